This design comes from an exercise in tuning for small area, a short achievable clock period and few clock cycles on the open sky130 flow, not from production work.
In this exercise RTL edits were held to simulation tests only and were not proved equivalent to the original.
The runs stand in the order in which they began. Some may have run side by side, so a run need not build on the results above it, and the first need not be the original design.
Some runs may be left out. An edit can pass the tests and still lose a function that they never use.
No activity file was given, so power comes from the tool's default toggle rates.

**design.v**
```verilog
`timescale 1ns/1ps
package nn_pkg;
 localparam int K_SIZE = 3;
 localparam int PROD_W = 17;
 localparam int ACC_CONV_W = PROD_W + $clog2(K_SIZE*K_SIZE);
 localparam int RES_W = ACC_CONV_W + 1;
 localparam int W_W = 8;
 localparam int ACC_FC_W = 40;
 localparam int SHIFT_NORM = 6;
endpackage
`timescale 1ns/1ps
module window_gen_3x3_flat #(
 parameter int IMG_W = 8,
 parameter int IMG_H = 8
)(
 input logic clk,
 input logic rst,
 input logic in_valid,
 input logic signed [8:0] in_pixel,
 output logic win_valid,
 output logic [80:0] win_flat,  
 output logic [$clog2(IMG_W)-1:0] out_x,
 output logic [$clog2(IMG_H)-1:0] out_y
);
 logic signed [8:0] line1 [0:IMG_W-1];
 logic signed [8:0] line2 [0:IMG_W-1];
 logic signed [8:0] s0[0:2], s1[0:2], s2[0:2];
 int unsigned x, y;
 integer k;
 task automatic put9(input int idx, input logic signed [8:0] val);
 begin
 win_flat[idx*9 +: 9] <= val;
 end
 endtask
 always_ff @(posedge clk) begin
 if (rst) begin
 x <= 0; y <= 0;
 win_valid <= 0;
 out_x <= '0; out_y <= '0;
 win_flat <= '0;
 for (k = 0; k < IMG_W; k = k + 1) begin
 line1[k] <= '0;
 line2[k] <= '0;
 end
 for (k = 0; k < 3; k = k + 1) begin
 s0[k] <= '0; s1[k] <= '0; s2[k] <= '0;
 end
 end else begin
 win_valid <= 0;
 if (in_valid) begin
 s0[0] <= s0[1]; s0[1] <= s0[2]; s0[2] <= line2[x];
 s1[0] <= s1[1]; s1[1] <= s1[2]; s1[2] <= line1[x];
 s2[0] <= s2[1]; s2[1] <= s2[2]; s2[2] <= in_pixel;
 line2[x] <= line1[x];
 line1[x] <= in_pixel;
 if (y >= 2 && x >= 2) begin
 put9(0, s0[1]); put9(1, s0[2]); put9(2, line2[x]);
 put9(3, s1[1]); put9(4, s1[2]); put9(5, line1[x]);
 put9(6, s2[1]); put9(7, s2[2]); put9(8, in_pixel);
 win_valid <= 1;
 out_x <= x - 2;
 out_y <= y - 2;
 end
 if (x == IMG_W-1) begin
 x <= 0;
 if (y != IMG_H-1) y <= y + 1;
 else y <= 0;
 end else begin
 x <= x + 1;
 end
 end
 end
 end
endmodule
`timescale 1ns/1ps
import nn_pkg::*;
module nn_block_flat #(
 parameter int SHIFT_NORM = nn_pkg::SHIFT_NORM
)(
 input logic clk,
 input logic rst,
 input logic [80:0] win_flat,
 input logic signed [7:0] k00, k01, k02,
 input logic signed [7:0] k10, k11, k12,
 input logic signed [7:0] k20, k21, k22,
 input logic signed [7:0] bias,
 input logic signed [7:0] scale,
 input logic signed [7:0] offset,
 input logic signed [W_W-1:0] w0,
 input logic signed [W_W-1:0] w1,
 input logic signed [W_W-1:0] w2,
 output logic signed [RES_W-1:0] conv_result,
 output logic signed [RES_W-1:0] norm_result,
 output logic signed [ACC_FC_W-1:0] acc0,
 output logic signed [ACC_FC_W-1:0] acc1,
 output logic signed [ACC_FC_W-1:0] acc2
);
 function automatic logic signed [8:0] pix(input int idx);
 begin
 pix = $signed(win_flat[idx*9 +: 9]);
 end
 endfunction
 integer signed sum_temp;
 integer signed sum_next;
 always_comb begin
 sum_temp =
 pix(0)*k00 + pix(1)*k01 + pix(2)*k02 +
 pix(3)*k10 + pix(4)*k11 + pix(5)*k12 +
 pix(6)*k20 + pix(7)*k21 + pix(8)*k22;
 sum_next = (sum_temp <<< 1) + $signed(bias);
 end
 logic signed [RES_W-1:0] conv_reg;
 always_ff @(posedge clk) begin
 if (rst) conv_reg <= '0;
 else conv_reg <= sum_next[RES_W-1:0];
 end
 always_ff @(posedge clk) begin
 if (rst) conv_result <= '0;
 else conv_result <= conv_reg;
 end
 localparam int PROD_W = RES_W + 8;
 logic signed [PROD_W-1:0] prod;
 integer signed prod_shifted;
 integer signed sum_off;
 integer signed norm_next;
 always_comb begin
 prod = $signed(conv_reg) * $signed(scale);
 if (SHIFT_NORM > 0) prod_shifted = $signed(prod) >>> SHIFT_NORM;
 else if (SHIFT_NORM < 0) prod_shifted = $signed(prod) <<< (-SHIFT_NORM);
 else prod_shifted = $signed(prod);
 sum_off = prod_shifted + $signed(offset);
 norm_next = (sum_off < 0) ? 0 : sum_off;
 end
 always_ff @(posedge clk) begin
 if (rst) norm_result <= '0;
 else norm_result <= norm_next[RES_W-1:0];
 end
 always_comb begin
 acc0 = $signed(norm_result) * $signed(w0);
 acc1 = $signed(norm_result) * $signed(w1);
 acc2 = $signed(norm_result) * $signed(w2);
 end
endmodule
`timescale 1ns/1ps
import nn_pkg::*;
module nn_image_top #(
 parameter int IMG_W = 8,
 parameter int IMG_H = 8
)(
 input logic clk,
 input logic rst,
 input logic in_valid,
 input logic signed [8:0] in_pixel,
 input logic signed [7:0] k00, k01, k02,
 input logic signed [7:0] k10, k11, k12,
 input logic signed [7:0] k20, k21, k22,
 input logic signed [7:0] bias,
 input logic signed [7:0] scale,
 input logic signed [7:0] offset,
 input logic signed [W_W-1:0] w0,
 input logic signed [W_W-1:0] w1,
 input logic signed [W_W-1:0] w2,
 output logic out_valid,
 output logic signed [RES_W-1:0] conv_result,
 output logic signed [RES_W-1:0] norm_result,
 output logic signed [ACC_FC_W-1:0] acc0,
 output logic signed [ACC_FC_W-1:0] acc1,
 output logic signed [ACC_FC_W-1:0] acc2,
 output logic [$clog2(IMG_W)-1:0] out_x,
 output logic [$clog2(IMG_H)-1:0] out_y
);
 logic win_valid;
 logic [80:0] win_flat;  
 logic [$clog2(IMG_W)-1:0] win_x;
 logic [$clog2(IMG_H)-1:0] win_y;
 window_gen_3x3_flat #(
 .IMG_W(IMG_W),
 .IMG_H(IMG_H)
 ) u_win (
 .clk (clk),
 .rst (rst),
 .in_valid (in_valid),
 .in_pixel (in_pixel),
 .win_valid(win_valid),
 .win_flat (win_flat),
 .out_x (win_x),
 .out_y (win_y)
 );
 nn_block_flat #(
 .SHIFT_NORM(SHIFT_NORM)
 ) u_core (
 .clk (clk),
 .rst (rst),
 .win_flat (win_flat),
 .k00(k00), .k01(k01), .k02(k02),
 .k10(k10), .k11(k11), .k12(k12),
 .k20(k20), .k21(k21), .k22(k22),
 .bias (bias),
 .scale (scale),
 .offset (offset),
 .w0(w0),
 .w1(w1),
 .w2(w2),
 .conv_result(conv_result),
 .norm_result(norm_result),
 .acc0(acc0),
 .acc1(acc1),
 .acc2(acc2)
 );
 logic [1:0] vpipe;
 logic [$clog2(IMG_W)-1:0] x_pipe0, x_pipe1;
 logic [$clog2(IMG_H)-1:0] y_pipe0, y_pipe1;
 always_ff @(posedge clk) begin
 if (rst) begin
 vpipe <= 2'b00;
 x_pipe0 <= '0; x_pipe1 <= '0;
 y_pipe0 <= '0; y_pipe1 <= '0;
 end else begin
 vpipe <= {vpipe[0], win_valid};
 if (win_valid) begin
 x_pipe0 <= win_x;
 y_pipe0 <= win_y;
 end
 x_pipe1 <= x_pipe0;
 y_pipe1 <= y_pipe0;
 end
 end
 assign out_valid = vpipe[1];
 assign out_x = x_pipe1;
 assign out_y = y_pipe1;
endmodule
```
**run.sh**
```bash
#!/bin/bash
# synth_recipe.tcl (not shown) runs the flow's synth.tcl, then flattens the netlist and writes it again
# the make line also repeats each setting of config.mk as NAME=value (left out here)
make -C /OpenROAD-flow-scripts/flow DESIGN_CONFIG=/design/flow/config.mk WORK_HOME=/design/flow/orfs CLKGATE_MAP_FILE= SYNTH_SCRIPT=/design/flow/synth_recipe.tcl finish
```
**config.mk**
```make
export PLATFORM = sky130hd
export DESIGN_NAME = nn_image_top
export DESIGN_NICKNAME = nn_image_top
export VERILOG_FILES = /design/flow/design.v
export SDC_FILE = /design/flow/constraint.sdc
export NUM_CORES = 4
export LEC_CHECK = 0
export CAP_MARGIN = 20
export CORE_MARGIN = 2
export CORE_UTILIZATION = 40
export SLEW_MARGIN = 20
```
**constraint.sdc**
```tcl
create_clock -name core_clock -period 12.0 [get_ports {clk}]
set_input_delay 2.4000 -clock core_clock [delete_from_list [all_inputs] [get_ports {clk}]]
set_output_delay 2.4000 -clock core_clock [all_outputs]
set_load 0.01 [all_outputs]
```
==> run notes, run 1 <==
Reg power frac approximately 8.6%; GPL Wtd Cong around 0.95; detailed-router iteration count before antenna repair 5; Comb pwr share about 84%; Clk Latency, worst-skew pair ~0.60 ns; switching share of total power around 49%; CP Launch Point w0[4]; Final Skew approximately 0.021 ns; gr usage total about 20%; io pins roughly 300; ratio of cells with drive above 1 in the final layout between 3 and 4%; Via density 4.91; total gr overflow 0; Yosys warnings 6; Mapped Area approximately 70000 um2; worst hold path type reg2reg; status no timing/DRC/antenna violations; hold path endpoint u_win.win_flat[56]; count of final hold-check violations 0; max_slew headroom 23.0%; Die Ht about 420 um; TritonCTS buffer count 48; NetSw about 10 mW; RSZ-0062 raised after global routing false; crit path time final 11.40 ns; Biggest register u_win.win_flat; Post-Synthesis Cells roughly 7.5k; Pleak roughly 36 nW; Port Buffer Count ~300; crit start category primary input; register area share after synthesis between 10 and 15%; first-pass GRT wire length roughly 290000 um; CTS H-tree depth 2; Internal ~11 mW; DP HPWL between 100000 and 150000 um; reg-to-reg startpoint u_win.win_flat[77]; max reg flops slightly above 80; clk sinks roughly 430; post-CTS setup buffer count 0; Die ar. approximately 180000 um2; max-cap viol count 0; Clk pin slew, worst setup/hold paths roughly 0.060 ns; hold depth 2; Overall Power approximately 21 mW; Routed Antenna Nets 0; Crit Path Max Fanout 14; Setup TNS Final 0 ns; Crit. End Element output pin; clock buffer depth 3; vias in the first global route ~53k; #FFs+latches synth ~430; Final nets approximately 9.6k; largest net degree at the start of global routing 88; via count between 40k and 50k; Register-to-Register Path Depth 35; detailed router's first-iteration violation count 2270; WP data required about 9.6 ns; pwr dens between 200 and 300 nW/um2; Critical Path AT approximately 9.0 ns; synth unique cells 66; wire per inst between 15 and 20 um; FF-to-FF setup slack 2.58 ns; Top Registers u_win.win_flat (81), u_win.line1 (72), u_win.line2 (72); Most used DFF post-synth dfxtp_1; Worst Setup Path Type in2out; cts repair resizes 0; worst reg2reg path endpoint u_core.conv_reg[21]; cell repeated most along the worst path fa_1; Starting Density around two fifths; Final setup viols 0; FMAX around 90 MHz; Post-Route WL between 150000 and 200000 um; Rows 153; slowest CP cell clkdlybuf4s50_1; slew of the pin with the lowest slew margin approximately 1.1 ns; EDFF count, synth between 100 and 150; root buffer cell clkbuf_16; Post-synth ARST share 0%; CTS tree built; hold_buf cts 0; DRC Markers 0; core footprint ~170000 um2; CP peak stage delay about 0.83 ns; CP Cell Sequence clkdlybuf4s50_1 -> and2_1 -> fa_1 -> inv_1 -> fa_1 -> fa_1 -> inv_1 -> fa_1 -> ha_1 -> o21a_1 -> o21ai_0 -> or3_1 -> or4b_1 -> nand3_1 -> a311o_1 -> a221o_1 -> a21oi_1 -> xnor2_1 -> buf_4 -> clkdlybuf4s50_1; Pins Over Slew Limit 0; Hold Crit Start u_win.s2[1][2]; area delta synth->final 10.1%; Die X-Extent between 400 and 500 um; syn_area_per_cell a little over 9 um2; initial antenna violation count 15; worst vdd ir 0.378 mV; Clock power frac under 10%; fin crit share approximately 95%
-- cells in the final DEF (no fill, tap or decap), drive strengths merged, types with 89 or more instances in the layout --
cell type,count
o21ai,89
clkdlybuf4s50,300
edfxtp,144
and3,100
xnor2,246
inv,1570
xor2,127
nand2,601
dfxtp,289
nand2b,143
and2,803
fa,1227
nor2,437
ha,579
a21oi,218
-- final cells by class --
type	count	area, um2
fillers	16800	96800
multi-input cells	5240	52700
flip-flops and latches	433	10100
inverters	1565	5870
repair buffers	379	3610
well taps	2325	2910
clock buffers	67	1370
clock inverters	22	270
diodes	11	27.5
-- cells by family after synthesis --
family / synth area share [%]
compound gates: 6.04
simple gates: 17.0
mux: 2.07
buf+inv: 10.2
flops: 14.5
xor+xnor: 4.68
fa+ha+maj: 45.6
-- worst max-delay path by stage --
stage / end / slack (ns) / depth (start not counted)
after floorplan: u_core.conv_reg[21] / 1.36 / 36
after global placement: u_core.conv_reg[21] / 0.12 / 36
after detailed placement: u_core.conv_reg[21] / 0.10 / 36
after CTS: acc0[34] / 0.62 / 20
after global routing: u_core.conv_reg[21] / 0.04 / 36
final: acc0[37] / 0.60 / 20
-- power by group through the flow --
stage	Combinational (mW)	Sequential (mW)	Clock, mW
3_3_place_gp	17.3	1.81	0
6_report	17.4	1.78	1.55
4_1_cts	17.7	1.78	1.59
2_1_floorplan	12.3	1.78	0
3_5_place_dp	17.6	1.82	0
5_1_grt	19.6	1.79	1.65
-- metrics by stage --
step           setup WS [ns]  hold WS (ns)  cells  area (um2)  utilization (%)
2_1_floorplan           1.36         0.414   7516       69800                -
3_3_place_gp           0.116         0.440   9941       75100             43.3
3_5_place_dp           0.104         0.441   9942       75200             43.3
4_1_cts                0.616         0.440  10000       76800             44.2
5_1_grt               0.0428         0.457  10000       76800             44.2
6_report               0.600         0.439  10000       76800             44.2
-- cells in the mapped netlist, drive strengths merged, types with 12 or more instances --
master	n	area (um2)
mux2i	61	611
nand3	36	180
nand4	18	113
o21bai	33	248
fa	1227	24600
a31oi	12	75.1
a21o	67	503
buf	59	389
nor2b	70	438
o21ai	89	445
dfxtp	289	5790
a211oi	56	475
inv	1565	5870
or3	15	93.8
nand2	601	2260
nor2	437	1640
nor3	50	250
o31a	21	184
o21a	53	398
edfxtp	144	4320
clkbuf	219	822
and3	100	626
ha	579	7240
and2	803	5020
xnor2	246	2150
xor2	127	1110
a21oi	218	1090
nand2b	143	895
nor4	18	113
mux4	36	811
o41ai	20	175
-- routing by layer --
layer  wire [um]  vias up  track usage [%]
li1            -    23200                -
met1       74800    25000             25.9
met2       87400      936             35.4
met3        7220      183             1.97
met4        6050        6             6.27
met5          43        -                0
-- worst max-delay path, delay by kind of cell --
kind	cells	cell delay, ns
xor+xnor	1	0.22
simple gates	4	1.56
fa+ha+maj	5	2.23
compound gates	5	0.84
buf+inv	5	1.72
Testbench counts, summed over its fixed seeds: cycles 8,216.
## Run 2: large edit since run 1, in outline
design.v: 231 -> 7297 lines; modules unchanged: 0
  nn_image_top: edited, 86 -> 7284 lines, shown in part
  nn_fa: new, 4 lines
  nn_ha: new, 4 lines
  removed: window_gen_3x3_flat, nn_block_flat
  code outside the modules changed too, not shown
==> module nn_image_top, changes in run 2, first 67 of 7343 lines <==
@@ -12,75 +12,7273 @@
  input logic signed [7:0] bias,
  input logic signed [7:0] scale,
  input logic signed [7:0] offset,
- input logic signed [W_W-1:0] w0,
- input logic signed [W_W-1:0] w1,
- input logic signed [W_W-1:0] w2,
+ input logic signed [7:0] w0,
+ input logic signed [7:0] w1,
+ input logic signed [7:0] w2,
  output logic out_valid,
- output logic signed [RES_W-1:0] conv_result,
- output logic signed [RES_W-1:0] norm_result,
- output logic signed [ACC_FC_W-1:0] acc0,
- output logic signed [ACC_FC_W-1:0] acc1,
- output logic signed [ACC_FC_W-1:0] acc2,
- output logic [$clog2(IMG_W)-1:0] out_x,
- output logic [$clog2(IMG_H)-1:0] out_y
+ output logic signed [21:0] conv_result,
+ output logic signed [21:0] norm_result,
+ output logic signed [39:0] acc0,
+ output logic signed [39:0] acc1,
+ output logic signed [39:0] acc2,
+ output logic [2:0] out_x,
+ output logic [2:0] out_y
 );
- logic win_valid;
- logic [80:0] win_flat;  
- logic [$clog2(IMG_W)-1:0] win_x;
- logic [$clog2(IMG_H)-1:0] win_y;
- window_gen_3x3_flat #(
- .IMG_W(IMG_W),
- .IMG_H(IMG_H)
- ) u_win (
- .clk (clk),
- .rst (rst),
- .in_valid (in_valid),
- .in_pixel (in_pixel),
- .win_valid(win_valid),
- .win_flat (win_flat),
- .out_x (win_x),
- .out_y (win_y)
- );
- nn_block_flat #(
- .SHIFT_NORM(SHIFT_NORM)
- ) u_core (
- .clk (clk),
- .rst (rst),
- .win_flat (win_flat),
- .k00(k00), .k01(k01), .k02(k02),
- .k10(k10), .k11(k11), .k12(k12),
- .k20(k20), .k21(k21), .k22(k22),
- .bias (bias),
- .scale (scale),
- .offset (offset),
- .w0(w0),
- .w1(w1),
- .w2(w2),
- .conv_result(conv_result),
- .norm_result(norm_result),
- .acc0(acc0),
- .acc1(acc1),
- .acc2(acc2)
- );
- logic [1:0] vpipe;
- logic [$clog2(IMG_W)-1:0] x_pipe0, x_pipe1;
- logic [$clog2(IMG_H)-1:0] y_pipe0, y_pipe1;
==> module nn_fa as of run 2 <==
module nn_fa (input logic a, b, c, output logic s, co);
 assign s = a ^ b ^ c;
 assign co = (a & b) | (a & c) | (b & c);
endmodule
==> module nn_ha as of run 2 <==
module nn_ha (input logic a, b, output logic s, co);
 assign s = a ^ b;
 assign co = a & b;
endmodule
--- a/config.mk
+++ b/config.mk
@@ -9,3 +9,4 @@
 export CORE_MARGIN = 2
 export CORE_UTILIZATION = 40
 export SLEW_MARGIN = 20
+export SYNTH_HIERARCHICAL = 1
==> run 2 against run 1 <==
Against the previous run: utilization grew 2.1 points; clock power grew to 2.5 times the previous value; first-iteration DRC count shrank 6.8%; register-to-register slack gained 5.7 ns; still clean on timing, DRC and antenna; largest cell class unchanged.
==> run notes, run 2 <==
status no timing/DRC/antenna violations; Pleak 29.2 nW (-18%); max-cap viol count 0 (unchanged); slowest CP cell clkdlybuf4s50_1; syn_area_per_cell 13.1 um2 (+42%); area delta synth->final 15.1%; core footprint 152000 um2 (-13%); Biggest register SR; post-CTS setup buffer count 0 (unchanged); slew of the pin with the lowest slew margin 1.09 ns (-0.0405 ns); Final nets 6341 (-34%); dominant cell type by area after synthesis fa_1; Die ar. 156000 um2 (-12%); Post-Route WL 160000 um (-8.8%); CP peak stage delay 0.62 ns (-0.21 ns); Pins Over Slew Limit 0 (unchanged); Setup TNS Final 0 ns (unchanged); vias in the first global route 39.9k (-24%); synth unique cells 71 (+7.6%); count leader, synth and2_1; Final Cell Area 70300 um2 (-8.5%); clock buffer depth 3 (unchanged); Rows 143 (-6.5%); Internal 13.0 mW (+22%); Worst Path Buf+Inv 1 (-4); DP HPWL 121000 um (-16%); Most used DFF post-synth dfxtp_1; Crit. End Element output pin; worst vdd ir 0.205 mV (-46%); Clk pin slew, worst setup/hold paths 0.06 ns (about the same); worst hold path type reg2reg; Yosys top cell area share 35.9% (+0.74 points); WP data required 9.60 ns (about the same); max reg flops 162 (+100%); CTS H-tree depth 3 (+1); Comb pwr share 54.9% (-29 points); Synth area leaders fa_1 36%, dfxtp_1 31%, and2_1 11%; clk sinks 1096 (+150%); Routed Antenna Nets 0 (unchanged); #FFs+latches synth 1096 (+150%); busiest grt layer met2; commonest cells in the netlist 1100 x and2_1, 1097 x fa_1, 934 x dfxtp_1; Post-Synthesis Cells 4647 (-38%); wire per inst 22.7 um (+30%); FMAX 230 MHz (+160%); M1 GR Usage 25.3% (-0.61 points); Post-synth ARST share 0% (unchanged); Final setup viols 0 (unchanged); crit path time final 4.34 ns (-7.06 ns); Die Ht 395 um (-6.4%); CP Cell Sequence clkdlybuf4s50_1; most frequent cells in the layout 1100 x and2_1, 1097 x fa_1, 931 x dfxtp_1, 301 x clkdlybuf4s50_1, 283 x nand2_1; Crit Path Max Fanout 12 (-2); via count 35.5k (-28%); M3 GR Usage 4.04% (+2.1 points); cts repair resizes 0 (unchanged); Die X-Extent 395 um (-6.4%); ratio of cells with drive above 1 in the final layout 5.05% (+2.0 points); detailed-router iteration count before antenna repair 7 (+2); hold_buf cts 0 (unchanged); Starting Density 40.3% (+0.079 points); gr usage total 21.0% (+0.92 points); Via density 5.02 (+2.3%); root buffer cell clkbuf_16; CTS tree built; switching share of total power 40.8% (-8.2 points); Mapped Area 61100 um2 (-12%); RSZ-0062 raised after global routing false; first-pass GRT wire length 245000 um (-14%); detailed router's first-iteration violation count 2115 (-6.8%); Final Skew 0.0281 ns (+0.00680 ns); GPL Wtd Cong 0.875 (-7.8%); Top Registers SR (162), conv_d (84), k_q (72); io pins 303 (unchanged); DP Area 66000 um2 (-12%); Clk Latency, worst-skew pair 0.76 ns (+0.16 ns); EDFF count, synth 162 (+13%); critical path's top delay family buffers and inverters; Port Buffer Count 301 (-0.33%); total gr overflow 0 (unchanged); count of final hold-check violations 0 (unchanged); Critical Path AT 1.94 ns (-7.06 ns); register area share after synthesis 38.6% (+24 points); NetSw 8.92 mW (-12%); GR Layer Usage met2 36.9% (+1.5 points); pwr dens 311 nW/um2 (+15%); fin crit share 36.2% (-59 points); DRC Markers 0 (unchanged); initial antenna violation count 9 (-6); TritonCTS buffer count 121 (+150%); fin util 46.3% (+2.1 points); Reg power frac 27.1% (+19 points); Worst Setup Path Type reg2out; largest net degree at the start of global routing 81 (-8.0%); Yosys warnings 12 (+6); most common cell after layout, fill and taps aside and2_1; max_slew headroom 27.1% (+4.1 points); Clock power frac 18.0% (+11 points); crit start category register
run 2: changes by cell type after synthesis, moves of 130 or more:
cell	delta
nand2_1	-318
and2_1	+297
dfxtp_1	+645
ha_1	-391
nor2_1	-345
nand2b_1	-131
inv_1	-1534
xnor2_1	-171
fa_1	-130
run 2: layout make-up:
type                            count  area (um2)
Fill cell                       13600       81400
Multi-Input combinational cell   3354       36700
Sequential cell                  1096       23600
Clock buffer                      154        3350
Timing Repair Buffer              320        3160
Tap cell                         2030        2540
Clock inverter                     73         926
Inverter                           31         116
Antenna cell                        3        7.51
run 2: final timing paths:
path / from / endpoint / slack, ns / cells after the start
worst max-delay path: a0_q[28] / acc0[35] / 7.66 / 1
worst min-delay path: conv_d[0][19] / conv_d[1][19] / 0.32 / 0
worst max register to register: ca1_2084 / conv_q[17] / 8.32 / 11
worst min register to register: conv_d[0][19] / conv_d[1][19] / 0.32 / 0
run 2: cells by family after synthesis:
family                     synth area share [%]
DFF                                        38.6
and+or+nand+nor                            14.8
xor gates and xnor gates                   1.53
muxes                                    0.0655
buffers and inverters                      1.56
other                                    0.0123
AOI/OAI and AO/OA                          3.65
adders and majority gates                  39.8
run 2: stage by stage:
step	hold WS, ns	total power, mW	cells	setup slack [ns]
final	0.317	21.9	7061	7.66
after global routing	0.319	23.9	7058	7.52
after CTS	0.322	22.2	7058	7.55
after detailed placement	0.312	18.2	6831	8.35
after global placement	0.311	17.9	6831	8.31
after floorplan	0.310	14.1	4664	7.35
run 2: Yosys stat by module, one instance, submodules excluded:
module,cells,flops+latches
nn_image_top,3495,1096
nn_fa,1,0
nn_ha,1,0
run 2: metal layers:
layer | vias up | share of wire (%)
met2 | 1335 | 51
met3 | 287 | 6.9
met1 | 18500 | 38
met5 | - | 0
met4 | 0 | 3.9
li1 | 15400 | -
run 2: power groups by stage:
| stage | Combinational (mW) | Sequential, mW | Clock, mW |
|---|---|---|---|
| after floorplan | 8.35 | 5.77 | 0 |
| after global placement | 11.9 | 6.01 | 0 |
| after detailed placement | 12.2 | 6.03 | 0 |
| after CTS | 12.2 | 5.95 | 4.04 |
| after global routing | 13.7 | 6.07 | 4.18 |
| final | 12.0 | 5.92 | 3.93 |
Testbench counts for the RTL of run 2, summed over its fixed seeds: cycles 8,256.
==> run 3: too many edits to list; what changed since run 2 <==
design.v: 7297 -> 4527 lines; modules unchanged: 2
  nn_image_top: edited, 7284 -> 4511 lines, shown in part
  nn_bsel: new, 3 lines
==> module nn_image_top, changes in run 3, first 42 of 10184 lines <==
@@ -39,6 +39,179 @@
   bias_q <= bias; scale_q <= scale; offset_q <= offset;
   w_q[0] <= w0; w_q[1] <= w1; w_q[2] <= w2;
  end
+ logic [3:0] kb0_one, kb0_two, kb0_neg;
+ logic [3:0] kb1_one, kb1_two, kb1_neg;
+ logic [3:0] kb2_one, kb2_two, kb2_neg;
+ logic [3:0] kb3_one, kb3_two, kb3_neg;
+ logic [3:0] kb4_one, kb4_two, kb4_neg;
+ logic [3:0] kb5_one, kb5_two, kb5_neg;
+ logic [3:0] kb6_one, kb6_two, kb6_neg;
+ logic [3:0] kb7_one, kb7_two, kb7_neg;
+ logic [3:0] kb8_one, kb8_two, kb8_neg;
+ logic [3:0] scb_one, scb_two, scb_neg;
+ logic [3:0] wb0_one, wb0_two, wb0_neg;
+ logic [3:0] wb1_one, wb1_two, wb1_neg;
+ logic [3:0] wb2_one, wb2_two, wb2_neg;
+ always_ff @(posedge clk) begin
+  kb0_one[0] <= k00[0] ^ 1'b0;
+  kb0_two[0] <= (k00[1] & ~k00[0] & ~1'b0) | (~k00[1] & k00[0] & 1'b0);
+  kb0_neg[0] <= k00[1];
+  kb0_one[1] <= k00[2] ^ k00[1];
+  kb0_two[1] <= (k00[3] & ~k00[2] & ~k00[1]) | (~k00[3] & k00[2] & k00[1]);
+  kb0_neg[1] <= k00[3];
+  kb0_one[2] <= k00[4] ^ k00[3];
+  kb0_two[2] <= (k00[5] & ~k00[4] & ~k00[3]) | (~k00[5] & k00[4] & k00[3]);
+  kb0_neg[2] <= k00[5];
+  kb0_one[3] <= k00[6] ^ k00[5];
+  kb0_two[3] <= (k00[7] & ~k00[6] & ~k00[5]) | (~k00[7] & k00[6] & k00[5]);
+  kb0_neg[3] <= k00[7];
+  kb1_one[0] <= k01[0] ^ 1'b0;
+  kb1_two[0] <= (k01[1] & ~k01[0] & ~1'b0) | (~k01[1] & k01[0] & 1'b0);
+  kb1_neg[0] <= k01[1];
+  kb1_one[1] <= k01[2] ^ k01[1];
+  kb1_two[1] <= (k01[3] & ~k01[2] & ~k01[1]) | (~k01[3] & k01[2] & k01[1]);
+  kb1_neg[1] <= k01[3];
+  kb1_one[2] <= k01[4] ^ k01[3];
+  kb1_two[2] <= (k01[5] & ~k01[4] & ~k01[3]) | (~k01[5] & k01[4] & k01[3]);
+  kb1_neg[2] <= k01[5];
+  kb1_one[3] <= k01[6] ^ k01[5];
+  kb1_two[3] <= (k01[7] & ~k01[6] & ~k01[5]) | (~k01[7] & k01[6] & k01[5]);
+  kb1_neg[3] <= k01[7];
==> module nn_bsel as of run 3 <==
module nn_bsel (input logic one, two, neg, a, b, output logic e);
 assign e = ((one & a) | (two & b)) ^ neg;
endmodule
==> run 3 against run 2 <==
Against the previous run: sequential power fell by 3%; first-iteration DRC count decreased by 5.3%; non-clock buffer count increased by 52; setup slack gained 0.077 ns; area after synthesis down 6.2%; design area shrank 4.8%; clock-buffer cell count is 9 lower; fmax rose by 1.8%; utilization increased by 0.83 points; total power fell by 4.1%; final cell count down 4.9%.
==> run notes, run 3 <==
worst hold path type reg2reg; pwr dens 313 nW/um2 (+0.73%); hold slack 0.295 ns (-0.0220 ns); Biggest register SR; Die X-Extent 383 um (-3.1%); Top Registers SR (162), conv_d (84), norm_d (42); largest net degree at the start of global routing 78 (-3.7%); Port Buffer Count 301 (unchanged); root buffer cell clkbuf_16; fin crit share 35.5% (-0.64 points); count of final hold-check violations 0 (unchanged); clk sinks 1036 (-5.5%); core footprint 142000 um2 (-6.5%); Most used DFF post-synth dfxtp_1; Setup TNS Final 0 ns (unchanged); post-CTS setup buffer count 0 (unchanged); Via density 5.20 (+3.5%); Critical Path AT 1.86 ns (-0.08 ns); Post-Synthesis Cells 4266 (-8.2%); Starting Density 40.4% (+0.11 points); max-cap viol count 0 (unchanged); DRC Markers 0 (unchanged); Crit Path Max Fanout 12 (unchanged); Final nets 5654 (-11%); Crit. End Element output pin; DP HPWL 110000 um (-9.0%); syn_area_per_cell 13.4 um2 (+2.2%); clock buffer depth 3 (unchanged); Final Cell Area 67000 um2 (-4.8%); critical path's top delay family buffers and inverters; CTS H-tree depth 3 (unchanged); Die ar. 146000 um2 (-6.1%); ratio of cells with drive above 1 in the final layout 19.3% (+14 points); Clk Latency, worst-skew pair 0.76 ns (about the same); Final Skew 0.0591 ns (+0.0310 ns); Routed Antenna Nets 0 (unchanged); register area share after synthesis 39.0% (+0.46 points); Clk pin slew, worst setup/hold paths 0.06 ns (about the same); cts repair resizes 0 (unchanged); Die Ht 383 um (-3.1%); max_slew headroom 32.5% (+5.4 points); dominant cell type by area after synthesis dfxtp_1; CTS tree built; slew of the pin with the lowest slew margin 1.01 ns (-0.0800 ns); Post-synth ARST share 0% (unchanged); wire per inst 22.2 um (-2.1%); TritonCTS buffer count 116 (-4.1%); Pins Over Slew Limit 0 (unchanged); Worst Setup Path Type reg2out; Rows 138 (-3.5%); first-pass GRT wire length 228000 um (-6.9%); synth unique cells 60 (-15%); Post-Route WL 149000 um (-6.9%); Yosys warnings 17 (+5); Placed Instances 6501 (-4.8%); #FFs+latches synth 1036 (-5.5%); io pins 303 (unchanged); gr usage total 20.4% (-0.57 points); DP Area 63000 um2 (-4.6%); status no timing/DRC/antenna violations; hold_buf cts 0 (unchanged); EDFF count, synth 162 (unchanged); crit path time final 4.26 ns (-0.0774 ns); count leader, synth dfxtp_1; via count 34.9k (-1.5%); area delta synth->final 16.8%; commonest cells in the netlist 874 x dfxtp_1, 792 x xnor2_1, 648 x a22oi_2; Antenna diodes 0 (-3); GPL Wtd Cong 0.887 (+1.4%); Final setup viols 0 (unchanged); most common cell after layout, fill and taps aside dfxtp_1; FMAX 235 MHz (+1.8%); CP Cell Sequence clkdlybuf4s50_1; WP data required 9.60 ns (about the same); worst vdd ir 0.322 mV (+57%); max reg flops 162 (unchanged); Yosys top cell area share 30.5% (-5.4 points); CP peak stage delay 0.62 ns (about the same); Worst Path Buf+Inv 1 (unchanged); Synth area leaders dfxtp_1 31%, fa_1 19%, a22oi_2 14%; crit start category register; Mapped Area 57300 um2 (-6.2%); initial antenna violation count 2 (-7); detailed router's first-iteration violation count 2003 (-5.3%); slowest CP cell clkdlybuf4s50_1; total gr overflow 0 (unchanged); Post-Layout Cell Count 6717 (-4.9%); vias in the first global route 36.8k (-7.6%); Pleak 24.2 nW (-17%); most frequent cells in the layout 871 x dfxtp_1, 792 x xnor2_1, 648 x a22oi_2, 556 x fa_1, 301 x clkdlybuf4s50_1; RSZ-0062 raised after global routing false; detailed-router iteration count before antenna repair 7 (unchanged)
==> run 3: cell count changes after synthesis, moves of 44 or more <==
cell,change
ha_1,+49
inv_1,+64
xnor2_1,+717
dfxtp_1,-60
fa_1,-541
xor2_1,+49
nand2_1,-172
a22oi_2,+648
o21ai_0,+44
and2_1,-1091
clkbuf_1,-126
==> run 3: power by group <==
group	total, mW	internal, mW	switching [mW]
registers	5.72	4.96	0.760
logic	11.6	5.37	6.26
clock network	3.63	2.11	1.52
==> run 3: stage by stage <==
stage | util (%) | total power, mW | setup WS [ns]
detailed placement | 44.4 | 17.6 | 8.47
CTS | 47.2 | 21.3 | 7.65
global placement | 44.4 | 17.3 | 8.50
floorplan | - | 13.4 | 7.32
global route | 47.2 | 22.8 | 7.61
finish | 47.2 | 21.0 | 7.74
==> run 3: final timing paths <==
| path | from | to | slack (ns) | cells after the start |
|---|---|---|---|---|
| worst max-delay path | a2_q[28] | acc2[31] | 7.74 | 1 |
| worst min-delay path | conv_d[2][10] | conv_d[3][10] | 0.30 | 0 |
| worst max register to register | kb0_neg[3] | negcnt[1] | 8.51 | 7 |
| worst min register to register | conv_d[2][10] | conv_d[3][10] | 0.30 | 0 |
==> run 3: cell type report <==
class | count | area [um2]
Clock buffer | 145 | 3190
Timing Repair Buffer | 372 | 3550
Sequential cell | 1036 | 22400
Clock inverter | 71 | 778
Tap cell | 1890 | 2360
Multi-Input combinational cell | 3108 | 34400
Inverter | 95 | 357
Fill cell | 12800 | 75000
==> run 3: layer usage <==
metal	GRT usage, %	routed length, um	up-vias
met5	0	0	-
met4	6.56	4650	0
met3	3.28	6710	234
met2	34.5	72800	858
met1	26.8	64900	17800
li1	-	-	16000
==> run 3: Yosys stat by module (local to each module, per instance) <==
module / cells inside / flip-flops and latches / times used
nn_ha: 1 / 0 / 102
nn_image_top: 2318 / 1036 / 1
nn_bsel: 2 / 0 / 648
nn_fa: 1 / 0 / 550
==> run 3: cell families after synthesis <==
kind of cell | count (synthesis) | share of synthesized area (%)
DFF | 1036 | 39.0
AOI/OAI and AO/OA | 1001 | 18.1
xor gates and xnor gates | 873 | 13.3
adders and majority gates | 793 | 24.6
and+or+nand+nor | 411 | 3.67
buffers and inverters | 149 | 1.21
other | 2 | 0.0131
muxes | 1 | 0.0175
Testbench counts for the RTL of run 3, summed over its fixed seeds: cycles 8,256.
==> run 4: too many edits to list; what changed since run 3 <==
design.v: 4527 -> 4559 lines; modules unchanged: 3
  nn_image_top: edited, 4511 -> 4540 lines, shown in part
  nn_bseln: new, 3 lines
==> module nn_image_top, changes in run 4, first 101 of 5189 lines <==
@@ -210,8 +210,11 @@
   wb2_two[3] <= (w2[7] & ~w2[6] & ~w2[5]) | (~w2[7] & w2[6] & w2[5]);
   wb2_neg[3] <= w2[7];
  end
- logic [3:0] negcnt;
- always_ff @(posedge clk) negcnt <= 4'(kb0_neg[3]) + 4'(kb1_neg[3]) + 4'(kb2_neg[3]) + 4'(kb3_neg[3]) + 4'(kb4_neg[3]) + 4'(kb5_neg[3]) + 4'(kb6_neg[3]) + 4'(kb7_neg[3]) + 4'(kb8_neg[3]);
+ logic [2:0] negc0, negc1;
+ always_ff @(posedge clk) begin
+  negc0 <= 3'(kb0_neg[3]) + 3'(kb1_neg[3]) + 3'(kb2_neg[3]) + 3'(kb3_neg[3]);
+  negc1 <= 3'(kb4_neg[3]) + 3'(kb5_neg[3]) + 3'(kb6_neg[3]) + 3'(kb7_neg[3]) + 3'(kb8_neg[3]);
+ end
  logic [8:0] SR [0:17];
  logic [2:0] xc, yc;
  always_ff @(posedge clk) begin
@@ -763,376 +766,376 @@
  wire s527;
  wire c528;
  wire s529;
- wire c530;
- wire s531;
- wire c532;
- wire s533;
- wire c534;
- wire s535;
- wire c536;
- wire s537;
- wire c538;
- wire s539;
- wire c540;
- wire s541;
- wire c542;
- wire s543;
- wire c544;
- wire s545;
- wire c546;
- wire s547;
- wire c548;
- wire s549;
- wire c550;
- wire s551;
- wire c552;
- wire s553;
- wire c554;
- wire s555;
- wire c556;
- wire s557;
- wire c558;
- wire s559;
- wire c560;
- wire s561;
- wire c562;
- wire s563;
- wire c564;
- wire s565;
- wire c566;
- wire s567;
- wire c568;
- wire s569;
- wire c570;
- wire s571;
- wire c572;
- wire s573;
- wire c574;
- wire s575;
- wire c576;
- wire s577;
- wire c578;
- wire s579;
- wire c580;
- wire s581;
- wire c582;
- wire s583;
- wire c584;
- wire s585;
- wire c586;
- wire s587;
- wire c588;
- wire s589;
- wire c590;
- wire s591;
- wire c592;
- wire s593;
- wire c594;
- wire s595;
- wire c596;
- wire s597;
- wire c598;
- wire s599;
- wire c600;
- wire s601;
- wire c602;
- wire s603;
- wire c604;
- wire s605;
- wire c606;
- wire s607;
- wire c608;
- wire s609;
- wire c610;
- wire s611;
- wire c612;
==> module nn_bseln as of run 4 <==
module nn_bseln (input logic one, two, neg, a, b, output logic e);
 assign e = ~(((one & a) | (two & b)) ^ neg);
endmodule
removed: run.sh
==> flow/run.sh (new file) <==
#!/bin/bash
# Own layout flow: the standard ORFS flow (standard.sh), with two changes to how the
# layout is made, none to the design's constraints:
#  1. synthesis maps logic with ORFS's ABC speed script minus its final buffer/upsize/dnsize
#     steps (the registers are exactly the standard synthesis's; only gate sizes differ);
#  2. the port buffers that ORFS inserts at global placement are buf_4 cells.
# Each tool's output goes to a log file in this folder.
set -euo pipefail
W=$(pwd)
mkdir -p "$W/scripts_mod"
cp -r "$FLOW_HOME/scripts/." "$W/scripts_mod/"
sed -i -e '/^buffer -c$/d' -e '/^upsize -c$/d' -e '/^dnsize -c$/d' "$W/scripts_mod/abc_speed.script"
SCRIPTS_DIR="$W/scripts_mod" bash standard.sh synth > "$W/synth.log" 2>&1
SETUP_SLACK_MARGIN=8.4 BUFFER_PORTS_ARGS="-buffer_cell sky130_fd_sc_hd__buf_4" bash standard.sh > "$W/layout.log" 2>&1
test -f "$W/out/final.def"
==> standard.sh (new file) <==
#!/bin/bash
# synth_recipe.tcl (not shown) runs the flow's synth.tcl, then flattens the netlist and writes it again
# the make line also repeats each setting of config.mk as NAME=value (left out here)
make -C /OpenROAD-flow-scripts/flow DESIGN_CONFIG=/design/flow/config.mk WORK_HOME=/design/flow/orfs CLKGATE_MAP_FILE= SYNTH_SCRIPT=/design/flow/synth_recipe.tcl "${@:-finish}"
--- a/config.mk
+++ b/config.mk
@@ -7,6 +7,9 @@
 export LEC_CHECK = 0
 export CAP_MARGIN = 20
 export CORE_MARGIN = 2
-export CORE_UTILIZATION = 40
+export CORE_UTILIZATION = 62
+export CTS_CLUSTER_DIAMETER = 100
+export CTS_CLUSTER_SIZE = 20
+export PLACE_DENSITY = 0.72
 export SLEW_MARGIN = 20
 export SYNTH_HIERARCHICAL = 1
==> run 4 against run 3 <==
Against the previous run: clock-buffer cell count fell by 69; wire length fell by 10%; area after synthesis fell by 5.6%; critical path depth did not move; global-route usage rose by 9.8 points; combinational power fell by 5%; flip-flop and latch count rose by 5; first-iteration DRC count rose by 77%; final cell count fell by 13%; sequential power rose by 0.9%.
==> run notes, run 4 <==
status no timing/DRC/antenna violations; EDFF count, synth 162 (unchanged); Port Buffer Count 301 (unchanged); Most used DFF post-synth dfxtp_1; Starting Density 62.4% (+22 points); max-cap viol count 0 (unchanged); Crit Path Max Fanout 6 (-6); Rows 108 (-22%); Via density 5.99 (+15%); Yosys warnings 17 (unchanged); initial antenna violation count 3 (+1); Clk Latency, worst-skew pair 0.69 ns (-0.07 ns); setup ws final 8.40 ns (+0.666 ns); Worst Path Buf+Inv 1 (unchanged); Top Registers SR (162), conv_d (84), norm_d (42); commonest cells in the netlist 879 x dfxtp_1, 746 x xnor2_1, 649 x a22oi_1; CP Cell Sequence buf_6; gr usage total 30.2% (+9.8 points); dominant cell type by area after synthesis dfxtp_1; critical path's top delay family flip-flops; count leader, synth dfxtp_1; CTS H-tree depth 2 (-1); Final Skew 0.0320 ns (-0.0272 ns); FMAX 278 MHz (+19%); area delta synth->final 10.2%; DRC Markers 0 (unchanged); Die ar. 89600 um2 (-39%); Clk pin slew, worst setup/hold paths 0.09 ns (+0.03 ns); Clock power frac 10.7% (-6.6 points); largest net degree at the start of global routing 78 (unchanged); Biggest register SR; worst reg2reg path endpoint ca0_982; Worst Setup Path Type reg2out; NetSw 7.87 mW (-7.9%); syn_area_per_cell 12.5 um2 (-6.7%); hold_buf cts 0 (unchanged); Setup TNS Final 0 ns (unchanged); wire per inst 22.9 um (+3.1%); pwr dens 315 nW/um2 (+0.58%); multi-input logic area 30900 um2 (-10%); FF/Latch Area 22500 um2 (+0.69%); clock buffer depth 3 (unchanged); Register-to-Register Path Depth 6 (-1); M3 GR Usage 4.04% (+0.76 points); clk sinks 1041 (+0.48%); Yosys top cell area share 32.5% (+2.0 points); Routed Antenna Nets 0 (unchanged); WP data required 9.60 ns (about the same); GR Layer Usage met2 50.3% (+16 points); fin crit share 30.0% (-5.6 points); RSZ-0062 raised after global routing true; hold slack 0.326 ns (+0.0314 ns); Final setup viols 0 (unchanged); synth unique cells 57 (-5.0%); vias in the first global route 35.7k (-3.0%); FF-to-FF setup slack 8.67 ns (+0.16 ns); total gr overflow 0 (unchanged); ratio of cells with drive above 1 in the final layout 9.31% (-10 points); pre-CTS setup slack 8.72 ns (+0.245 ns); crit path time final 3.60 ns (-0.666 ns); Die X-Extent 299 um (-22%); worst vdd ir 0.279 mV (-13%); TritonCTS buffer count 58 (-50%); Overall Power 18.8 mW (-10%); detailed router's first-iteration violation count 3537 (+77%); worst hold path type reg2reg; core footprint 86600 um2 (-39%); Filler Cell Count 6396 (-50%); Mapped Area 54100 um2 (-5.6%); most common cell after layout, fill and taps aside dfxtp_1; Pleak 22.7 nW (-6.4%); switching share of total power 41.9% (+1.1 points); Post-Route WL 134000 um (-10%); slew of the pin with the lowest slew margin 1.09 ns (+0.0766 ns); Pins Over Slew Limit 0 (unchanged); register area share after synthesis 41.5% (+2.5 points); reg-to-reg startpoint SR[17][8]; Die Ht 299 um (-22%); slowest CP cell dfxtp_4; detailed-router iteration count before antenna repair 6 (-1); Post-Synthesis Cells 4317 (+1.2%); max_slew headroom 27.3% (-5.2 points); Comb pwr share 58.6% (+3.2 points); hold path endpoint conv_d[1][1]; Critical Path AT 1.20 ns (-0.66 ns); Placed Instances 5777 (-11%); CTS tree built; Internal 10.9 mW (-12%); max reg flops 162 (unchanged); CP peak stage delay 0.41 ns (-0.21 ns); first-pass GRT wire length 209000 um (-8.6%); hold depth 0 (unchanged); DP HPWL 101000 um (-8.6%); Final nets 5599 (-0.97%); CP Launch Point a0_s; Crit. End Element output pin; GPL Wtd Cong 0.948 (+6.9%); count of final hold-check violations 0 (unchanged); most frequent cells in the layout 847 x dfxtp_1, 746 x xnor2_1, 649 x a22oi_1, 541 x fa_1, 303 x buf_4; Synth area leaders dfxtp_1 33%, fa_1 20%, xnor2_1 12%; crit start category register; root buffer cell clkbuf_16; Post-Layout Cell Count 5861 (-13%); busiest grt layer met2; via count 35.1k (+0.48%); #FFs+latches synth 1041 (+0.48%); Hold Crit Start conv_d[0][1]; io pins 303 (unchanged); M1 GR Usage 39.7% (+13 points); Reg power frac 30.7% (+3.4 points); Post-synth ARST share 0% (unchanged)
## run 4: kinds of logic (layout without fill, tap and decap cells)
| kind of cell | Yosys count | count (layout) | synth area share (%) |
|---|---|---|---|
| and+or+nand+nor | 456 | 456 | 4.27 |
| muxes | 4 | 4 | 0.0740 |
| buffers and inverters | 157 | 545 | 1.33 |
| other | 2 | 3 | 0.0139 |
| AOI/OAI and AO/OA | 1013 | 1013 | 13.2 |
| DFF | 1041 | 1041 | 41.5 |
| xor gates and xnor gates | 861 | 861 | 13.9 |
| adders and majority gates | 783 | 783 | 25.6 |
## run 4: metrics by stage
step	utilization [%]	area, um2
after global routing	68.8	59600
after detailed placement	66.8	57800
final	68.8	59600
after floorplan	-	54100
after global placement	66.8	57800
after CTS	68.8	59600
## run 4: power by group through the flow
stage	logic [mW]	clock network (mW)	registers (mW)
CTS	11.0	2.07	5.77
floorplan	7.35	0	5.80
finish	11.0	2.02	5.77
global route	12.5	2.18	5.88
global placement	10.7	0	5.81
detailed placement	10.9	0	5.83
## run 4: per-module statistics from Yosys (local to each module, per instance)
| module | cell area, um2 | flip-flops and latches |
|---|---|---|
| nn_bsel | 16.3 | 0 |
| nn_fa | 20.0 | 0 |
| nn_bseln | 16.3 | 0 |
| nn_ha | 12.5 | 0 |
| nn_image_top | 31700 | 1041 |
## run 4: per-layer routing
layer	part of all wire, %	vias up
li1	-	16000
met1	40	17500
met2	49	1325
met3	6.5	261
met4	4.7	2
met5	0.0075	-
## run 4: layout make-up
cell class              count  share of cell area (%)
clock buffers              76                    2.56
flip-flops and latches   1041                    37.8
diodes                      1                 0.00420
well taps                1155                    2.42
inverters                 122                   0.768
multi-input cells        3119                    51.8
clock inverters             5                  0.0902
repair buffers            342                    4.55
## run 4: worst max path at each step
stage                           to  depth (start not counted)
after global routing      acc0[31]                          1
after floorplan            ca0_982                          6
after detailed placement   ca0_982                          6
final                     acc0[39]                          1
after CTS                 acc0[34]                          1
after global placement     ca0_973                          6
## run 4: repair_timing
item,in CTS,in global routing
pin swaps,0,0
buffers inserted,2,0
gates resized for setup,74,2
endpoints found under the setup margin,59,37
Testbench counts for the RTL of run 4, summed over its fixed seeds: cycles 8,256.
==> run 5, diff against run 4 <==
--- a/design.v
+++ b/design.v
@@ -4516,12 +4516,14 @@
   for (int i = 1; i < 2; i++) norm_d[i] <= norm_d[i-1];
  end
  logic [28:0] a0_q, a1_q, a2_q;
- logic a0_s, a1_s, a2_s;
+ logic a0_s, a1_s, a2_s, a0_e, a1_e, a2_e, a0_t, a1_t, a2_t;
  logic ov;
  logic [2:0] ox, oy;
  always_ff @(posedge clk) begin
   a0_q <= fc_sum0; a1_q <= fc_sum1; a2_q <= fc_sum2;
   a0_s <= (|norm_d[0]) & wb0_neg[3]; a1_s <= (|norm_d[0]) & wb1_neg[3]; a2_s <= (|norm_d[0]) & wb2_neg[3];
+  a0_e <= (|norm_q) & wb0_neg[3]; a1_e <= (|norm_q) & wb1_neg[3]; a2_e <= (|norm_q) & wb2_neg[3];
+  a0_t <= a0_e; a1_t <= a1_e; a2_t <= a2_e;
   ov <= vp[5] & ~rst_q & ~rst;
  end
  always_ff @(posedge clk) begin
@@ -4539,9 +4541,9 @@
  assign out_y = oy;
  assign conv_result = {conv_d[3][20], conv_d[3]};
  assign norm_result = {1'b0, norm_d[1]};
- assign acc0 = {{6{a0_s}}, {5{a0_q[28]}}, a0_q};
- assign acc1 = {{6{a1_s}}, {5{a1_q[28]}}, a1_q};
- assign acc2 = {{6{a2_s}}, {5{a2_q[28]}}, a2_q};
+ assign acc0 = {{4{a0_t}}, {4{a0_s}}, {3{a0_q[28]}}, a0_q};
+ assign acc1 = {{4{a1_t}}, {4{a1_s}}, {3{a1_q[28]}}, a1_q};
+ assign acc2 = {{4{a2_t}}, {4{a2_s}}, {3{a2_q[28]}}, a2_q};
 endmodule
 module nn_fa (input logic a, b, c, output logic s, co);
  assign s = a ^ b ^ c;
==> flow/run.sh (replaced) <==
#!/bin/bash
# Own layout flow: the standard ORFS flow (standard.sh), with these changes to how the
# layout is made, none to the design's constraints (clock period, I/O delays, loads):
#  1. synthesis maps logic with ORFS's ABC speed script minus its final buffer/upsize/dnsize
#     steps (the registers are exactly the standard synthesis's; only gate sizes differ);
#  2. the port buffers that ORFS inserts at global placement are buf_4 cells;
#  3. repair_timing works on every path slower than about 3.5 ns (SETUP_SLACK_MARGIN),
#     not only on paths that miss the 12 ns clock.
# Each tool's output goes to a log file in this folder.
set -euo pipefail
W=$(pwd)
mkdir -p "$W/scripts_mod"
cp -r "$FLOW_HOME/scripts/." "$W/scripts_mod/"
sed -i -e '/^buffer -c$/d' -e '/^upsize -c$/d' -e '/^dnsize -c$/d' "$W/scripts_mod/abc_speed.script"
SCRIPTS_DIR="$W/scripts_mod" bash standard.sh synth > "$W/synth.log" 2>&1
SETUP_SLACK_MARGIN=8.5 BUFFER_PORTS_ARGS="-buffer_cell sky130_fd_sc_hd__buf_4" bash standard.sh > "$W/layout.log" 2>&1
test -f "$W/out/final.def"
==> run 5 against run 4 <==
Against the previous run: combinational power about the same; synthesized cell count decreased by 0.65%; first-iteration DRC count decreased by 11%; clock skew increased by 0.0074 ns; sequential share of layout area about the same; clock-buffer cell count decreased by 1; critical path type unchanged; critical endpoint is now acc1[30].
==> run notes, run 5 <==
Routed Antenna Nets 0 (unchanged); DP HPWL 99800 um (-1.1%); max-cap viol count 0 (unchanged); first-pass GRT wire length 209000 um (+0.13%); pwr dens 313 nW/um2 (-0.78%); WP data required 9.60 ns (about the same); #FFs+latches synth 1047 (+0.58%); Yosys top cell area share 32.8% (+0.28 points); Pleak 22.9 nW (+0.87%); synth unique cells 57 (unchanged); Die ar. 89500 um2 (-0.17%); clock buffer depth 3 (unchanged); area delta synth->final 11.6%; max_slew headroom 31.1% (+3.8 points); syn_area_per_cell 12.6 um2 (+0.48%); dominant cell type by area after synthesis dfxtp_1; Post-Layout Cell Count 5843 (-0.31%); total gr overflow 0 (unchanged); crit start category register; Worst Setup Path Type reg2out; detailed router's first-iteration violation count 3149 (-11%); Yosys warnings 17 (unchanged); slew of the pin with the lowest slew margin 1.03 ns (-0.0573 ns); count of final hold-check violations 0 (unchanged); worst hold path type reg2reg; EDFF count, synth 162 (unchanged); TritonCTS buffer count 58 (unchanged); Crit Path Max Fanout 4 (-2); Mapped Area 54000 um2 (-0.17%); multi-input logic area 30700 um2 (-0.67%); Post-synth ARST share 0% (unchanged); Post-Route WL 134000 um (about the same); M1 GR Usage 40.1% (+0.42 points); M3 GR Usage 4.36% (+0.33 points); commonest cells in the netlist 885 x dfxtp_1, 740 x xnor2_1, 649 x a22oi_1; Filler Cell Count 6279 (-1.8%); Critical Path AT 1.16 ns (-0.04 ns); critical path's top delay family flip-flops; status no timing/DRC/antenna violations; max reg flops 162 (unchanged); fin crit share 29.7% (-0.27 points); Top Registers SR (162), conv_d (84), norm_d (42); Final nets 5580 (-0.34%); Post-Synthesis Cells 4289 (-0.65%); io pins 303 (unchanged); Most used DFF post-synth dfxtp_1; CP peak stage delay 0.39 ns (-0.02 ns); DRC Markers 0 (unchanged); register area share after synthesis 41.8% (+0.29 points); most common cell after layout, fill and taps aside dfxtp_1; RSZ-0062 raised after global routing true; Rows 108 (unchanged); GPL Wtd Cong 0.959 (+1.1%); root buffer cell clkbuf_16; initial antenna violation count 7 (+4); detailed-router iteration count before antenna repair 6 (unchanged); Final setup viols 0 (unchanged); Overall Power 18.8 mW (+0.25%); busiest grt layer met2; clk sinks 1047 (+0.58%); hold slack 0.324 ns (-0.00292 ns); CP Cell Sequence buf_6; vias in the first global route 35.8k (+0.11%); Die X-Extent 299 um (about the same); count leader, synth dfxtp_1; Clk pin slew, worst setup/hold paths 0.08 ns (about the same); slowest CP cell dfxtp_4; most frequent cells in the layout 747 x dfxtp_1, 740 x xnor2_1, 649 x a22oi_1, 541 x fa_1, 242 x ha_1; FF/Latch Area 22800 um2 (+1.2%); Setup TNS Final 0 ns (unchanged); Via density 5.99 (about the same); Synth area leaders dfxtp_1 33%, fa_1 20%, xnor2_1 12%; CTS tree built; FMAX 281 MHz (+0.92%); Crit. End Element output pin; crit path time final 3.56 ns (-0.0327 ns); Die Ht 299 um (about the same); worst vdd ir 0.313 mV (+12%); Worst Path Buf+Inv 1 (unchanged); via count 35.0k (-0.28%); Biggest register SR; Pins Over Slew Limit 0 (unchanged); Clk Latency, worst-skew pair 0.67 ns (-0.02 ns); GR Layer Usage met2 50.2% (-0.13 points); Port Buffer Count 301 (unchanged); Placed Instances 5751 (-0.45%); Final Skew 0.0394 ns (+0.00741 ns); wire per inst 23.0 um (+0.38%); core footprint 86500 um2 (-0.16%); largest net degree at the start of global routing 77 (-1.3%); Starting Density 62.4% (about the same); gr usage total 30.2% (about the same); CTS H-tree depth 2 (unchanged); ratio of cells with drive above 1 in the final layout 11.8% (+2.5 points)
[run 5: cell count changes after synthesis, moves of 7 or more]
| cell | delta |
|---|---|
| a21oi_1 | -20 |
| nor2_1 | +19 |
| nand2_1 | -17 |
| o21ai_0 | -11 |
| and3_1 | -10 |
| a211o_1 | -7 |
| a21o_1 | +7 |
| nor4_1 | +7 |
[run 5: worst paths after layout]
path	startpoint	end	slack [ns]	cells after the start
setup / recovery	a1_q[28]	acc1[30]	8.44	1
hold reg to reg	conv_d[2][17]	conv_d[3][17]	0.32	0
setup reg to reg	SR[15][3]	ca0_955	8.61	6
hold / removal	conv_d[2][17]	conv_d[3][17]	0.32	0
[run 5: cell families (layout without fill, tap and decap cells)]
group / after synthesis / in the layout / synth area share, %
XOR/XNOR: 856 / 856 / 13.9
other: 2 / 7 / 0.0139
adder cells (fa/ha/maj): 783 / 783 / 25.7
buffers and inverters: 161 / 555 / 1.36
multiplexers: 2 / 2 / 0.0371
AND/OR/NAND/NOR: 451 / 451 / 4.21
flip-flops: 1047 / 1047 / 41.8
AO/OA/AOI/OAI: 987 / 987 / 13.0
[run 5: what timing repair did]
item	4_1_cts	5_1_grt
hold buffers	0	0
hold endpoints to repair	0	0
resized for setup	264	55
pin swaps	0	1
setup endpoints to repair	170	183
setup buffers	7	2
[run 5: per-module statistics from Yosys, one instance, submodules excluded]
module	cell area, um2	times used
nn_fa	20.0	537
nn_bsel	16.3	608
nn_ha	12.5	91
nn_bseln	16.3	40
nn_image_top	31600	1
[run 5: metal layers]
metal	vias up	wire, um
li1	15900	-
met1	17400	54000
met2	1479	64800
met3	276	9540
met4	0	5860
met5	-	0
[run 5: worst reg2reg max path, stage by stage, from the launching register on]
cell	delay (ns)
edfxtp_1	0.55
a22oi_1	0.29
xnor2_1	0.14
fa_1	0.58
fa_1	0.68
fa_1	0.50
fa_1	0.51
[run 5: per-stage QoR]
step / setup slack [ns] / area, um2 / utilization [%]
global placement: 8.70 / 57800 / 66.8
CTS: 8.39 / 60100 / 69.5
finish: 8.44 / 60300 / 69.7
floorplan: 8.56 / 54000 / -
global route: 8.39 / 60200 / 69.7
detailed placement: 8.64 / 57800 / 66.8
[run 5: where the power goes]
part	total (mW)	internal [mW]	switching (mW)
registers	5.82	5.04	0.781
clock network	2.01	0.893	1.11
logic	11.0	5.12	5.90
total	18.8	11.0	7.79
[run 5: area by class of cell]
cell class,count,share of cell area (%)
multi-input cells,3081,51.0
flip-flops and latches,1047,37.8
repair buffers,351,5.43
clock buffers,75,2.55
well taps,1155,2.40
inverters,126,0.785
clock inverters,3,0.0436
diodes,5,0.0208
Testbench counts for the RTL of run 5, summed over its fixed seeds: cycles 8,256.
--- run 6: outline of the changes from run 5 ---
design.v: 4561 -> 5772 lines; modules unchanged: 4
  nn_image_top: edited, 4542 -> 5746 lines, shown in part
  nn_gp: new, 4 lines
  nn_g: new, 3 lines
==> module nn_image_top as of run 6, first 56 of 5746 lines <==
module nn_image_top #(
 parameter int IMG_W = 8,
 parameter int IMG_H = 8
)(
 input logic clk,
 input logic rst,
 input logic in_valid,
 input logic signed [8:0] in_pixel,
 input logic signed [7:0] k00, k01, k02,
 input logic signed [7:0] k10, k11, k12,
 input logic signed [7:0] k20, k21, k22,
 input logic signed [7:0] bias,
 input logic signed [7:0] scale,
 input logic signed [7:0] offset,
 input logic signed [7:0] w0,
 input logic signed [7:0] w1,
 input logic signed [7:0] w2,
 output logic out_valid,
 output logic signed [21:0] conv_result,
 output logic signed [21:0] norm_result,
 output logic signed [39:0] acc0,
 output logic signed [39:0] acc1,
 output logic signed [39:0] acc2,
 output logic [2:0] out_x,
 output logic [2:0] out_y
);
 logic [8:0] pix0;
 logic v0, rst_q;
 logic [7:0] k_q [0:8];
 logic [7:0] bias_q, scale_q, offset_q;
 logic [7:0] w_q [0:2];
 always_ff @(posedge clk) begin
  pix0 <= in_pixel;
  v0 <= in_valid & ~rst;
  rst_q <= rst;
  k_q[0] <= k00; k_q[1] <= k01; k_q[2] <= k02;
  k_q[3] <= k10; k_q[4] <= k11; k_q[5] <= k12;
  k_q[6] <= k20; k_q[7] <= k21; k_q[8] <= k22;
  bias_q <= bias; scale_q <= scale; offset_q <= offset;
  w_q[0] <= w0; w_q[1] <= w1; w_q[2] <= w2;
 end
 logic [3:0] kb0_one, kb0_two, kb0_neg;
 logic [3:0] kb1_one, kb1_two, kb1_neg;
 logic [3:0] kb2_one, kb2_two, kb2_neg;
 logic [3:0] kb3_one, kb3_two, kb3_neg;
 logic [3:0] kb4_one, kb4_two, kb4_neg;
 logic [3:0] kb5_one, kb5_two, kb5_neg;
 logic [3:0] kb6_one, kb6_two, kb6_neg;
 logic [3:0] kb7_one, kb7_two, kb7_neg;
 logic [3:0] kb8_one, kb8_two, kb8_neg;
 logic [3:0] scb_one, scb_two, scb_neg;
 logic [3:0] wb0_one, wb0_two, wb0_neg;
 logic [3:0] wb1_one, wb1_two, wb1_neg;
 logic [3:0] wb2_one, wb2_two, wb2_neg;
 always_ff @(posedge clk) begin
  kb0_one[0] <= k00[0] ^ 1'b0;
==> module nn_gp as of run 6 <==
module nn_gp (input logic gh, ph, gl, pl, output logic g, p);
 assign g = gh | (ph & gl);
 assign p = ph & pl;
endmodule
==> module nn_g as of run 6 <==
module nn_g (input logic gh, ph, gl, output logic g);
 assign g = gh | (ph & gl);
endmodule
==> run 6 against run 5 <==
Against the previous run: final cell count fell by 3.8%; die area fell by 1.2%; clock-buffer cell count rose by 2; clock power barely moved; non-clock buffer count rose by 1; critical endpoint is now acc0[34]; first-iteration DRC count fell by 13%.
==> run notes, run 6 <==
setup ws final 8.44 ns (-0.00166 ns); clk sinks 1047 (unchanged); DRC Markers 0 (unchanged); #FFs+latches synth 1047 (unchanged); GPL Wtd Cong 0.960 (+0.15%); hold slack 0.322 ns (-0.00112 ns); Worst Path Buf+Inv 1 (unchanged); first-pass GRT wire length 205000 um (-1.7%); Clk Latency, worst-skew pair 0.67 ns (about the same); Top Registers SR (162), conv_d (84), norm_d (42); Die Ht 297 um (-0.62%); FMAX 281 MHz (about the same); most common cell after layout, fill and taps aside dfxtp_1; Final setup viols 0 (unchanged); DP HPWL 100000 um (+0.18%); Register-to-Register Path Depth 5 (-1); Crit Path Max Fanout 4 (unchanged); commonest cells in the netlist 885 x dfxtp_1, 696 x xnor2_1, 648 x a22oi_1; worst reg2reg path endpoint ca0_973; worst vdd ir 0.282 mV (-10%); wire per inst 23.8 um (+3.8%); syn_area_per_cell 13.1 um2 (+3.9%); TritonCTS buffer count 58 (unchanged); Rows 107 (-0.93%); crit path time final 3.56 ns (+0.00166 ns); pre-CTS setup slack 8.70 ns (+0.0584 ns); crit start category register; Final Cell Area 59600 um2 (-1.1%); hold_buf cts 0 (unchanged); Reg power frac 31.6% (+0.7 points); ratio of cells with drive above 1 in the final layout 12.4% (+0.57 points); total gr overflow 0 (unchanged); register area share after synthesis 42.3% (+0.53 points); Synth area leaders dfxtp_1 33%, fa_1 20%, xnor2_1 11%; core footprint 85100 um2 (-1.5%); Yosys warnings 17 (unchanged); Pleak 23.8 nW (+4.0%); pwr dens 310 nW/um2 (-0.84%); Clock power frac 10.9% (+0.2 points); CP peak stage delay 0.40 ns (about the same); Starting Density 62.6% (+0.19 points); Routed Antenna Nets 0 (unchanged); Post-synth ARST share 0% (unchanged); gr usage total 30.3% (+0.16 points); Hold Crit Start conv_d[0][13]; Post-Route WL 134000 um (-0.14%); Setup TNS Final 0 ns (unchanged); Die X-Extent 297 um (-0.62%); area delta synth->final 11.7%; FF-to-FF setup slack 8.70 ns (+0.09 ns); Via density 5.89 (-1.8%); Internal 10.9 mW (-0.90%); WP data required 9.60 ns (about the same); status no timing/DRC/antenna violations; count leader, synth dfxtp_1; critical path's top delay family flip-flops; NetSw 7.52 mW (-3.5%); dominant cell type by area after synthesis dfxtp_1; count of final hold-check violations 0 (unchanged); slowest CP cell dfxtp_4; slew of the pin with the lowest slew margin 1.11 ns (+0.0753 ns); CTS tree built; Final nets 5370 (-3.8%); detailed router's first-iteration violation count 2746 (-13%); hold path endpoint conv_d[1][13]; Biggest register SR; worst hold path type reg2reg; Pins Over Slew Limit 0 (unchanged); root buffer cell clkbuf_16; Critical Path AT 1.16 ns (about the same); Final Skew 0.0282 ns (-0.0112 ns); DP Area 57100 um2 (-1.2%); Crit. End Element output pin; switching share of total power 40.7% (-0.64 points); Yosys top cell area share 33.2% (+0.41 points); RSZ-0062 raised after global routing true; io pins 303 (unchanged); Comb pwr share 57.5% (-1.0 points); max-cap viol count 0 (unchanged); CTS H-tree depth 2 (unchanged); fin util 70.0% (+0.29 points); Clk pin slew, worst setup/hold paths 0.08 ns (about the same); EDFF count, synth 162 (unchanged); largest net degree at the start of global routing 82 (+6.5%); CP Cell Sequence buf_6; Port Buffer Count 301 (unchanged); clock buffer depth 3 (unchanged); Most used DFF post-synth dfxtp_1; Post-Synthesis Cells 4076 (-5.0%); Die ar. 88400 um2 (-1.2%); detailed-router iteration count before antenna repair 6 (unchanged); fin crit share 29.7% (about the same); initial antenna violation count 6 (-1); Worst Setup Path Type reg2out; max_slew headroom 26.1% (-5.0 points); via count 33.1k (-5.5%); most frequent cells in the layout 746 x dfxtp_1, 696 x xnor2_1, 648 x a22oi_1, 540 x fa_1, 245 x ha_1; reg-to-reg startpoint kb0_neg[2]; vias in the first global route 33.7k (-5.7%); Mapped Area 53300 um2 (-1.2%); synth unique cells 29 (-49%); max reg flops 162 (unchanged); hold depth 0 (unchanged)
[run 6: cell types whose count changed after synthesis, moves of 44 or more]
cell / before / now
nand2_1: 114 / 68
nor2_1: 107 / 30
and2_0: 9 / 97
a21o_1: 53 / 215
xnor2_1: 740 / 696
xor2_1: 116 / 181
a21oi_1: 84 / 10
[run 6: Yosys stat by module, one instance, submodules excluded]
module        flops+latches  cells inside  copies in the design
nn_ha                     0             1                   221
nn_bseln                  0             2                    40
nn_bsel                   0             2                   608
nn_g                      0             1                   119
nn_image_top           1047          1711                     1
nn_fa                     0             1                   537
nn_gp                     0             2                    96
[run 6: worst max-delay path by stage]
stage / from / to / cells past startpoint / slack (ns)
after floorplan: SR[17][8] / ca0_982 / 6 / 9.00
after global placement: SR[9][8] / ca0_982 / 6 / 8.72
after detailed placement: SR[17][8] / ca0_973 / 6 / 8.70
after CTS: a1_q[28] / acc1[29] / 1 / 8.41
after global routing: a0_s / acc0[34] / 1 / 8.39
final: a0_s / acc0[34] / 1 / 8.44
[run 6: cell type report]
cell class,instances,area [um2]
antenna,3,7.51
tap,1144,1430
clock buffer,77,1530
inverter,98,368
fill,6203,25600
clock inverter,5,47.5
sequential,1047,22800
timing repair buffer,352,3270
multi-input combinational,2896,30100
[run 6: power groups by stage]
stage	clock network, mW	registers [mW]	logic, mW
CTS	2.06	5.83	10.6
detailed placement	0	5.83	10.4
finish	2.02	5.84	10.6
global route	2.19	5.95	11.8
global placement	0	5.81	10.1
floorplan	0	5.79	6.71
[run 6: repair_timing]
action	in CTS	in global routing
hold endpoints to repair	0	0
endpoints found under the setup margin	170	171
buffers inserted	7	3
gates resized for setup	271	44
[run 6: metrics by stage]
step	cells	power, mW
6_report	5622	18.5
4_1_cts	5616	18.5
2_1_floorplan	4076	12.5
3_5_place_dp	5527	16.3
3_3_place_gp	5527	15.9
5_1_grt	5622	20.0
[run 6: metal layers]
metal / GRT usage, % / wire [um]
met1: 40.2 / 54300
met2: 52.4 / 67600
met3: 3.11 / 7230
met4: 10.2 / 4950
met5: 0 / 0
[run 6: cell families (layout without fill, tap and decap cells)]
group | after synthesis | count (layout) | share of synthesized area, %
flops | 1047 | 1047 | 42.3
compound gates | 915 | 915 | 12.6
xor+xnor | 877 | 877 | 14.4
fa+ha+maj | 785 | 785 | 26.0
simple gates | 314 | 314 | 3.34
buf+inv | 133 | 532 | 1.18
mux | 3 | 3 | 0.0563
other cells | 2 | 5 | 0.0141
Testbench counts for the RTL of run 6, summed over its fixed seeds: cycles 8,256.
## Run 7: large edit since run 6, in outline
design.v: 5772 -> 5606 lines; modules unchanged: 6
  nn_image_top: edited, 5746 -> 5580 lines, shown in part
==> module nn_image_top as of run 7, first 56 of 5580 lines <==
module nn_image_top #(
 parameter int IMG_W = 8,
 parameter int IMG_H = 8
)(
 input logic clk,
 input logic rst,
 input logic in_valid,
 input logic signed [8:0] in_pixel,
 input logic signed [7:0] k00, k01, k02,
 input logic signed [7:0] k10, k11, k12,
 input logic signed [7:0] k20, k21, k22,
 input logic signed [7:0] bias,
 input logic signed [7:0] scale,
 input logic signed [7:0] offset,
 input logic signed [7:0] w0,
 input logic signed [7:0] w1,
 input logic signed [7:0] w2,
 output logic out_valid,
 output logic signed [21:0] conv_result,
 output logic signed [21:0] norm_result,
 output logic signed [39:0] acc0,
 output logic signed [39:0] acc1,
 output logic signed [39:0] acc2,
 output logic [2:0] out_x,
 output logic [2:0] out_y
);
 logic [8:0] pix0;
 logic v0, rst_q;
 logic [7:0] k_q [0:8];
 logic [7:0] bias_q, scale_q, offset_q;
 logic [7:0] w_q [0:2];
 always_ff @(posedge clk) begin
  pix0 <= in_pixel;
  v0 <= in_valid & ~rst;
  rst_q <= rst;
  k_q[0] <= k00; k_q[1] <= k01; k_q[2] <= k02;
  k_q[3] <= k10; k_q[4] <= k11; k_q[5] <= k12;
  k_q[6] <= k20; k_q[7] <= k21; k_q[8] <= k22;
  bias_q <= bias; scale_q <= scale; offset_q <= offset;
  w_q[0] <= w0; w_q[1] <= w1; w_q[2] <= w2;
 end
 logic [3:0] kb0_one, kb0_two, kb0_neg;
 logic [3:0] kb1_one, kb1_two, kb1_neg;
 logic [3:0] kb2_one, kb2_two, kb2_neg;
 logic [3:0] kb3_one, kb3_two, kb3_neg;
 logic [3:0] kb4_one, kb4_two, kb4_neg;
 logic [3:0] kb5_one, kb5_two, kb5_neg;
 logic [3:0] kb6_one, kb6_two, kb6_neg;
 logic [3:0] kb7_one, kb7_two, kb7_neg;
 logic [3:0] kb8_one, kb8_two, kb8_neg;
 logic [3:0] scb_one, scb_two, scb_neg;
 logic [3:0] wb0_one, wb0_two, wb0_neg;
 logic [3:0] wb1_one, wb1_two, wb1_neg;
 logic [3:0] wb2_one, wb2_two, wb2_neg;
 always_ff @(posedge clk) begin
  kb0_one[0] <= k00[0] ^ 1'b0;
==> run 7 against run 6 <==
Against the previous run: still clean on timing, DRC and antenna; hold slack barely moved; global-route usage decreased by 0.95 points; synthesized cell count is 1.7% lower; clock power fell by 5%; flip-flop and latch count shrank 59; utilization is 0.29 points lower; sequential share of layout area is 1.0 points lower; register-to-register slack worse by 0.13 ns; non-clock buffer count down 6; critical endpoint is now acc0[26]; largest power group unchanged; highest routed layer is now met5.
==> run notes, run 7 <==
Via density 5.93 (+0.70%); setup ws final 8.47 ns (+0.0293 ns); pre-CTS setup slack 8.63 ns (-0.0666 ns); Clk pin slew, worst setup/hold paths 0.09 ns (about the same); via count 32.5k (-1.9%); crit path time final 3.53 ns (-0.0293 ns); Port Buffer Count 301 (unchanged); fin crit share 29.5% (-0.24 points); critical path's top delay family flip-flops; slew of the pin with the lowest slew margin 1.17 ns (+0.0626 ns); CP Cell Sequence buf_6; status no timing/DRC/antenna violations; most frequent cells in the layout 696 x xnor2_1, 694 x dfxtp_1, 648 x a22oi_1, 540 x fa_1, 234 x ha_1; WP data required 9.60 ns (about the same); area delta synth->final 11.6% (about the same); Final Skew 0.0186 ns (-0.00963 ns); Clk Latency, worst-skew pair 0.64 ns (-0.03 ns); Pleak 23.1 nW (-2.9%); Post-Synth Adder-Cell Area 26.4% (+0.41 points); register area share after synthesis 41.2% (-1.2 points); vias in the first global route 32.8k (-2.6%); Worst Setup Path Type reg2out; Biggest register SR; NetSw 6.78 mW (-9.8%); Synth area leaders dfxtp_1 32%, fa_1 21%, xnor2_1 12%; mux share of post-synthesis cell area 0.0578% (+0.0015 points); CP peak stage delay 0.37 ns (-0.03 ns); Reg power frac 32.5% (+0.9 points); count of final hold-check violations 0 (unchanged); CTS tree built; Comb pwr share 56.2% (-1.3 points); Compound-Gate Fraction of Synth Area 12.9% (+0.28 points); count leader, synth dfxtp_1; Setup TNS Final 0 ns (unchanged); Die ar. 86200 um2 (-2.5%); Die X-Extent 294 um (-1.2%); RSZ-0062 raised after global routing true; Post-synth ARST share 0% (unchanged); fin util 69.7% (-0.29 points); DP HPWL 94000 um (-6.0%); hold slack 0.323 ns (+0.000449 ns); detailed router's first-iteration violation count 2574 (-6.3%); largest family of logic cells by synthesized area adder cells; Final setup viols 0 (unchanged); Top Registers SR (162), conv_d (84), norm_d (42); Most used DFF post-synth dfxtp_1; commonest cells in the netlist 826 x dfxtp_1, 696 x xnor2_1, 648 x a22oi_1; Overall Power 17.0 mW (-8.2%); largest net degree at the start of global routing 76 (-7.3%); wire per inst 22.8 um (-4.4%); hold_buf cts 0 (unchanged); Crit. End Element output pin; Post-Synthesis Cells 4006 (-1.7%); Routed Antenna Nets 0 (unchanged); clock buffer depth 3 (unchanged); Yosys top cell area share 31.8% (-1.4 points); total gr overflow 0 (unchanged); Rows 106 (-0.93%); post-synthesis xor/xnor area fraction 14.7% (+0.34 points); #FFs+latches synth 988 (-5.6%); max-cap viol count 0 (unchanged); Starting Density 62.4% (-0.22 points); dominant cell type by area after synthesis dfxtp_1; slowest CP cell dfxtp_4; Critical Path AT 1.13 ns (-0.03 ns); core footprint 83300 um2 (-2.2%); Simple-Gate Fraction of Synth Area 3.41% (+0.074 points); first-pass GRT wire length 194000 um (-5.4%); DRC Markers 0 (unchanged); clk sinks 988 (-5.6%); synth unique cells 29 (unchanged); worst hold path type reg2reg; crit start category register; io pins 303 (unchanged); max_slew headroom 21.9% (-4.2 points); GPL Wtd Cong 0.964 (+0.45%); most common cell after layout, fill and taps aside xnor2_1; Die Ht 294 um (-1.2%); syn_area_per_cell 13.0 um2 (-0.81%); gr usage total 29.4% (-0.95 points); FF-to-FF setup slack 8.57 ns (-0.13 ns); Internal 10.2 mW (-7.0%); Post-Route WL 125000 um (-6.8%); initial antenna violation count 7 (+1); Worst Path Buf+Inv 1 (unchanged); Crit Path Max Fanout 1 (-3); Final nets 5280 (-1.7%); Pins Over Slew Limit 0 (unchanged); Yosys warnings 17 (unchanged); ratio of cells with drive above 1 in the final layout 12.2% (-0.16 points); EDFF count, synth 162 (unchanged); switching share of total power 40.0% (-0.74 points); pwr dens 292 nW/um2 (-5.7%); Clock power frac 11.3% (+0.4 points); FMAX 283 MHz (+0.83%); CTS H-tree depth 2 (unchanged); max reg flops 162 (unchanged); worst vdd ir 0.164 mV (-42%); TritonCTS buffer count 55 (-5.2%); detailed-router iteration count before antenna repair 6 (unchanged); Filler Cell Count 6095 (-1.7%); root buffer cell clkbuf_16; Mapped Area 52000 um2 (-2.5%)
-- run 7: cell types whose count changed in the layout (fill, tap and decap cells not counted), sizes merged, moves of 2 or more --
cell | before | now
xor2 | 181 | 179
dfxtp | 885 | 826
buf | 352 | 346
ha | 245 | 234
clkinv | 100 | 107
a21o | 215 | 212
clkbuf | 77 | 73
-- run 7: worst reg2reg max path, delay by kind of cell (launching register included) --
kind                       cells  cell delay, ns
adders and majority gates      4            2.12
DFF                            1            0.57
xor gates and xnor gates       1            0.34
AOI/OAI and AO/OA              1            0.27
-- run 7: layout make-up --
| cell class | instances | area, um2 | share of cell area [%] |
|---|---|---|---|
| sequential | 988 | 21600 | 37.2 |
| clock buffer | 73 | 1470 | 2.52 |
| clock inverter | 4 | 40.0 | 0.0690 |
| antenna | 4 | 10.0 | 0.0172 |
| timing repair buffer | 346 | 3240 | 5.58 |
| inverter | 105 | 394 | 0.679 |
| tap | 1080 | 1350 | 2.33 |
| multi-input combinational | 2878 | 29900 | 51.6 |
-- run 7: power by group through the flow --
stage	clock, mW	sequential [mW]	combinational, mW
finish	1.91	5.52	9.54
global route	2.08	5.62	10.8
CTS	1.96	5.51	9.64
detailed placement	0	5.51	9.45
global placement	0	5.48	9.22
floorplan	0	5.49	6.26
-- run 7: stage by stage --
stage               std cells  instance area (um2)
global route             5476                58000
CTS                      5472                58000
detailed placement       5390                55600
floorplan                4006                52000
finish                   5478                58000
global placement         5390                55600
-- run 7: final timing paths --
path,depth (start not counted),end,startpoint
worst min-delay path,0,conv_d[1][1],conv_d[0][1]
worst min register to register,0,conv_d[1][1],conv_d[0][1]
worst max-delay path,1,acc0[26],a0_q[26]
worst max register to register,6,ca0_1036,SR[17][8]
-- run 7: kinds of logic (layout without fill, tap and decap cells) --
group / count (synthesis) / count (layout)
buffers and inverters: 140 / 528
flip-flops: 988 / 988
AO/OA/AOI/OAI: 912 / 912
multiplexers: 3 / 3
XOR/XNOR: 875 / 875
other: 1 / 5
AND/OR/NAND/NOR: 313 / 313
adder cells (fa/ha/maj): 774 / 774
-- run 7: per-module statistics from Yosys (local to each module, per instance) --
module | area [um2] | times used
nn_bsel | 16.3 | 608
nn_bseln | 16.3 | 40
nn_g | 7.51 | 117
nn_ha | 12.5 | 208
nn_image_top | 25900 | 1
nn_fa | 20.0 | 537
nn_gp | 13.8 | 95
-- run 7: per-layer routing --
| metal | vias up | global-route usage [%] | share of wire [%] |
|---|---|---|---|
| met4 | 8 | 12.1 | 4.7 |
| met5 | - | 0 | 0.047 |
| li1 | 14700 | - | - |
| met2 | 1185 | 50.1 | 50 |
| met3 | 247 | 3.80 | 5.8 |
| met1 | 16300 | 38.1 | 40 |
-- run 7: repair_timing --
action / CTS / global route
setup buffers: 5 / 2
resized for setup: 282 / 32
setup endpoints to repair: 170 / 166
Testbench counts for the RTL of run 7, summed over its fixed seeds: cycles 8,256.
==> run 8, diff against run 7 <==
==> flow/run.sh (replaced) <==
#!/bin/bash
# Own layout flow: the standard ORFS flow (standard.sh), with these changes to how the
# layout is made, none to the design's constraints (clock period, I/O delays, loads):
#  1. synthesis maps logic with ORFS's ABC speed script minus its final buffer/upsize/dnsize
#     steps (the registers are exactly the standard synthesis's; only gate sizes differ);
#  2. the port buffers that ORFS inserts at global placement are buf_1 cells (timing repair
#     then sizes them up where needed);
#  3. repair_timing works on every path slower than about 3.5 ns (SETUP_SLACK_MARGIN),
#     not only on paths that miss the 12 ns clock.
# Each tool's output goes to a log file in this folder.
set -euo pipefail
W=$(pwd)
mkdir -p "$W/scripts_mod"
cp -r "$FLOW_HOME/scripts/." "$W/scripts_mod/"
sed -i -e '/^buffer -c$/d' -e '/^upsize -c$/d' -e '/^dnsize -c$/d' "$W/scripts_mod/abc_speed.script"
SCRIPTS_DIR="$W/scripts_mod" bash standard.sh synth > "$W/synth.log" 2>&1
SETUP_SLACK_MARGIN=8.5 BUFFER_PORTS_ARGS="-buffer_cell sky130_fd_sc_hd__buf_1" bash standard.sh > "$W/layout.log" 2>&1
test -f "$W/out/final.def"
==> run 8 against run 7 <==
Against the previous run: wire length grew 0.49%; flip-flop and latch count did not move; sequential power decreased by 1%; critical path depth did not move; fmax barely moved; critical endpoint is now acc2[35]; largest power group unchanged.
==> run notes, run 8 <==
status no timing/DRC/antenna violations; CTS H-tree depth 2 (unchanged); gr usage total 29.3% (-0.14 points); Port Buffer Count 301 (unchanged); GPL Wtd Cong 0.964 (about the same); CP Cell Sequence buf_6; worst vdd ir 0.157 mV (-3.7%); most common cell after layout, fill and taps aside dfxtp_1; synth unique cells 29 (unchanged); vias in the first global route 32.7k (-0.39%); Post-synth ARST share 0% (unchanged); Clk Latency, worst-skew pair 0.65 ns (about the same); crit start category register; ratio of cells with drive above 1 in the final layout 8.01% (-4.2 points); Worst Path Buf+Inv 1 (unchanged); Clock power frac 11.4% (about the same); dominant cell type by area after synthesis dfxtp_1; total gr overflow 0 (unchanged); critical path's top delay family flip-flops; Final Cell Area 56900 um2 (-1.9%); detailed router's first-iteration violation count 2992 (+16%); Reg power frac 32.6% (about the same); Starting Density 62.4% (unchanged); Comb pwr share 56.1% (about the same); detailed-router iteration count before antenna repair 8 (+2); WP data required 9.60 ns (about the same); Via density 5.93 (about the same); Yosys warnings 17 (unchanged); Worst Setup Path Type reg2out; TritonCTS buffer count 55 (unchanged); Synth area leaders dfxtp_1 32%, fa_1 21%, xnor2_1 12%; clock buffer depth 3 (unchanged); first-pass GRT wire length 193000 um (-0.73%); core footprint 83300 um2 (unchanged); Post-Synthesis Cells 4006 (unchanged); CP peak stage delay 0.39 ns (+0.02 ns); Die X-Extent 294 um (unchanged); Setup TNS Final 0 ns (unchanged); Biggest register SR; Clk pin slew, worst setup/hold paths 0.09 ns (about the same); area delta synth->final 9.55%; crit path time final 3.53 ns (-0.00162 ns); syn_area_per_cell 13.0 um2 (unchanged); NetSw 6.76 mW (-0.34%); Final setup viols 0 (unchanged); pwr dens 295 nW/um2 (+0.77%); max_slew headroom 23.6% (+1.7 points); fin crit share 29.4% (about the same); slowest CP cell dfxtp_4; root buffer cell clkbuf_16; FMAX 283 MHz (about the same); Pleak 22.5 nW (-2.7%); DP HPWL 93500 um (-0.50%); io pins 303 (unchanged); commonest cells in the netlist 826 x dfxtp_1, 696 x xnor2_1, 648 x a22oi_1; clk sinks 988 (unchanged); Mapped Area 52000 um2 (unchanged); DRC Markers 0 (unchanged); Crit. End Element output pin; Most used DFF post-synth dfxtp_1; Filler Cell Count 6186 (+1.5%); EDFF count, synth 162 (unchanged); CTS tree built; max reg flops 162 (unchanged); Crit Path Max Fanout 4 (+3); DP Area 54500 um2 (-2.0%); worst hold path type reg2reg; largest net degree at the start of global routing 79 (+3.9%); register area share after synthesis 41.2% (unchanged); Pins Over Slew Limit 0 (unchanged); RSZ-0062 raised after global routing true; Critical Path AT 1.13 ns (about the same); Die ar. 86200 um2 (unchanged); Final nets 5284 (+0.076%); Final Skew 0.0318 ns (+0.0132 ns); via count 32.5k (+0.034%); wire per inst 22.9 um (+0.49%); max-cap viol count 0 (unchanged); initial antenna violation count 4 (-3); Yosys top cell area share 31.8% (unchanged); count leader, synth dfxtp_1; Top Registers SR (162), conv_d (84), norm_d (42); count of final hold-check violations 0 (unchanged); Die Ht 294 um (unchanged); switching share of total power 40.3% (+0.31 points); #FFs+latches synth 988 (unchanged); Routed Antenna Nets 0 (unchanged); Internal 10.0 mW (-1.6%); most frequent cells in the layout 752 x dfxtp_1, 696 x xnor2_1, 648 x a22oi_1, 540 x fa_1, 234 x ha_1; slew of the pin with the lowest slew margin 1.14 ns (-0.0248 ns); Rows 106 (unchanged); Post-Route WL 125000 um (+0.49%)
run 8: cell counts after synthesis:
Identical to the previous run, type by type.
run 8: stage by stage:
| step | hold WS [ns] | worst slack, ns | util, % | std cells | total power, mW |
|---|---|---|---|---|---|
| CTS | 0.319 | 8.43 | 68.0 | 5475 | 16.8 |
| global route | 0.328 | 8.42 | 68.4 | 5477 | 18.2 |
| floorplan | 0.310 | 9.03 | - | 4006 | 11.8 |
| global placement | 0.310 | 8.71 | 65.5 | 5393 | 14.4 |
| finish | 0.320 | 8.47 | 68.4 | 5478 | 16.8 |
| detailed placement | 0.312 | 8.66 | 65.5 | 5393 | 14.7 |
run 8: metal layers:
layer / vias to the layer above / GRT usage (%) / routed length, um
li1: 14700 / - / -
met1: 16300 / 38.4 / 50400
met2: 1178 / 49.6 / 62000
met3: 229 / 3.44 / 7160
met4: 2 / 12.1 / 5960
met5: - / 0 / 13
run 8: kinds of logic after synthesis:
group	count (synthesis)	synth area share, %
compound gates	912	12.9
xor+xnor	875	14.7
fa+ha+maj	774	26.4
buf+inv	140	1.26
flops	988	41.2
mux	3	0.0578
other cells	1	0.00721
simple gates	313	3.41
run 8: worst register-to-register path: cells and delay by family, from the launching register on:
kind,cells,cell delay (ns)
XOR/XNOR,1,0.18
flip-flops,1,0.71
AO/OA/AOI/OAI,1,0.20
adder cells (fa/ha/maj),4,2.15
run 8: area by class of cell:
cell class / count / area (um2) / share of cell area, %
timing repair buffer: 350 / 2260 / 3.97
clock inverter: 2 / 13.8 / 0.0242
antenna: 2 / 5.00 / 0.00879
tap: 1080 / 1350 / 2.37
clock buffer: 73 / 1490 / 2.61
sequential: 988 / 21500 / 37.8
inverter: 105 / 394 / 0.692
multi-input combinational: 2878 / 29900 / 52.6
run 8: worst paths after layout:
| path | from | endpoint | slack (ns) | cells after the start |
|---|---|---|---|---|
| worst min register to register | conv_d[0][1] | conv_d[1][1] | 0.32 | 0 |
| worst min-delay path | conv_d[0][1] | conv_d[1][1] | 0.32 | 0 |
| worst max register to register | SR[1][2] | ca0_1036 | 8.65 | 6 |
| worst max-delay path | a2_s | acc2[35] | 8.47 | 1 |
run 8: power by group through the flow:
stage / clock [mW] / sequential (mW) / combinational, mW
3_5_place_dp: 0 / 5.50 / 9.25
2_1_floorplan: 0 / 5.49 / 6.26
6_report: 1.91 / 5.46 / 9.41
3_3_place_gp: 0 / 5.48 / 8.97
5_1_grt: 2.07 / 5.56 / 10.6
4_1_cts: 1.96 / 5.44 / 9.43
run 8: repair_timing:
item | in CTS | in global routing
hold buffers | 0 | 0
pin swaps | 0 | 0
resized for setup | 274 | 65
endpoints found under the setup margin | 170 | 155
buffers inserted | 7 | 1
run 8: Yosys stat by module, one instance, submodules excluded:
module,flops+latches,cells,copies in the design,area (um2)
nn_bseln,0,2,40,16.3
nn_image_top,988,1658,1,25900
nn_fa,0,1,537,20.0
nn_gp,0,2,95,13.8
nn_bsel,0,2,608,16.3
nn_g,0,1,117,7.51
nn_ha,0,1,208,12.5
==> run 9, diff against run 8 <==
--- a/design.v
+++ b/design.v
@@ -5555,6 +5555,8 @@
  end
  logic [28:0] a0_q, a1_q, a2_q;
  logic a0_s, a1_s, a2_s, a0_e, a1_e, a2_e, a0_t, a1_t, a2_t;
+ logic ws2_0, ws2_1, ws2_2, ws3_0, ws3_1, ws3_2;
+ logic a0_u, a1_u, a2_u, a0_f, a1_f, a2_f, a0_v, a1_v, a2_v, a0_x, a1_x, a2_x;
  logic ov;
  logic [2:0] ox, oy;
  always_ff @(posedge clk) begin
@@ -5562,6 +5564,18 @@
   a0_s <= (|norm_d[0]) & wb0_neg[3]; a1_s <= (|norm_d[0]) & wb1_neg[3]; a2_s <= (|norm_d[0]) & wb2_neg[3];
   a0_e <= (|norm_q) & wb0_neg[3]; a1_e <= (|norm_q) & wb1_neg[3]; a2_e <= (|norm_q) & wb2_neg[3];
   a0_t <= a0_e; a1_t <= a1_e; a2_t <= a2_e;
+  ws2_0 <= wb0_neg[3]; ws3_0 <= ws2_0;
+  a0_u <= (|norm_d[0]) & ws2_0;
+  a0_f <= (|norm_q) & ws2_0; a0_v <= a0_f;
+  a0_x <= (|norm_d[0]) & ws3_0;
+  ws2_1 <= wb1_neg[3]; ws3_1 <= ws2_1;
+  a1_u <= (|norm_d[0]) & ws2_1;
+  a1_f <= (|norm_q) & ws2_1; a1_v <= a1_f;
+  a1_x <= (|norm_d[0]) & ws3_1;
+  ws2_2 <= wb2_neg[3]; ws3_2 <= ws2_2;
+  a2_u <= (|norm_d[0]) & ws2_2;
+  a2_f <= (|norm_q) & ws2_2; a2_v <= a2_f;
+  a2_x <= (|norm_d[0]) & ws3_2;
   ov <= vp[5] & ~rst_q & ~rst;
  end
  always_ff @(posedge clk) begin
@@ -5579,9 +5593,9 @@
  assign out_y = oy;
  assign conv_result = {conv_d[3][20], conv_d[3]};
  assign norm_result = {1'b0, norm_d[1]};
- assign acc0 = {{4{a0_t}}, {4{a0_s}}, {3{a0_q[28]}}, a0_q};
- assign acc1 = {{4{a1_t}}, {4{a1_s}}, {3{a1_q[28]}}, a1_q};
- assign acc2 = {{4{a2_t}}, {4{a2_s}}, {3{a2_q[28]}}, a2_q};
+ assign acc0 = {{2{a0_x}}, {2{a0_v}}, {2{a0_u}}, {2{a0_t}}, {2{a0_s}}, a0_q[28], a0_q};
+ assign acc1 = {{2{a1_x}}, {2{a1_v}}, {2{a1_u}}, {2{a1_t}}, {2{a1_s}}, a1_q[28], a1_q};
+ assign acc2 = {{2{a2_x}}, {2{a2_v}}, {2{a2_u}}, {2{a2_t}}, {2{a2_s}}, a2_q[28], a2_q};
 endmodule
 module nn_fa (input logic a, b, c, output logic s, co);
  assign s = a ^ b ^ c;
==> run 9 against run 8 <==
Against the previous run: setup slack got worse by 0.0078 ns; largest cell class unchanged; clock-buffer cell count rose by 2; wire length is 2.3% higher; clock skew down 0.0080 ns; still clean on timing, DRC and antenna; non-clock buffer count decreased by 4; design area grew 1.2%; critical endpoint is now acc2[28]; hold slack worse by 0.0062 ns; flip-flop and latch count is 18 higher; highest routed layer is now met4; area after synthesis rose by 0.82%; via count rose by 0.80%; fmax is 0.22% lower.
==> run notes, run 9 <==
pwr dens 293 nW/um2 (-0.69%); Port Buffer Count 301 (unchanged); syn_area_per_cell 13.0 um2 (+0.15%); ratio of cells with drive above 1 in the final layout 8.39% (+0.38 points); Post-Route WL 128000 um (+2.3%); dominant cell type by area after synthesis dfxtp_1; Yosys top cell area share 32.2% (+0.43 points); max reg flops 162 (unchanged); initial antenna violation count 2 (-2); Yosys warnings 17 (unchanged); FF-to-FF setup slack 8.60 ns (-0.05 ns); Pleak 22.7 nW (+0.97%); Biggest register SR; detailed-router iteration count before antenna repair 7 (-1); Post-synth ARST share 0% (unchanged); critical path's top delay family flip-flops; Final Skew 0.0239 ns (-0.00795 ns); slowest CP cell dfxtp_4; Starting Density 62.6% (+0.21 points); vias in the first global route 33.5k (+2.5%); most common cell after layout, fill and taps aside dfxtp_1; crit path time final 3.54 ns (+0.00782 ns); Die X-Extent 295 um (+0.41%); Most used DFF post-synth dfxtp_1; RSZ-0062 raised after global routing true; Final setup viols 0 (unchanged); worst reg2reg path endpoint ca0_1020; gr usage total 29.9% (+0.60 points); TritonCTS buffer count 56 (+1.8%); #FFs+latches synth 1006 (+1.8%); first-pass GRT wire length 198000 um (+2.7%); Worst Path Buf+Inv 1 (unchanged); fin crit share 29.5% (+0.065 points); count leader, synth dfxtp_1; CTS H-tree depth 2 (unchanged); Post-Synthesis Cells 4033 (+0.67%); hold depth 0 (unchanged); synth unique cells 30 (+3.4%); Setup TNS Final 0 ns (unchanged); CP peak stage delay 0.37 ns (-0.02 ns); Final nets 5308 (+0.45%); Internal 10.1 mW (+0.65%); worst hold path type reg2reg; Die Ht 295 um (+0.41%); clk sinks 1006 (+1.8%); Clk Latency, worst-skew pair 0.66 ns (about the same); count of final hold-check violations 0 (unchanged); EDFF count, synth 162 (unchanged); hold path endpoint a2_t; Rows 106 (unchanged); max-cap viol count 0 (unchanged); root buffer cell clkbuf_16; commonest cells in the netlist 844 x dfxtp_1, 696 x xnor2_1, 648 x a22oi_1; Pins Over Slew Limit 0 (unchanged); io pins 303 (unchanged); Register-to-Register Path Depth 6 (unchanged); Top Registers SR (162), conv_d (84), norm_d (42); Clock power frac 11.6% (+0.2 points); Mapped Area 52400 um2 (+0.82%); CTS tree built; Routed Antenna Nets 0 (unchanged); max_slew headroom 27.3% (+3.8 points); Die ar. 86900 um2 (+0.81%); Worst Setup Path Type reg2out; DRC Markers 0 (unchanged); total gr overflow 0 (unchanged); hold_buf cts 0 (unchanged); FMAX 282 MHz (-0.22%); slew of the pin with the lowest slew margin 1.09 ns (-0.0565 ns); Crit Path Max Fanout 2 (-2); worst vdd ir 0.156 mV (-0.90%); Reg power frac 33.0% (+0.4 points); WP data required 9.60 ns (about the same); core footprint 83700 um2 (+0.48%); Critical Path AT 1.14 ns (about the same); switching share of total power 40.2% (-0.11 points); Comb pwr share 55.4% (-0.7 points); Clk pin slew, worst setup/hold paths 0.08 ns (about the same); reg-to-reg startpoint SR[9][1]; clock buffer depth 3 (unchanged); Synth area leaders dfxtp_1 32%, fa_1 21%, xnor2_1 12%; via count 32.7k (+0.80%); Hold Crit Start a2_e; most frequent cells in the layout 749 x dfxtp_1, 696 x xnor2_1, 648 x a22oi_1, 540 x fa_1, 234 x ha_1; NetSw 6.77 mW (+0.18%); largest net degree at the start of global routing 82 (+3.8%); detailed router's first-iteration violation count 3102 (+3.7%); Via density 5.89 (-0.65%); CP Cell Sequence buf_6; wire per inst 23.1 um (+0.78%); status no timing/DRC/antenna violations; Crit. End Element output pin; DP HPWL 94300 um (+0.85%); GPL Wtd Cong 0.954 (-1.1%); crit start category register; Overall Power 16.9 mW (+0.46%); area delta synth->final 9.92%; register area share after synthesis 41.5% (+0.35 points)
## run 9: cells by family after synthesis
group / count (synthesis) / synth area share [%]
and+or+nand+nor: 313 / 3.39
DFF: 1006 / 41.5
AOI/OAI and AO/OA: 921 / 12.9
other: 1 / 0.00715
muxes: 3 / 0.0573
buffers and inverters: 140 / 1.25
xor gates and xnor gates: 875 / 14.6
adders and majority gates: 774 / 26.2
## run 9: modules after synthesis, one instance, submodules excluded
module	flops+latches	cells
nn_gp	0	2
nn_bseln	0	2
nn_ha	0	1
nn_g	0	1
nn_image_top	1006	1685
nn_bsel	0	2
nn_fa	0	1
## run 9: per-stage QoR
stage          setup WS [ns]  hold slack (ns)  std cells  area, um2  util (%)
3_5_place_dp            8.64            0.312       5471      55000      65.7
6_report                8.46            0.314       5558      57600      68.8
3_3_place_gp            8.64            0.310       5471      55000      65.7
2_1_floorplan           9.03            0.310       4033      52400         -
4_1_cts                 8.41            0.304       5554      57400      68.6
5_1_grt                 8.42            0.319       5556      57600      68.8
## run 9: what timing repair did
item,CTS,global route
buffers inserted,6,1
gates resized for setup,321,50
setup endpoints to repair,170,169
## run 9: how the worst max path moves through the flow
stage,start,endpoint,slack [ns],cells after the start
after floorplan,SR[17][8],ca0_1036,9.03,6
after global placement,SR[17][8],ca0_1063,8.64,6
after detailed placement,kb1_neg[2],ca0_1020,8.64,5
after CTS,a2_q[28],acc2[28],8.41,1
after global routing,a2_q[28],acc2[28],8.42,1
final,a2_q[28],acc2[28],8.46,1
## run 9: layout make-up
class	count	area (um2)
clock buffers	75	1520
repair buffers	346	2360
inverters	105	394
multi-input cells	2887	30000
flip-flops and latches	1006	21900
clock inverters	2	32.5
fillers	6115	26100
well taps	1134	1420
diodes	3	7.51
## run 9: power groups by stage
stage / sequential [mW] / clock (mW) / combinational (mW)
after floorplan: 5.55 / 0 / 6.24
after global placement: 5.57 / 0 / 8.93
after detailed placement: 5.58 / 0 / 9.17
after CTS: 5.54 / 2.01 / 9.37
after global routing: 5.66 / 2.12 / 10.6
final: 5.56 / 1.96 / 9.34
## run 9: per-layer routing
| layer | track usage (%) | up-vias | routed length [um] |
|---|---|---|---|
| met3 | 3.18 | 211 | 7220 |
| met4 | 11.6 | 0 | 5540 |
| met2 | 51.1 | 1172 | 63700 |
| met5 | 0 | - | 0 |
| li1 | - | 14800 | - |
| met1 | 39.2 | 16500 | 51800 |
Testbench counts for the RTL of run 9, summed over its fixed seeds: cycles 8,256.
==> run 10, diff against run 9 <==
--- a/config.mk
+++ b/config.mk
@@ -8,8 +8,8 @@
 export CAP_MARGIN = 20
 export CORE_MARGIN = 2
 export CORE_UTILIZATION = 62
-export CTS_CLUSTER_DIAMETER = 100
-export CTS_CLUSTER_SIZE = 20
+export CTS_CLUSTER_DIAMETER = 120
+export CTS_CLUSTER_SIZE = 25
 export PLACE_DENSITY = 0.72
 export SLEW_MARGIN = 20
 export SYNTH_HIERARCHICAL = 1
==> run 10 against run 9 <==
Against the previous run: still clean; fmax grew 0.33%; die area unchanged; register-to-register slack worse by 0.03 ns; area after synthesis unchanged; design area is 0.43% lower; final cell count is 0.18% lower; critical path depth stayed put; synthesized cell count did not move; clock skew up 0.0055 ns; setup slack gained 0.011 ns; clock power decreased by 8%; hold slack better by 0.012 ns; critical endpoint is now acc2[23].
==> run notes, run 10 <==
status no timing/DRC/antenna violations; TritonCTS buffer count 46 (-18%); count of final hold-check violations 0 (unchanged); DP HPWL 94300 um (unchanged); most common cell after layout, fill and taps aside dfxtp_1; first-pass GRT wire length 197000 um (-0.47%); via count 32.8k (+0.070%); Final nets 5299 (-0.17%); commonest cells in the netlist 844 x dfxtp_1, 696 x xnor2_1, 648 x a22oi_1; routed length on met3 7180 um (-0.53%); register area share after synthesis 41.5% (unchanged); detailed router's first-iteration violation count 3009 (-3.0%); Setup TNS Final 0 ns (unchanged); crit path time final 3.53 ns (-0.0115 ns); initial antenna violation count 5 (+3); EDFF count, synth 162 (unchanged); syn_area_per_cell 13.0 um2 (unchanged); slowest CP cell dfxtp_2; WP data required 9.60 ns (about the same); DRC Markers 0 (unchanged); Via density 5.90 (+0.25%); CP peak stage delay 0.38 ns (about the same); Filler Cell Count 6151 (+0.59%); detailed-router iteration count before antenna repair 6 (-1); Mapped Area 52400 um2 (unchanged); wire per inst 23.0 um (-0.53%); vias in the first global route 33.4k (-0.47%); dominant cell type by area after synthesis dfxtp_1; count leader, synth dfxtp_1; RSZ-0062 raised after global routing true; CTS tree built; Placed Instances 5471 (unchanged); #FFs+latches synth 1006 (unchanged); metal2 WL 63200 um (-0.82%); Rows 106 (unchanged); area delta synth->final 9.45%; clk sinks 1006 (unchanged); Synth area leaders dfxtp_1 32%, fa_1 21%, xnor2_1 12%; io pins 303 (unchanged); Worst Path Buf+Inv 1 (unchanged); worst vdd ir 0.186 mV (+19%); Post-Synthesis Cells 4033 (unchanged); Yosys warnings 17 (unchanged); Port Buffer Count 301 (unchanged); Crit. End Element output pin; Final Skew 0.0294 ns (+0.00552 ns); pwr dens 290 nW/um2 (-0.71%); ratio of cells with drive above 1 in the final layout 8.23% (-0.16 points); worst hold path type reg2reg; highest metal used met5; synth unique cells 30 (unchanged); DRT met1 WL 51100 um (-1.4%); Pins Over Slew Limit 0 (unchanged); total gr overflow 0 (unchanged); core footprint 83700 um2 (unchanged); Critical Path AT 1.13 ns (about the same); max_slew headroom 26.4% (-0.90 points); hold slack 0.326 ns (+0.0117 ns); Crit Path Max Fanout 1 (-1); Post-Route WL 127000 um (-0.71%); Top Registers SR (162), conv_d (84), norm_d (42); crit start category register; gr usage total 29.7% (-0.16 points); Most used DFF post-synth dfxtp_1; Clk Latency, worst-skew pair 0.65 ns (about the same); Die X-Extent 295 um (unchanged); Pleak 22.6 nW (-0.52%); fin crit share 29.4% (-0.096 points); slew of the pin with the lowest slew margin 1.10 ns (+0.0135 ns); Starting Density 62.6% (unchanged); Final setup viols 0 (unchanged); Biggest register SR; largest net degree at the start of global routing 82 (unchanged); GPL Wtd Cong 0.954 (unchanged); CP Cell Sequence buf_6; Die Ht 295 um (unchanged); Final Cell Area 57400 um2 (-0.43%); clock buffer depth 3 (unchanged); FF/Latch Area 21900 um2 (about the same); Worst Setup Path Type reg2out; hold_buf cts 0 (unchanged); Routed Antenna Nets 0 (unchanged); Post-Layout Cell Count 5548 (-0.18%); Die ar. 86900 um2 (unchanged); multi-input logic area 30000 um2 (about the same); CTS H-tree depth 2 (unchanged); Post-synth ARST share 0% (unchanged); max-cap viol count 0 (unchanged); Clk pin slew, worst setup/hold paths 0.10 ns (+0.02 ns); root buffer cell clkbuf_16; max reg flops 162 (unchanged); critical path's top delay family flip-flops; most frequent cells in the layout 748 x dfxtp_1, 696 x xnor2_1, 648 x a22oi_1, 540 x fa_1, 234 x ha_1; FMAX 283 MHz (+0.33%); Yosys top cell area share 32.2% (unchanged); DP Area 55000 um2 (unchanged)
## run 10: logic make-up (layout without fill, tap and decap cells)
kind of cell             after synthesis  count (layout)  synth area share [%]
AO/OA/AOI/OAI                        921             921                  12.9
buffers and inverters                140             516                  1.25
flip-flops                          1006            1006                  41.5
other                                  1               6               0.00715
multiplexers                           3               3                0.0573
AND/OR/NAND/NOR                      313             313                  3.39
adder cells (fa/ha/maj)              774             774                  26.2
XOR/XNOR                             875             875                  14.6
## run 10: area by class of cell
cell class	instances	area share, %
multi-input combinational	2887	52.3
sequential	1006	38.2
timing repair buffer	347	4.11
tap	1134	2.47
clock buffer	62	2.22
inverter	105	0.687
clock inverter	2	0.0393
antenna	5	0.0218
## run 10: modules after synthesis (local to each module, per instance)
module | flip-flops and latches | cell area [um2]
nn_fa | 0 | 20.0
nn_image_top | 1006 | 26300
nn_ha | 0 | 12.5
nn_g | 0 | 7.51
nn_bseln | 0 | 16.3
nn_gp | 0 | 13.8
nn_bsel | 0 | 16.3
## run 10: report_power, final
| group | leakage (nW) | switching (mW) | internal, mW |
|---|---|---|---|
| Combinational | 13.3 | 4.93 | 4.39 |
| Sequential | 8.63 | 0.740 | 4.81 |
| Clock | 0.631 | 1.05 | 0.749 |
## run 10: per-layer routing
metal	up-vias	global-route usage, %
li1	14800	-
met1	16500	39.2
met2	1215	50.5
met3	234	2.79
met4	2	12.2
met5	-	0
## run 10: worst paths after layout
check,slack [ns],cells after the start,startpoint,endpoint
worst max-delay path,8.47,1,a2_q[23],acc2[23]
worst min-delay path,0.33,0,conv_d[0][13],conv_d[1][13]
worst max register to register,8.57,6,SR[9][1],ca0_1020
worst min register to register,0.33,0,conv_d[0][13],conv_d[1][13]
## run 10: metrics by stage
stage | power (mW) | setup WS [ns] | util (%)
2_1_floorplan | 11.8 | 9.03 | -
3_3_place_gp | 14.5 | 8.64 | 65.7
3_5_place_dp | 14.8 | 8.64 | 65.7
4_1_cts | 16.7 | 8.44 | 68.3
5_1_grt | 18.2 | 8.44 | 68.5
6_report | 16.7 | 8.47 | 68.5
## run 10: repair_timing
action | 4_1_cts | 5_1_grt
buffers inserted | 6 | 2
pin swaps | 0 | 0
setup endpoints to repair | 170 | 153
resized for setup | 317 | 55
==> run 11, diff against run 10 <==
--- a/design.v
+++ b/design.v
@@ -5555,8 +5555,6 @@
  end
  logic [28:0] a0_q, a1_q, a2_q;
  logic a0_s, a1_s, a2_s, a0_e, a1_e, a2_e, a0_t, a1_t, a2_t;
- logic ws2_0, ws2_1, ws2_2, ws3_0, ws3_1, ws3_2;
- logic a0_u, a1_u, a2_u, a0_f, a1_f, a2_f, a0_v, a1_v, a2_v, a0_x, a1_x, a2_x;
  logic ov;
  logic [2:0] ox, oy;
  always_ff @(posedge clk) begin
@@ -5564,18 +5562,6 @@
   a0_s <= (|norm_d[0]) & wb0_neg[3]; a1_s <= (|norm_d[0]) & wb1_neg[3]; a2_s <= (|norm_d[0]) & wb2_neg[3];
   a0_e <= (|norm_q) & wb0_neg[3]; a1_e <= (|norm_q) & wb1_neg[3]; a2_e <= (|norm_q) & wb2_neg[3];
   a0_t <= a0_e; a1_t <= a1_e; a2_t <= a2_e;
-  ws2_0 <= wb0_neg[3]; ws3_0 <= ws2_0;
-  a0_u <= (|norm_d[0]) & ws2_0;
-  a0_f <= (|norm_q) & ws2_0; a0_v <= a0_f;
-  a0_x <= (|norm_d[0]) & ws3_0;
-  ws2_1 <= wb1_neg[3]; ws3_1 <= ws2_1;
-  a1_u <= (|norm_d[0]) & ws2_1;
-  a1_f <= (|norm_q) & ws2_1; a1_v <= a1_f;
-  a1_x <= (|norm_d[0]) & ws3_1;
-  ws2_2 <= wb2_neg[3]; ws3_2 <= ws2_2;
-  a2_u <= (|norm_d[0]) & ws2_2;
-  a2_f <= (|norm_q) & ws2_2; a2_v <= a2_f;
-  a2_x <= (|norm_d[0]) & ws3_2;
   ov <= vp[5] & ~rst_q & ~rst;
  end
  always_ff @(posedge clk) begin
@@ -5593,9 +5579,9 @@
  assign out_y = oy;
  assign conv_result = {conv_d[3][20], conv_d[3]};
  assign norm_result = {1'b0, norm_d[1]};
- assign acc0 = {{2{a0_x}}, {2{a0_v}}, {2{a0_u}}, {2{a0_t}}, {2{a0_s}}, a0_q[28], a0_q};
- assign acc1 = {{2{a1_x}}, {2{a1_v}}, {2{a1_u}}, {2{a1_t}}, {2{a1_s}}, a1_q[28], a1_q};
- assign acc2 = {{2{a2_x}}, {2{a2_v}}, {2{a2_u}}, {2{a2_t}}, {2{a2_s}}, a2_q[28], a2_q};
+ assign acc0 = {{4{a0_t}}, {4{a0_s}}, {3{a0_q[28]}}, a0_q};
+ assign acc1 = {{4{a1_t}}, {4{a1_s}}, {3{a1_q[28]}}, a1_q};
+ assign acc2 = {{4{a2_t}}, {4{a2_s}}, {3{a2_q[28]}}, a2_q};
 endmodule
 module nn_fa (input logic a, b, c, output logic s, co);
  assign s = a ^ b ^ c;
==> run 11 against run 10 <==
Against the previous run: register-to-register slack gained 0.06 ns; total power shrank 0.30%; fmax grew 0.20%; non-clock buffer count grew 2; first-iteration DRC count grew 0.37%; synthesized cell count shrank 0.67%; critical path depth is the same; global-route usage shrank 0.49 points; sequential share of layout area shrank 0.20 points; utilization shrank 0.54 points.
==> run notes, run 11 <==
Worst Setup Path Type reg2out; Biggest register SR; Register-to-Register Path Depth 6 (unchanged); Post-synth ARST share 0% (unchanged); Setup TNS Final 0 ns (unchanged); commonest cells in the netlist 826 x dfxtp_1, 696 x xnor2_1, 648 x a22oi_1; CP peak stage delay 0.35 ns (-0.03 ns); TritonCTS buffer count 45 (-2.2%); most common cell after layout, fill and taps aside dfxtp_1; RSZ-0062 raised after global routing true; register area share after synthesis 41.2% (-0.35 points); CTS tree built; Die Ht 294 um (-0.40%); crit start category register; Die X-Extent 294 um (-0.40%); Starting Density 62.4% (-0.21 points); Yosys top cell area share 31.8% (-0.43 points); wire per inst 22.9 um (-0.26%); Worst Path Buf+Inv 1 (unchanged); worst vdd ir 0.153 mV (-18%); max_slew headroom 25.0% (-1.4 points); Crit Path Max Fanout 4 (+3); most frequent cells in the layout 751 x dfxtp_1, 696 x xnor2_1, 648 x a22oi_1, 540 x fa_1, 234 x ha_1; worst hold path type reg2reg; Rows 106 (unchanged); Post-Synthesis Cells 4006 (-0.67%); fin crit share 29.4% (-0.058 points); total gr overflow 0 (unchanged); io pins 303 (unchanged); Die ar. 86200 um2 (-0.81%); CTS H-tree depth 2 (unchanged); Clk pin slew, worst setup/hold paths 0.11 ns (about the same); DP HPWL 93500 um (-0.84%); count leader, synth dfxtp_1; largest net degree at the start of global routing 79 (-3.7%); clk sinks 988 (-1.8%); gr usage total 29.2% (-0.49 points); initial antenna violation count 6 (+1); slowest CP cell dfxtp_2; Crit. End Element output pin; hold_buf cts 0 (unchanged); Port Buffer Count 301 (unchanged); crit path time final 3.52 ns (-0.00702 ns); synth unique cells 29 (-3.3%); GPL Wtd Cong 0.964 (+1.1%); Final setup viols 0 (unchanged); max reg flops 162 (unchanged); Synth area leaders dfxtp_1 32%, fa_1 21%, xnor2_1 12%; Routed Antenna Nets 0 (unchanged); detailed router's first-iteration violation count 3020 (+0.37%); Post-Route WL 125000 um (-1.7%); Mapped Area 52000 um2 (-0.82%); detailed-router iteration count before antenna repair 6 (unchanged); DRC Markers 0 (unchanged); max-cap viol count 0 (unchanged); #FFs+latches synth 988 (-1.8%); Most used DFF post-synth dfxtp_1; area delta synth->final 8.97%; WP data required 9.60 ns (about the same); critical path's top delay family flip-flops; FMAX 284 MHz (+0.20%); ratio of cells with drive above 1 in the final layout 7.83% (-0.41 points); hold depth 0 (unchanged); status no timing/DRC/antenna violations; Via density 5.96 (+0.87%); first-pass GRT wire length 193000 um (-2.3%); fin util 68.0% (-0.54 points); slew of the pin with the lowest slew margin 1.12 ns (+0.0216 ns); Yosys warnings 17 (unchanged); core footprint 83300 um2 (-0.48%); via count 32.5k (-0.64%); syn_area_per_cell 13.0 um2 (-0.15%); Top Registers SR (162), conv_d (84), norm_d (42); Clk Latency, worst-skew pair 0.64 ns (about the same); root buffer cell clkbuf_16; cell depth of the worst setup path 1 (unchanged); Critical Path AT 1.12 ns (about the same); vias in the first global route 32.6k (-2.3%); pwr dens 293 nW/um2 (+0.97%); EDFF count, synth 162 (unchanged); Pleak 22.3 nW (-1.1%); Final nets 5273 (-0.49%); Final Skew 0.0312 ns (+0.00181 ns); CP Cell Sequence buf_2; Pins Over Slew Limit 0 (unchanged); clock buffer depth 3 (unchanged); count of final hold-check violations 0 (unchanged); dominant cell type by area after synthesis dfxtp_1
==> run 11: changes by cell type after synthesis, sizes merged <==
| cell | previous run | this run |
|---|---|---|
| dfxtp | 844 | 826 |
| a21boi | 9 | 0 |
==> run 11: worst paths after layout <==
path                              startpoint      endpoint  slack (ns)
worst max-delay path                a0_q[28]      acc0[28]        8.48
worst min-delay path            conv_d[2][1]  conv_d[3][1]        0.32
worst max register to register      SR[1][2]      ca0_1036        8.63
worst min register to register  conv_d[2][1]  conv_d[3][1]        0.32
==> run 11: repair_timing <==
action,4_1_cts,5_1_grt
setup endpoints to repair,170,140
gates resized for setup,268,59
setup buffers,7,0
==> run 11: per-module statistics from Yosys, one instance, submodules excluded <==
module	flops+latches	cells inside
nn_fa	0	1
nn_image_top	988	1658
nn_ha	0	1
nn_bseln	0	2
nn_g	0	1
nn_gp	0	2
nn_bsel	0	2
==> run 11: per-layer routing <==
layer,vias to the layer above,global-route usage [%],share of wire (%)
li1,14700,-,-
met1,16400,38.4,40
met2,1183,49.5,50
met3,223,3.49,5.9
met4,4,11.9,4.7
met5,-,0,0.021
==> run 11: cell families (layout without fill, tap and decap cells) <==
| logic type | Yosys count | after routing | synth area share (%) |
|---|---|---|---|
| buffers and inverters | 140 | 517 | 1.26 |
| flip-flops | 988 | 988 | 41.2 |
| other | 1 | 3 | 0.00721 |
| AND/OR/NAND/NOR | 313 | 313 | 3.41 |
| XOR/XNOR | 875 | 875 | 14.7 |
| multiplexers | 3 | 3 | 0.0578 |
| AO/OA/AOI/OAI | 912 | 912 | 12.9 |
| adder cells (fa/ha/maj) | 774 | 774 | 26.4 |
==> run 11: cell type report <==
type                            count  area [um2]
Multi-Input combinational cell   2878       29900
Fill cell                        6207       26600
Sequential cell                   988       21500
Timing Repair Buffer              349        2200
Tap cell                         1080        1350
Clock buffer                       61        1250
Inverter                          105         394
Clock inverter                      2        17.5
Antenna cell                        2        5.00
==> run 11: power by group <==
part	internal, mW	switching (mW)	total, mW	leakage [nW]
Sequential	4.74	0.712	5.45	8.47
Clock	0.734	1.03	1.76	0.616
Combinational	4.40	5.00	9.40	13.2
==> run 11: stage by stage <==
step	total power, mW	instance area [um2]	hold slack (ns)	cells	setup slack [ns]
final	16.6	56600	0.320	5465	8.48
after global routing	18.1	56600	0.334	5464	8.43
after CTS	16.7	56400	0.323	5463	8.44
after detailed placement	14.7	54500	0.312	5393	8.66
after global placement	14.4	54500	0.310	5393	8.71
after floorplan	11.8	52000	0.310	4006	9.03
Testbench counts for the RTL of run 11, summed over its fixed seeds: cycles 8,256.

afterwards: timing with drivers on the ports:
How much do the figures lean on ideal ports? The routed layouts below were timed once more, with nothing changed but the port constraints.
Step 1: set_driving_cell puts a clkbuf_16 on clk and a buf_2 on each other input, an assumption about the parent block.
Step 2 adds t to the input delays and takes it off the output delays; t is the mean of the earliest and latest rising clock arrival at the registers after step 1. Input paths then give back, and output paths get back, about the clock's delay inside the block.
Three values: ideal ports, drivers, drivers and shift; two values: the first two.
run	t (ns)	slack for setup (ns)	slew at the worst register clock pin (ns)	worst data-port slew with drivers (ns)	cell pins on the clock port's net
run 1	0.655	0.600 / 0.574 / 0.048	0.06 / 0.06	0.21	1
run 2	0.825	7.661 / 7.587 / 8.322	0.07 / 0.07	0.15	1
run 3	0.806	7.739 / 7.667 / 8.464	0.07 / 0.07	0.08	1
run 4	0.744	8.405 / 8.331 / 8.674	0.10 / 0.10	0.08	1
run 5	0.717	8.438 / 8.368 / 8.606	0.09 / 0.09	0.10	1
run 6	0.722	8.436 / 8.364 / 8.697	0.09 / 0.09	0.09	1
run 7	0.704	8.465 / 8.396 / 8.574	0.10 / 0.10	0.16	1
run 8	0.700	8.467 / 8.396 / 8.649	0.09 / 0.09	0.19	1
run 9	0.708	8.459 / 8.395 / 8.596	0.10 / 0.10	0.14	1
run 10	0.700	8.470 / 8.406 / 8.570	0.11 / 0.11	0.14	1
run 11	0.695	8.477 / 8.407 / 8.631	0.11 / 0.11	0.18	1
After both steps every run listed still meets setup and hold. For run 1, which loses most, drivers alone change the setup slack by -0.026 ns; drivers and shift together by -0.552 ns.
